From an optimization exercise on the open Yosys and OpenROAD flow, aimed at small area; shortcuts taken in it are not production practice. In this exercise RTL edits were held to simulation tests only and were not proved equivalent to the original. Order is by start time. A run may have started before the one above it ended, and the first run may already hold edits. The series may have gaps, and a smaller design here may also do less where the tests do not look. The clock cells of runs 6 to 8 come from the design's own scripts or RTL, not from TritonCTS. The clock port is modelled as an ideal driver, which makes a skipped or thinned clock tree look cheaper than it is; a real chip needs a root buffer or a tree. Power figures rest on the tool's default switching activity, not on a simulated workload.

### design/flow/run.sh
#!/bin/bash
# synth_recipe.tcl (not shown) runs the flow's synth.tcl, then flattens the netlist and writes it again
# the make line also repeats each setting of config.mk as NAME=value (left out here)
make -C /OpenROAD-flow-scripts/flow DESIGN_CONFIG=/design/flow/config.mk WORK_HOME=/design/flow/orfs CLKGATE_MAP_FILE= SYNTH_SCRIPT=/design/flow/synth_recipe.tcl finish
### design/flow/config.mk
export PLATFORM = sky130hd
export DESIGN_NAME = stopwatch
export DESIGN_NICKNAME = stopwatch
export VERILOG_FILES = /design/flow/design.v
export SDC_FILE = /design/flow/constraint.sdc
export NUM_CORES = 4
export LEC_CHECK = 0
export CAP_MARGIN = 20
export CORE_MARGIN = 2
export CORE_UTILIZATION = 40
export SLEW_MARGIN = 20
### design/flow/constraint.sdc
create_clock -name core_clock -period 4.0 [get_ports {clkIn}]
set_input_delay 0.8000 -clock core_clock [delete_from_list [all_inputs] [get_ports {clkIn}]]
set_output_delay 0.8000 -clock core_clock [all_outputs]
set_load 0.01 [all_outputs]
### design/flow/design.v
module stopwatch_fsm
  (
    input clkIn,
    input rstIn,
    input btnRunIn,
    input btnPauseIn,
    input btnClearIn,
    output reg enCounterOut,
    output reg clrCounterOut);
    parameter IDLE  = 4'b0001;
    parameter RUN   = 4'b0010;
    parameter PAUSE = 4'b0100;
    parameter CLEAR = 4'b1000;
    reg [3:0] state;
  always @ (posedge clkIn) begin
    if (rstIn == 1'b1) begin
      state         <= IDLE;
      enCounterOut  <= 1'b0;
      clrCounterOut <= 1'b0;
    end
    else begin
      case (state)
        IDLE:
          begin
            enCounterOut  <= 1'b0;
            clrCounterOut <= 1'b0;
            if (btnRunIn == 1'b1) begin
              state <= RUN;
            end
            else if (btnClearIn == 1'b1) begin
              state <= CLEAR;
            end
          end
        RUN:
          begin
            enCounterOut  <= 1'b1;
            clrCounterOut <= 1'b0;
            if (btnPauseIn == 1'b1) begin
              state <= PAUSE;
            end
            else if (btnClearIn == 1'b1) begin
              state <= CLEAR;
            end
          end
        PAUSE:
          begin
            enCounterOut  <= 1'b0;
            clrCounterOut <= 1'b0;
            if (btnRunIn == 1'b1) begin
              state <= RUN;
            end
            else if (btnClearIn == 1'b1) begin
              state <= CLEAR;
            end
          end
        CLEAR:
          begin
            enCounterOut  <= 1'b0;
            clrCounterOut <= 1'b1;
            state <= IDLE;
          end
        default: state <= IDLE;
      endcase
    end
  end
endmodule
module stopwatch_counter
  #(
    parameter CLK_FREQUENCY = 100000000)  
  (
    input clkIn,
    input rstIn,
    input enCounterIn,
    input clrCounterIn,
    output reg [3:0] milliBcdOneOut,
    output reg [3:0] milliBcdTenOut,
    output reg [3:0] milliBcdHundredOut,
    output reg [3:0] secondBcdOneOut,
    output reg [3:0] secondBcdTenOut,
    output reg [3:0] minuteBcdOneOut,
    output reg [3:0] minuteBcdTenOut,
    output reg [3:0] hourBcdOneOut);
  localparam UPDATE_COUNT = CLK_FREQUENCY / 1000;
  reg incrMilliBcdOneCnt;
  reg incrMilliBcdTenCnt;
  reg incrMilliBcdHundredCnt;
  reg incrSecondBcdOneCnt;
  reg incrSecondBcdTenCnt;
  reg incrMinuteBcdOneCnt;
  reg incrMinuteBcdTenCnt;
  reg incrHourBcdOneCnt;
  integer cnt;
  always @ (posedge clkIn) begin
    if (rstIn == 1'b1 || clrCounterIn == 1'b1) begin
      cnt <= 0;
      incrMilliBcdOneCnt <= 1'b0;
    end
    else begin
      incrMilliBcdOneCnt <= 1'b0;
      if (cnt == UPDATE_COUNT-1) begin
        incrMilliBcdOneCnt <= 1'b1;
        cnt <= 0;
      end
      else begin
        if (enCounterIn == 1'b1) begin
          cnt <= cnt + 1;
        end
      end
    end
  end
  always @ (posedge clkIn) begin
    if (rstIn == 1'b1 || clrCounterIn == 1'b1) begin
      milliBcdOneOut     <= 0;
      incrMilliBcdTenCnt <= 1'b0;
    end
    else begin
      incrMilliBcdTenCnt <= 1'b0;
      if (milliBcdOneOut == 10) begin
        incrMilliBcdTenCnt <= 1'b1;
        milliBcdOneOut <= 0;
      end
      else begin
        if (incrMilliBcdOneCnt == 1'b1) begin
          milliBcdOneOut <= milliBcdOneOut + 1;
        end
      end
    end
  end
  always @ (posedge clkIn) begin
    if (rstIn == 1'b1 || clrCounterIn == 1'b1) begin
      milliBcdTenOut     <= 0;
      incrMilliBcdHundredCnt <= 1'b0;
    end
    else begin
      incrMilliBcdHundredCnt <= 1'b0;
      if (milliBcdTenOut == 10) begin
        incrMilliBcdHundredCnt <= 1'b1;
        milliBcdTenOut <= 0;
      end
      else begin
        if (incrMilliBcdTenCnt == 1'b1) begin
          milliBcdTenOut <= milliBcdTenOut + 1;
        end
      end
    end
  end
  always @ (posedge clkIn) begin
    if (rstIn == 1'b1 || clrCounterIn == 1'b1) begin
      milliBcdHundredOut     <= 0;
      incrSecondBcdOneCnt <= 1'b0;
    end
    else begin
      incrSecondBcdOneCnt <= 1'b0;
      if (milliBcdHundredOut == 10) begin
        incrSecondBcdOneCnt <= 1'b1;
        milliBcdHundredOut <= 0;
      end
      else begin
        if (incrMilliBcdHundredCnt == 1'b1) begin
          milliBcdHundredOut <= milliBcdHundredOut + 1;
        end
      end
    end
  end
  always @ (posedge clkIn) begin
    if (rstIn == 1'b1 || clrCounterIn == 1'b1) begin
      secondBcdOneOut     <= 0;
      incrSecondBcdTenCnt <= 1'b0;
    end
    else begin
      incrSecondBcdTenCnt <= 1'b0;
      if (secondBcdOneOut == 10) begin
        incrSecondBcdTenCnt <= 1'b1;
        secondBcdOneOut <= 0;
      end
      else begin
        if (incrSecondBcdOneCnt == 1'b1) begin
          secondBcdOneOut <= secondBcdOneOut + 1;
        end
      end
    end
  end
  always @ (posedge clkIn) begin
    if (rstIn == 1'b1 || clrCounterIn == 1'b1) begin
      secondBcdTenOut     <= 0;
      incrMinuteBcdOneCnt <= 1'b0;
    end
    else begin
      incrMinuteBcdOneCnt <= 1'b0;
      if (secondBcdTenOut == 6) begin
        incrMinuteBcdOneCnt <= 1'b1;
        secondBcdTenOut <= 0;
      end
      else begin
        if (incrSecondBcdTenCnt == 1'b1) begin
          secondBcdTenOut <= secondBcdTenOut + 1;
        end
      end
    end
  end
  always @ (posedge clkIn) begin
    if (rstIn == 1'b1 || clrCounterIn == 1'b1) begin
      minuteBcdOneOut     <= 0;
      incrMinuteBcdTenCnt <= 1'b0;
    end
    else begin
      incrMinuteBcdTenCnt <= 1'b0;
      if (minuteBcdOneOut == 10) begin
        incrMinuteBcdTenCnt <= 1'b1;
        minuteBcdOneOut <= 0;
      end
      else begin
        if (incrMinuteBcdOneCnt == 1'b1) begin
          minuteBcdOneOut <= minuteBcdOneOut + 1;
        end
      end
    end
  end
  always @ (posedge clkIn) begin
    if (rstIn == 1'b1 || clrCounterIn == 1'b1) begin
      minuteBcdTenOut     <= 0;
      incrHourBcdOneCnt <= 1'b0;
    end
    else begin
      incrHourBcdOneCnt <= 1'b0;
      if (minuteBcdTenOut == 6) begin
        incrHourBcdOneCnt <= 1'b1;
        minuteBcdTenOut <= 0;
      end
      else begin
        if (incrMinuteBcdTenCnt == 1'b1) begin
          minuteBcdTenOut <= minuteBcdTenOut + 1;
        end
      end
    end
  end
  always @ (posedge clkIn) begin
    if (rstIn == 1'b1 || clrCounterIn == 1'b1) begin
      hourBcdOneOut <= 0;
    end
    else begin
      if (hourBcdOneOut == 10) begin
        hourBcdOneOut <= 0;
      end
      else begin
        if (incrHourBcdOneCnt == 1'b1) begin
          hourBcdOneOut <= hourBcdOneOut + 1;
        end
      end
    end
  end
endmodule
module mux_controller
  #(
    parameter INPUT_COUNT      = 8,
    parameter INPUT_DATA_WIDTH = 4,
    parameter CLK_FREQUENCY    = 100000000,  
    parameter REFRESH_RATE     = 1)         
  (
    input clkIn,
    input rstIn,
    input [INPUT_DATA_WIDTH-1:0] channe0In,
    input [INPUT_DATA_WIDTH-1:0] channe1In,
    input [INPUT_DATA_WIDTH-1:0] channe2In,
    input [INPUT_DATA_WIDTH-1:0] channe3In,
    input [INPUT_DATA_WIDTH-1:0] channe4In,
    input [INPUT_DATA_WIDTH-1:0] channe5In,
    input [INPUT_DATA_WIDTH-1:0] channe6In,
    input [INPUT_DATA_WIDTH-1:0] channe7In,
    output [$clog2(INPUT_COUNT)-1:0] selOut,
    output reg [INPUT_DATA_WIDTH-1:0] channelOut);
  localparam REFRESH_COUNT = CLK_FREQUENCY / REFRESH_RATE;
  integer cnt;
  reg [$clog2(INPUT_COUNT)-1:0] channelSel;
  assign selOut = channelSel;
  always @ (posedge clkIn) begin
    if (rstIn == 1'b1) begin
      channelSel <= 0;
      cnt        <= 0;
    end
    else begin
      if (cnt == REFRESH_COUNT-1) begin
        channelSel <= channelSel + 1;
        cnt <= 0;
      end
      else begin
        cnt <= cnt + 1;
      end
    end
  end
  always @ (posedge clkIn) begin
    if (rstIn == 1'b1) begin
      channelOut <= 0;
    end
    else begin
      case (channelSel)
        0 : channelOut <= channe0In;
        1 : channelOut <= channe1In;
        2 : channelOut <= channe2In;
        3 : channelOut <= channe3In;
        4 : channelOut <= channe4In;
        5 : channelOut <= channe5In;
        6 : channelOut <= channe6In;
        7 : channelOut <= channe7In;
        default : channelOut <= 0;
      endcase
    end
  end
endmodule
module seven_seg_display 
  #(
    parameter DIGIT_COUNT = 8,  
    parameter DP_SEG_EN  = 1'b0,
    parameter ACTIVE_LOW = 1'b1)
  (
    input clkIn,
    input rstIn,
    input [$clog2(DIGIT_COUNT)-1:0] selIn,
    input [3:0] bcdIn,
    output reg [DIGIT_COUNT-1:0] aSegOut,
    output [7:0] cSegOut);
  reg [6:0] ledSeg;
  integer i;
  always @ (posedge clkIn) begin
    for (i = 0; i < DIGIT_COUNT; i = i + 1) begin
      if (i == selIn) begin
        aSegOut[i] = 1'b1 ^ ACTIVE_LOW;
      end
      else begin
        aSegOut[i] = 1'b0 ^ ACTIVE_LOW;
      end
    end
  end
  always @ (posedge clkIn) begin
    if (rstIn == 1'b1) begin
      ledSeg <= 7'b0000000;
    end
    else begin
      case (bcdIn)
        0 : ledSeg <= 7'b0111111;
        1 : ledSeg <= 7'b0000110;
        2 : ledSeg <= 7'b1011011;
        3 : ledSeg <= 7'b1001111;
        4 : ledSeg <= 7'b1100110;
        5 : ledSeg <= 7'b1101101;
        6 : ledSeg <= 7'b1111101;
        7 : ledSeg <= 7'b0000111;
        8 : ledSeg <= 7'b1111111;
        9 : ledSeg <= 7'b1100111;
        default : ledSeg <= 7'b0000000;
      endcase
    end
  end
  assign cSegOut = (ACTIVE_LOW == 1'b1) ? ~{DP_SEG_EN, ledSeg} : {DP_SEG_EN, ledSeg};
endmodule
module stopwatch (
  input clkIn,
  input rstIn,
  input btnRunIn,
  input btnPauseIn,
  input btnClearIn,
  output [7:0] aSegOut,
  output [7:0] cSegOut);
  localparam CLK_FREQUENCY = 2000;
  wire enCounter;
  wire clrCounter;
  wire [3:0] milliBcdOne;
  wire [3:0] milliBcdTen;
  wire [3:0] milliBcdHundred;
  wire [3:0] secondBcdOne;
  wire [3:0] secondBcdTen;
  wire [3:0] minuteBcdOne;
  wire [3:0] minuteBcdTen;
  wire [3:0] hourBcdOne;
  wire [3:0] muxSelData;
  wire [2:0] muxSel;
  stopwatch_fsm FSM (
    .clkIn(clkIn),
    .rstIn(rstIn),
    .btnRunIn(btnRunIn),
    .btnPauseIn(btnPauseIn),
    .btnClearIn(btnClearIn),
    .enCounterOut(enCounter),
    .clrCounterOut(clrCounter));
  stopwatch_counter #(.CLK_FREQUENCY(CLK_FREQUENCY)) COUNTER (
    .clkIn(clkIn),
    .rstIn(rstIn),
    .enCounterIn(enCounter),
    .clrCounterIn(clrCounter),
    .milliBcdOneOut(milliBcdOne),
    .milliBcdTenOut(milliBcdTen),
    .milliBcdHundredOut(milliBcdHundred),
    .secondBcdOneOut(secondBcdOne),
    .secondBcdTenOut(secondBcdTen),
    .minuteBcdOneOut(minuteBcdOne),
    .minuteBcdTenOut(minuteBcdTen),
    .hourBcdOneOut(hourBcdOne));
  mux_controller #(.CLK_FREQUENCY(CLK_FREQUENCY), .REFRESH_RATE(480)) DATA_SEL_CONTROLLER (
    .clkIn(clkIn),
    .rstIn(rstIn),
    .channe0In(milliBcdOne),
    .channe1In(milliBcdTen),
    .channe2In(milliBcdHundred),
    .channe3In(secondBcdOne),
    .channe4In(secondBcdTen),
    .channe5In(minuteBcdOne),
    .channe6In(minuteBcdTen),
    .channe7In(hourBcdOne),
    .selOut(muxSel),
    .channelOut(muxSelData));
  seven_seg_display SSEG_CONTROLLER (
    .clkIn(clkIn),
    .rstIn(rstIn),
    .selIn(muxSel),
    .bcdIn(muxSelData),
    .aSegOut(aSegOut),
    .cSegOut(cSegOut));
endmodule
==> results of run 1 <==
[power by group]
| group | leakage [nW] | switching (W) | internal [W] | total (W) |
|---|---|---|---|---|
| Sequential | 1.07 | 0.0000282 | 0.00134 | 0.00137 |
| Combinational | 1.25 | 0.0000958 | 0.0000733 | 0.000169 |
| Clock | 0.285 | 0.000558 | 0.000958 | 0.00152 |
[metal layers]
| layer | wire [um] | up-vias | track usage (%) | share of wire (%) |
|---|---|---|---|---|
| met1 | 5870 | 2303 | 19.6 | 47 |
| met3 | 484 | 26 | 4.82 | 3.9 |
| met5 | 0 | - | 0 | 0 |
| li1 | - | 2435 | - | - |
| met2 | 5860 | 90 | 26.8 | 47 |
| met4 | 250 | 0 | 6.33 | 2.0 |
[cell type report]
cell class	instances	area share, %
multi-input combinational	513	46.7
sequential	132	37.3
clock buffer	22	6.70
tap	188	3.32
timing repair buffer	22	3.00
clock inverter	10	1.48
inverter	27	1.43
[cell usage in the layout (no fill, tap or decap), types with 4 or more instances in the layout]
master           synthesis  routed
a211oi_1                12      12
a21oi_1                 21      21
a222oi_1                 5       5
and2_1                   5       5
and3_1                  13      13
and4_1                   7       7
clkbuf_16                0      17
clkdlybuf4s50_1          0      19
clkinv_2                 0       6
dfxtp_1                132     132
ha_1                    31      31
inv_1                   27      27
nand2_1                 50      50
nand3_1                 20      20
nand3b_1                 8       8
nand4_1                 37      37
nor2_1                 124     124
nor2_2                   5       5
nor3_1                  12      12
nor3_2                   4       4
nor4_1                  16      16
nor4_2                   4       4
o21ai_0                  8       8
or3_1                    8       8
xnor2_1                 33      33
xor2_1                  51      51
[critical path: cells and delay by family, from the launching register on]
family	cells	cell delay [ps]
and+or+nand+nor	5	1590
adders and majority gates	1	260
DFF	1	430
[stage by stage]
step	area [um2]	util (%)	setup slack [ps]	cells	total power (W)
CTS	7080	46.7	1600	914	0.00309
finish	7080	46.7	1590	914	0.00305
global placement	6500	42.9	1320	882	0.00156
global route	7080	46.7	1320	914	0.00317
floorplan	6190	-	2220	700	0.00151
detailed placement	6500	42.9	1290	882	0.00157
[sequential cells by signal, summed over array words and instances, names as in the netlist, 4 cells and up]
register,cells
SSEG_CONTROLLER.aSegOut,8
COUNTER.milliBcdOneOut,4
COUNTER.secondBcdOneOut,4
COUNTER.minuteBcdOneOut,4
COUNTER.secondBcdTenOut,4
COUNTER.milliBcdTenOut,4
DATA_SEL_CONTROLLER.cnt,32
COUNTER.milliBcdHundredOut,4
FSM.state,4
COUNTER.hourBcdOneOut,4
COUNTER.minuteBcdTenOut,4
DATA_SEL_CONTROLLER.channelOut,4
COUNTER.cnt,32
SSEG_CONTROLLER.ledSeg,7
[path summary, 6_finish.rpt]
path                            slack, ps                          to                  startpoint  cells after the start
worst max-delay path                 1590  DATA_SEL_CONTROLLER.cnt[6]  DATA_SEL_CONTROLLER.cnt[0]                      6
worst min-delay path                  490             COUNTER.cnt[31]             COUNTER.cnt[31]                      2
worst max register to register       1590  DATA_SEL_CONTROLLER.cnt[6]  DATA_SEL_CONTROLLER.cnt[0]                      6
worst min register to register        490             COUNTER.cnt[31]             COUNTER.cnt[31]                      2
[logic make-up after synthesis]
kind of cell / after synthesis
simple gates: 332
fa+ha+maj: 31
flops: 132
xor+xnor: 84
mux: 2
buf+inv: 55
compound gates: 63
other cells: 1
==> metrics.md, run 1 <==
| Metric | Value |
|---|---|
| Status | `no timing/DRC/antenna violations` |
| Total number of H-tree levels | `4` |
| Post-Synth Simple-Gate Area | `28.2%` |
| Overall routing resource usage | `16.1%` |
| CTS Hold Buffers Added | `0` |
| Area share of the largest cell type after synthesis | `42.7%` |
| DIE HEIGHT | `128 um` |
| Initial antenna violation count | `0` |
| DR vias | `4854` |
| Worst-Margin Slew | `773 ps` |
| Synth Area in Adders | `6.27%` |
| Via count of the first global-routing pass | `4662` |
| Main combinational cell family by area after synthesis | `simple AND/OR/NAND/NOR gates` |
| CTS sink cnt | `132` |
| CP endpoint kind | `flip-flop` |
| Port bufs | `19` |
| Relative slew slack | `48.0%` |
| Multi-input logic area | `3310 um2` |
| Worst Path Arrival | `2690 ps` |
| Syn_nets | `736` |
| Ant diodes | `0` |
| Layout cells sized above 1 | `7.99%` |
| Row cnt | `45` |
| DRT Pass-1 Iters | `5` |
| Nets@finish | `749` |
| Synth Area in Compound Gates | `6.67%` |
| Crit-path slowest cell | `or2_2` |
| Die area | `16500 um2` |
| ANT nets after route | `0` |
| Crit path largest cell delay | `570 ps` |
| Largest net degree at the start of global routing | `33` |
| Max clock buf depth | `2` |
| Postcts setup bufs | `0` |
| CTS buffer count | `17` |
| PD cells | `432 nW/um2` |
| Synth Area in XOR/XNOR | `11.9%` |
| Synthesis Warnings | `4` |
| CP Cell Sequence | `ha_1 > nor4b_1 > nand4_1 > nor2_2 > or2_2 > nor2_1` |
| CTS tree | `done` |
| CP required | `4280 ps` |
| Vias per cell | `5.31` |
| Max Clock Freq | `415 MHz` |
| Global-route wire length before repair | `21.5 mm` |
| Drt drc | `0` |
| Area growth syn-to-layout | `14.4%` |
| FFs w/ async S/R, synth | `0%` |
| Critical path type | `reg -> reg` |
| Max VDD drop | `0.262 mV` |
| Fill cells | `1416` |
| CTS clock-pin slew for the worst setup and hold paths | `60 ps` |
| Synthesized area | `6190 um2` |
| Most common library cells after synthesis | `dfxtp_1, nor2_1, xor2_1` |
| Clk latency of the worst-skew pair | `420 ps` |
| Post-CTS sizing | `0` |
| Top post-synthesis cells by area | `dfxtp_1, nor2_1, xor2_1` |
| Post-Synthesis Cells | `700` |
| Most common flop cell mapped by yosys | `dfxtp_1` |
| Min-Delay Path Class | `reg -> reg` |
| Die Wd | `128 um` |
| Most frequent cell after synthesis | `dfxtp_1` |
| Iter 0 DRT Violations | `326` |
| Multiplexer share of the synthesized area | `0.323%` |
| Core area | `15100 um2` |
| RSZ-0062 raised after global routing | `no` |
| Clk_skew | `5.84 ps` |
| Crit start category | `flip-flop` |
| Maxcap violations | `0` |
| Leak | `2.61 nW` |
| EDFF count, synth | `0` |
| Clk root buf | `clkbuf_16` |
| DP HPWL | `8.52 mm` |
| Sequential area share after synthesis | `42.7%` |
| Final setup fails | `0` |
| Worst hold margin | `490 ps` |
| Number of synthesized register bits | `132` |
| Initial Util | `40.9%` |
| Final min period | `2410 ps` |
| WL/cell | `13.6 um` |
| Syn_area_per_cell | `8.84 um2` |
| Dominant cell type by area after synthesis | `dfxtp_1` |
| Crit-path max FO | `32` |
| Synth cell types | `51` |
| Fin. max-slew vios | `0` |
| Top Ports | `21` |
| Final Hold Vio Count | `0` |
| Drt total wl | `12.5 mm` |
| Fin crit share | `60.3%` |
| Final setup TNS | `0 ps` |
| Register area | `2640 um2` |
| Routability cong. | `0.829` |
| Grt ovf | `0` |
==> run 2: changes to the inputs <==
==> design/flow/design.v (replaced) <==
module stopwatch (
  input clkIn,
  input rstIn,
  input btnRunIn,
  input btnPauseIn,
  input btnClearIn,
  output [7:0] aSegOut,
  output [7:0] cSegOut);
  localparam [1:0] S_IDLE  = 2'd0;   
  localparam [1:0] S_IDLEC = 2'd1;   
  localparam [1:0] S_RUN   = 2'd2;
  localparam [1:0] S_CLEAR = 2'd3;
  reg [1:0] state;
  reg       en;
  always @(posedge clkIn) begin
    if (rstIn) begin
      state <= S_IDLE;
      en    <= 1'b0;
    end else begin
      en <= (state == S_RUN);
      case (state)
        S_RUN:   state <= btnPauseIn ? S_IDLE : (btnClearIn ? S_CLEAR : S_RUN);
        S_CLEAR: state <= S_IDLEC;
        default: state <= btnRunIn ? S_RUN : (btnClearIn ? S_CLEAR : S_IDLE);
      endcase
    end
  end
  wire clr = rstIn | (state == S_IDLEC);
  reg pc, tick;
  always @(posedge clkIn) begin
    if (clr) begin
      pc   <= 1'b0;
      tick <= 1'b0;
    end else begin
      tick <= pc;
      pc   <= ~pc & en;
    end
  end
  reg [3:0] d0, d1, d2, d3, d5, d7;
  reg [2:0] d4, d6;
  wire z0 = (d0 == 4'hF);
  wire z1 = (d1 == 4'hF);
  wire z2 = (d2 == 4'hF);
  wire z3 = (d3 == 4'hF);
  wire z4 = (d4 == 3'h7);
  wire z5 = (d5 == 4'hF);
  wire z6 = (d6 == 3'h7);
  function [3:0] nxt10(input [3:0] d, input inc);
    if (d == 4'd10)      nxt10 = 4'hF;
    else if (d == 4'hF)  nxt10 = inc ? 4'd1 : 4'd0;
    else                 nxt10 = inc ? d + 4'd1 : d;
  endfunction
  function [2:0] nxt6(input [2:0] d, input inc);
    if (d == 3'd6)       nxt6 = 3'h7;
    else if (d == 3'h7)  nxt6 = inc ? 3'd1 : 3'd0;
    else                 nxt6 = inc ? d + 3'd1 : d;
  endfunction
  always @(posedge clkIn) begin
    if (clr) begin
      d0 <= 4'd0; d1 <= 4'd0; d2 <= 4'd0; d3 <= 4'd0;
      d4 <= 3'd0; d5 <= 4'd0; d6 <= 3'd0; d7 <= 4'd0;
    end else begin
      d0 <= nxt10(d0, tick);
      d1 <= nxt10(d1, z0);
      d2 <= nxt10(d2, z1);
      d3 <= nxt10(d3, z2);
      d4 <= nxt6(d4, z3);
      d5 <= nxt10(d5, z4);
      d6 <= nxt6(d6, z5);
      d7 <= (d7 == 4'd10) ? 4'd0 : (z6 ? d7 + 4'd1 : d7);
    end
  end
  reg [1:0] rc;     
  reg [2:0] sel;    
  reg [2:0] psel;   
  reg [3:0] ch;     
  reg [3:0] seg;    
  always @(posedge clkIn) begin
    psel <= sel;
    if (rstIn) begin
      rc  <= 2'd0;
      sel <= 3'd0;
      ch  <= 4'd0;
      seg <= 4'd10;
    end else begin
      {sel, rc} <= {sel, rc} + 5'd1;
      case (sel)
        3'd0: ch <= d0;
        3'd1: ch <= d1;
        3'd2: ch <= d2;
        3'd3: ch <= d3;
        3'd4: ch <= {z4, d4};
        3'd5: ch <= d5;
        3'd6: ch <= {z6, d6};
        default: ch <= d7;
      endcase
      seg <= ch;
    end
  end
  localparam [55:0] LOW = {7'b0000111, 7'b1111101, 7'b1101101, 7'b1100110,
                           7'b1001111, 7'b1011011, 7'b0000110, 7'b0111111};
  localparam [27:0] HIGH = {7'b0111111, 7'b0000000, 7'b1100111, 7'b1111111};
  wire [6:0] led = seg[3] ? HIGH[seg[1:0]*7 +: 7] : LOW[seg[2:0]*7 +: 7];
  assign cSegOut = ~{1'b0, led};
  assign aSegOut = ~(8'd1 << psel);
endmodule
==> metrics.md, run 2 <==
| Metric | Value |
|---|---|
| Fin. max-slew vios | `0 (unchanged)` |
| PD cells | `291 nW/um2 (was 432 nW/um2)` |
| DR vias | `2406 (was 4854)` |
| Drt drc | `0 (unchanged)` |
| Final Hold Vio Count | `0 (unchanged)` |
| Most frequent cell after synthesis | `dfxtp_1 (unchanged)` |
| Synthesis Warnings | `1 (was 4)` |
| Global-route wire length before repair | `10.1 mm (was 21.5 mm)` |
| Dominant cell type by area after synthesis | `dfxtp_1 (unchanged)` |
| Postcts setup bufs | `0 (unchanged)` |
| Total number of H-tree levels | `2 (was 4)` |
| Routability cong. | `0.762 (was 0.829)` |
| CP required | `3200 ps (was 4280 ps)` |
| Number of synthesized register bits | `51 (was 132)` |
| Max VDD drop | `0.125 mV (was 0.262 mV)` |
| Net switching power | `0.000225 W (was 0.000682 W)` |
| Most frequent cells in the layout | `dfxtp_1, ha_1, clkdlybuf4s50_1, inv_1, o21ai_0 (was dfxtp_1, nor2_1, xor2_1, nand2_1, nand4_1)` |
| Largest net degree at the start of global routing | `35 (was 33)` |
| DIE HEIGHT | `90.3 um (was 128 um)` |
| Clock power frac | `38.5% (was 49.6%)` |
| Max Clock Freq | `371 MHz (was 415 MHz)` |
| Clk_skew | `5.88 ps (was 5.84 ps)` |
| CTS tree | `done (unchanged)` |
| Via count of the first global-routing pass | `2095 (was 4662)` |
| Iter 0 DRT Violations | `185 (was 326)` |
| Top post-synthesis cells by area | `dfxtp_1, ha_1, and3b_1 (was dfxtp_1, nor2_1, xor2_1)` |
| Worst-Margin Slew | `1000 ps (was 773 ps)` |
| Relative slew slack | `33.0% (was 48.0%)` |
| Final setup TNS | `0 ps (unchanged)` |
| Nets@finish | `368 (was 749)` |
| Synthesized area | `2980 um2 (was 6190 um2)` |
| Worst Path Arrival | `1890 ps (was 2690 ps)` |
| Fill cells | `719 (was 1416)` |
| Syn_area_per_cell | `9.03 um2 (was 8.84 um2)` |
| Internal Pwr Total | `0.000738 W (was 0.00237 W)` |
| WL/cell | `13.6 um (about the same)` |
| EDFF count, synth | `0 (unchanged)` |
| Drt total wl | `5.97 mm (was 12.5 mm)` |
| Initial antenna violation count | `0 (unchanged)` |
| CTS Hold Buffers Added | `0 (unchanged)` |
| CTS clock-pin slew for the worst setup and hold paths | `90 ps (was 60 ps)` |
| Crit start category | `flip-flop (unchanged)` |
| Fin crit share | `67.4% (was 60.3%)` |
| DRT Pass-1 Iters | `5 (unchanged)` |
| Synth cell types | `59 (was 51)` |
| Reg power frac | `55.0% (was 44.8%)` |
| DP HPWL | `4.24 mm (was 8.52 mm)` |
| Top Ports | `21 (unchanged)` |
| Area after DPL | `3200 um2 (was 6500 um2)` |
| Most common flop cell mapped by yosys | `dfxtp_1 (unchanged)` |
| Min-Delay Path Class | `reg -> reg (unchanged)` |
| Final instance area | `3310 um2 (was 7080 um2)` |
| Row cnt | `31 (was 45)` |
| Die Wd | `90.3 um (was 128 um)` |
| CTS sink cnt | `51 (was 132)` |
| Vias per cell | `5.49 (was 5.31)` |
| Crit-path max FO | `5 (was 32)` |
| Port bufs | `19 (unchanged)` |
| Area share of the largest cell type after synthesis | `34.3% (was 42.7%)` |
| CP endpoint kind | `primary output (was flip-flop)` |
| Final core utilization | `45.7% (was 46.7%)` |
| Layout cells sized above 1 | `9.14% (was 7.99%)` |
| Most common cell after layout, fill and taps aside | `dfxtp_1 (unchanged)` |
| Clk latency of the worst-skew pair | `310 ps (was 420 ps)` |
| Post-CTS sizing | `0 (unchanged)` |
| Maxcap violations | `0 (unchanged)` |
| Initial Util | `41.1% (was 40.9%)` |
| Comb power frac | `6.6% (was 5.5%)` |
| Post-Synthesis Cells | `330 (was 700)` |
| Core area | `7250 um2 (was 15100 um2)` |
| Critical path type | `reg -> out (was reg -> reg)` |
| Syn_nets | `360 (was 736)` |
| Leak | `1.29 nW (was 2.61 nW)` |
| Sequential area share after synthesis | `34.3% (was 42.7%)` |
| Final setup fails | `0 (unchanged)` |
| FFs w/ async S/R, synth | `0% (unchanged)` |
| Most common library cells after synthesis | `dfxtp_1, ha_1, inv_1 (was dfxtp_1, nor2_1, xor2_1)` |
| Net Sw Frac | `23.4% (was 22.3%)` |
| Overall routing resource usage | `14.6% (was 16.1%)` |
| Status | `no timing/DRC/antenna violations (unchanged)` |
| RSZ-0062 raised after global routing | `no (unchanged)` |
| Grt ovf | `0 (unchanged)` |
| Final min period | `2690 ps (was 2410 ps)` |
| Clk root buf | `clkbuf_8 (was clkbuf_16)` |
| CTS buffer count | `5 (was 17)` |
| ANT nets after route | `0 (unchanged)` |
| Ant diodes | `0 (unchanged)` |
| Area growth syn-to-layout | `11.1% (was 14.4%)` |
| Die area | `8160 um2 (was 16500 um2)` |
| Max clock buf depth | `2 (unchanged)` |
-- run 2: final cells by class --
cell class | count | area (um2) | share of cell area (%)
sequential | 51 | 1020 | 30.8
tap | 99 | 124 | 3.74
timing repair buffer | 20 | 198 | 5.97
inverter | 18 | 67.6 | 2.04
multi-input combinational | 242 | 1790 | 53.9
clock buffer | 5 | 68.8 | 2.08
clock inverter | 3 | 46.3 | 1.40
-- run 2: stage by stage --
step / hold slack (ps) / total power [W] / setup WS (ps) / std cells
3_3_place_gp: 409 / 0.000604 / 1590 / 430
5_1_grt: 460 / 0.000999 / 1180 / 438
2_1_floorplan: 357 / 0.000578 / 2110 / 330
3_5_place_dp: 409 / 0.000605 / 1590 / 430
4_1_cts: 430 / 0.000973 / 1280 / 438
6_report: 427 / 0.000962 / 1310 / 438
-- run 2: cell families (layout without fill, tap and decap cells) --
group | Yosys count | in the layout | share of synthesized area [%]
other | 1 | 1 | 0.126
AND/OR/NAND/NOR | 106 | 106 | 21.3
buffers and inverters | 37 | 46 | 5.79
XOR/XNOR | 8 | 8 | 2.35
multiplexers | 4 | 4 | 1.55
adder cells (fa/ha/maj) | 25 | 25 | 10.5
flip-flops | 51 | 51 | 34.3
AO/OA/AOI/OAI | 98 | 98 | 24.1
-- run 2: final timing paths --
path / from / end / slack [ps] / depth (start not counted)
worst min register to register: pc / pc / 430 / 1
worst max register to register: sel[0] / ch[0] / 2140 / 3
worst min-delay path: pc / pc / 430 / 1
worst max-delay path: seg[1] / cSegOut[3] / 1310 / 4
-- run 2: power by group through the flow --
stage / combinational, W / clock, W / sequential [W]
final: 0.0000631 / 0.000370 / 0.000529
after global routing: 0.0000690 / 0.000399 / 0.000531
after CTS: 0.0000639 / 0.000380 / 0.000529
after detailed placement: 0.0000637 / 0 / 0.000541
after global placement: 0.0000633 / 0 / 0.000541
after floorplan: 0.0000444 / 0 / 0.000533
-- run 2: metal layers --
layer	up-vias	routed length, um	share of wire [%]	global-route usage [%]
li1	1239	-	-	-
met1	1125	3030	51	20.7
met2	37	2710	45	23.2
met3	5	156	2.6	2.09
met4	0	65	1.1	4.23
met5	-	0	0	0
-- run 2: worst max-delay path: stages (launching register included) --
cell and delay (ps):
dfxtp_1 390, inv_1 110, ha_1 350, mux2i_1 190, clkdlybuf4s50_1 550
==> run 3: changes to the inputs <==
==> design/flow/design.v (replaced) <==
module stopwatch (
  input clkIn,
  input rstIn,
  input btnRunIn,
  input btnPauseIn,
  input btnClearIn,
  output [7:0] aSegOut,
  output [7:0] cSegOut);
  localparam [1:0] S_IDLE  = 2'd0;   
  localparam [1:0] S_IDLEC = 2'd1;   
  localparam [1:0] S_RUN   = 2'd3;
  localparam [1:0] S_CLEAR = 2'd2;
  reg [1:0] state;
  reg       en;
  always @(posedge clkIn) begin
    if (rstIn) begin
      state <= S_IDLE;
      en    <= 1'b0;
    end else begin
      en <= (state == S_RUN);
      case (state)
        S_RUN:   state <= btnPauseIn ? S_IDLE : (btnClearIn ? S_CLEAR : S_RUN);
        S_CLEAR: state <= S_IDLEC;
        default: state <= btnRunIn ? S_RUN : (btnClearIn ? S_CLEAR : S_IDLE);
      endcase
    end
  end
  wire clr = rstIn | (state == S_IDLEC);
  reg pc, tick;
  always @(posedge clkIn) begin
    if (clr) begin
      pc   <= 1'b0;
      tick <= 1'b0;
    end else begin
      tick <= pc;
      pc   <= ~pc & en;
    end
  end
  function [3:0] nx_ones0(input [3:0] d, input inc);
    begin
      nx_ones0[0] = (d[0] & ~inc) | (d[1] & d[2] & ~d[3]) | (d[1] & ~d[3] & inc) | (d[0] & d[2]);
      nx_ones0[1] = (d[1] & ~inc) | (~d[2] & d[3]) | (d[3] & ~inc) | (d[2] & ~d[3] & inc);
      nx_ones0[2] = (d[2] & ~inc) | (~d[0] & ~d[2] & inc) | (d[2] & d[3]);
      nx_ones0[3] = (d[1] & d[3]) | (d[0] & ~d[1] & d[2] & inc);
    end
  endfunction
  function [3:0] nx_ones(input [3:0] d, input inc);
    begin
      nx_ones[0] = (d[0] & ~inc) | (d[1] & d[2] & ~d[3]) | (d[1] & ~d[3] & inc) | (d[0] & d[2]);
      nx_ones[1] = (d[1] & ~inc) | (~d[2] & d[3]) | (d[3] & ~inc) | (d[2] & ~d[3] & inc);
      nx_ones[2] = (d[2] & ~inc) | (~d[0] & ~d[2] & inc) | (d[2] & d[3]);
      nx_ones[3] = (d[1] & d[3]) | (d[0] & ~d[1] & d[2] & inc);
    end
  endfunction
  function [2:0] nx_tens(input [2:0] d, input inc);
    begin
      nx_tens[0] = (d[0] & ~d[2] & ~inc) | (d[1] & d[2]) | (d[1] & inc);
      nx_tens[1] = (d[1] & ~inc) | (d[2] & inc) | (d[0] & d[2]);
      nx_tens[2] = (d[2] & ~inc) | (~d[0] & ~d[2] & inc);
    end
  endfunction
  function [3:0] nx_hour(input [3:0] d, input inc);
    begin
      nx_hour[0] = (d[0] & ~inc) | (~d[1] & d[3]) | (d[1] & ~d[3] & inc) | (d[0] & d[2]);
      nx_hour[1] = (d[1] & ~inc) | (~d[2] & d[3]) | (d[3] & ~inc) | (d[2] & ~d[3] & inc);
      nx_hour[2] = (d[2] & ~inc) | (~d[0] & ~d[2] & inc) | (d[2] & d[3]);
      nx_hour[3] = (d[0] & ~d[1] & d[2] & inc) | (d[1] & d[3]);
    end
  endfunction
  function zo(input [3:0] d); zo = (~d[0] & d[1] & d[2] & ~d[3]); endfunction
  function zt(input [2:0] d); zt = (~d[0] & d[1] & d[2]); endfunction
  reg [3:0] d0, d1, d2, d3, d5, d7;
  reg [2:0] d4, d6;
  always @(posedge clkIn) begin
    if (clr) begin
      d0 <= 4'd7; d1 <= 4'd7; d2 <= 4'd7; d3 <= 4'd7;
      d4 <= 3'd7; d5 <= 4'd7; d6 <= 3'd7; d7 <= 4'd7;
    end else begin
      d0 <= nx_ones0(d0, tick);
      d1 <= nx_ones(d1, zo(d0));
      d2 <= nx_ones(d2, zo(d1));
      d3 <= nx_ones(d3, zo(d2));
      d4 <= nx_tens(d4, zo(d3));
      d5 <= nx_ones(d5, zt(d4));
      d6 <= nx_tens(d6, zo(d5));
      d7 <= nx_hour(d7, zt(d6));
    end
  end
  reg [1:0] rc;     
  reg [2:0] sel;    
  reg [2:0] psel;   
  reg [3:0] ch;     
  reg [3:0] seg;    
  always @(posedge clkIn) begin
    psel <= sel;
    if (rstIn) begin
      rc  <= 2'd0;
      sel <= 3'd0;
      ch  <= 4'd7;
      seg <= 4'd12;
    end else begin
      rc <= {rc[0], ~rc[1]};   
      if (rc == 2'd2) sel <= {sel[2] ^ (sel[1] & sel[0]), sel[1] ^ sel[0], ~sel[0]};
      case (sel)
        3'd0: ch <= d0;
        3'd1: ch <= d1;
        3'd2: ch <= d2;
        3'd3: ch <= d3;
        3'd4: ch <= {1'b0, d4};
        3'd5: ch <= d5;
        3'd6: ch <= {1'b0, d6};
        default: ch <= d7;
      endcase
      seg <= ch;
    end
  end
  assign cSegOut[0] = (seg[0] & seg[1] & ~seg[2] & ~seg[3]) | (~seg[0] & ~seg[1] & seg[2]);
  assign cSegOut[1] = (~seg[0] & seg[1] & ~seg[2] & ~seg[3]) | (~seg[1] & seg[3]) | (seg[0] & ~seg[1] & seg[2]);
  assign cSegOut[2] = (seg[0] & ~seg[1] & ~seg[2]) | (~seg[1] & seg[3]);
  assign cSegOut[3] = ~((~seg[0] & ~seg[2]) | (seg[0] & ~seg[1]) | (seg[1] & seg[2] & ~seg[3]));
  assign cSegOut[4] = ~((seg[0] & ~seg[1]) | (~seg[0] & ~seg[2] & seg[3]) | (seg[1] & seg[2] & ~seg[3]));
  assign cSegOut[5] = ~((~seg[0] & seg[1]) | (seg[2] & ~seg[3]));
  assign cSegOut[6] = (seg[0] & seg[1]) | (~seg[1] & seg[3]) | (seg[1] & seg[2] & ~seg[3]);
  assign cSegOut[7] = 1'b1;
  assign aSegOut = ~(8'd1 << psel);
endmodule
==> metrics.md, run 3 <==
| Metric | Value |
|---|---|
| Worst-Margin Slew | `597 ps (was 1000 ps)` |
| Worst hold margin | `406 ps (was 427 ps)` |
| Status | `no timing/DRC/antenna violations (unchanged)` |
| Most common cell after layout, fill and taps aside | `dfxtp_1 (unchanged)` |
| CP Cell Sequence | `nor2b_1 > o2bb2ai_1 > a21oi_1 > clkdlybuf4s50_1 (was inv_1 > ha_1 > mux2i_1 > clkdlybuf4s50_1)` |
| Synthesized area | `2450 um2 (was 2980 um2)` |
| Final worst setup slack | `1510 ps (was 1310 ps)` |
| Ant diodes | `0 (unchanged)` |
| Nets@finish | `295 (was 368)` |
| Clk_skew | `5.85 ps (was 5.88 ps)` |
| Global-route wire length before repair | `8.36 mm (was 10.1 mm)` |
| Routability cong. | `0.770 (was 0.762)` |
| Port bufs | `19 (unchanged)` |
| CP endpoint kind | `primary output (unchanged)` |
| Post-CTS sizing | `0 (unchanged)` |
| Number of synthesized register bits | `51 (unchanged)` |
| Placed cells | `353 (was 430)` |
| Fin crit share | `62.3% (was 67.4%)` |
| CTS buffer count | `5 (unchanged)` |
| Most frequent cell after synthesis | `dfxtp_1 (unchanged)` |
| Fill cells | `583 (was 719)` |
| Most common library cells after synthesis | `dfxtp_1, nor2_1, nand2_1, o21ai_0, a21oi_1 (was dfxtp_1, ha_1, inv_1)` |
| Dominant cell type by area after synthesis | `dfxtp_1 (unchanged)` |
| Sequential area share after synthesis | `41.7% (was 34.3%)` |
| Overall routing resource usage | `15.9% (was 14.6%)` |
| DRT Pass-1 Iters | `5 (unchanged)` |
| Crit start category | `flip-flop (unchanged)` |
| Final min period | `2490 ps (was 2690 ps)` |
| Die Wd | `82.2 um (was 90.3 um)` |
| CP required | `3200 ps (about the same)` |
| Crit path largest cell delay | `480 ps (was 550 ps)` |
| Total power draw | `0.000941 W (was 0.000962 W)` |
| Register area | `1020 um2 (unchanged)` |
| Die area | `6760 um2 (was 8160 um2)` |
| Max Clock Freq | `401 MHz (was 371 MHz)` |
| Synthesis Warnings | `1 (unchanged)` |
| Worst Path Arrival | `1690 ps (was 1890 ps)` |
| Top post-synthesis cells by area | `dfxtp_1, o21ai_0, nor2_1 (was dfxtp_1, ha_1, and3b_1)` |
| DP HPWL | `3.30 mm (was 4.24 mm)` |
| Relative slew slack | `60.1% (was 33.0%)` |
| Final setup fails | `0 (unchanged)` |
| Area share of the largest cell type after synthesis | `41.7% (was 34.3%)` |
| Postcts setup bufs | `0 (unchanged)` |
| ANT nets after route | `0 (unchanged)` |
| RSZ-0062 raised after global routing | `no (unchanged)` |
| Total number of H-tree levels | `2 (unchanged)` |
| Critical path type | `reg -> out (unchanged)` |
| Via count of the first global-routing pass | `1757 (was 2095)` |
| Synth cell types | `49 (was 59)` |
| Max clock buf depth | `2 (unchanged)` |
| Most common flop cell mapped by yosys | `dfxtp_1 (unchanged)` |
| Most frequent cells in the layout | `dfxtp_1, nor2_1, nand2_1, o21ai_0, clkdlybuf4s50_1 (was dfxtp_1, ha_1, clkdlybuf4s50_1, inv_1, o21ai_0)` |
| Clk latency of the worst-skew pair | `300 ps (was 310 ps)` |
| EDFF count, synth | `0 (unchanged)` |
| Syn_nets | `281 (was 360)` |
| Worst Path Buf+Inv | `1 (was 2)` |
| Row cnt | `28 (was 31)` |
| Initial antenna violation count | `0 (unchanged)` |
| PD cells | `341 nW/um2 (was 291 nW/um2)` |
| Clk root buf | `clkbuf_8 (unchanged)` |
| WL/cell | `13.2 um (was 13.6 um)` |
| CTS clock-pin slew for the worst setup and hold paths | `90 ps (about the same)` |
| Iter 0 DRT Violations | `132 (was 185)` |
| Final setup TNS | `0 ps (unchanged)` |
| Area growth syn-to-layout | `12.7% (was 11.1%)` |
| Post-Synthesis Cells | `271 (was 330)` |
| Top Ports | `21 (unchanged)` |
| Maxcap violations | `0 (unchanged)` |
| Final Hold Vio Count | `0 (unchanged)` |
| Drt total wl | `4.77 mm (was 5.97 mm)` |
| Grt ovf | `0 (unchanged)` |
| FFs w/ async S/R, synth | `0% (unchanged)` |
| Post-Layout Cell Count | `361 (was 438)` |
| CTS sink cnt | `51 (unchanged)` |
| CTS Hold Buffers Added | `0 (unchanged)` |
| Crit-path slowest cell | `clkdlybuf4s50_1 (unchanged)` |
| Largest net degree at the start of global routing | `23 (was 35)` |
| Fin. max-slew vios | `0 (unchanged)` |
| CTS tree | `done (unchanged)` |
| Max VDD drop | `0.172 mV (was 0.125 mV)` |
| Core area | `5920 um2 (was 7250 um2)` |
| Layout cells sized above 1 | `9.44% (was 9.14%)` |
| Min-Delay Path Class | `reg -> reg (unchanged)` |
| Drt drc | `0 (unchanged)` |
| Syn_area_per_cell | `9.03 um2 (about the same)` |
| DR vias | `1969 (was 2406)` |
| Pre-CTS WS | `1600 ps (was 1590 ps)` |
| Initial Util | `41.3% (was 41.1%)` |
| Crit path max-delay family | `buffers and inverters (unchanged)` |
| Vias per cell | `5.45 (was 5.49)` |
| DIE HEIGHT | `82.2 um (was 90.3 um)` |
| Crit-path max FO | `8 (was 5)` |
| Multi-input logic area | `1300 um2 (was 1790 um2)` |
| Leak | `0.973 nW (was 1.29 nW)` |
## run 3: cell types whose count changed after synthesis, sizes merged, moves of 7 or more
cell	change
nor3b	-7
and3b	-10
a31oi	-8
ha	-20
buf	-8
nor3	+9
o311ai	+8
and3	-10
inv	-7
a311oi	-7
nor2	+8
nand3	-7
## run 3: worst paths after layout
check / slack (ps) / startpoint / end / cells after the start
worst max-delay path: 1510 / seg[1] / cSegOut[4] / 4
worst min-delay path: 410 / rc[1] / rc[0] / 1
worst max register to register: 2190 / sel[0] / ch[2] / 5
worst min register to register: 410 / rc[1] / rc[0] / 1
## run 3: per-layer routing
layer	share of wire (%)	vias to the layer above	GRT usage (%)	routed length, um
li1	-	1026	-	-
met1	50	908	21.7	2380
met2	45	26	24.8	2160
met3	3.0	9	3.26	141
met4	1.9	0	5.67	91
met5	0	-	0	0
## run 3: cells by family (layout without fill, tap and decap cells)
group / after synthesis / in the layout / synth area share, %
simple gates: 111 / 111 / 28.0
fa+ha+maj: 5 / 5 / 2.56
mux: 3 / 3 / 1.28
xor+xnor: 1 / 1 / 0.358
other cells: 1 / 1 / 0.153
buf+inv: 24 / 39 / 5.01
compound gates: 75 / 75 / 20.9
flops: 51 / 51 / 41.7
## run 3: cell type report
class / count / share of cell area, %
clock buffer: 8 / 3.63
inverter: 11 / 1.50
multi-input combinational: 196 / 47.3
sequential: 51 / 37.0
tap: 75 / 3.40
timing repair buffer: 20 / 7.17
## run 3: metrics by stage
stage	cell area, um2	util, %
after floorplan	2450	-
after global placement	2660	44.9
after detailed placement	2660	44.9
after CTS	2760	46.6
after global routing	2760	46.6
final	2760	46.6
## run 3: where the power goes
part / switching, W / internal, W / leakage, nW
Combinational: 0.0000427 / 0.0000451 / 0.506
Sequential: 0.0000114 / 0.000519 / 0.415
Clock: 0.000165 / 0.000158 / 0.0515
Total: 0.000219 / 0.000722 / 0.973
==> run 4: changes to the inputs <==
==> design/flow/design.v (replaced) <==
module stopwatch (
  input clkIn,
  input rstIn,
  input btnRunIn,
  input btnPauseIn,
  input btnClearIn,
  output [7:0] aSegOut,
  output [7:0] cSegOut);
  localparam [1:0] S_IDLE  = 2'd0;   
  localparam [1:0] S_IDLEC = 2'd1;   
  localparam [1:0] S_RUN   = 2'd3;
  localparam [1:0] S_CLEAR = 2'd2;
  reg [1:0] state;
  reg       en;
  always @(posedge clkIn) begin
    if (rstIn) begin
      state <= S_IDLE;
      en    <= 1'b0;
    end else begin
      en <= (state == S_RUN);
      case (state)
        S_RUN:   state <= btnPauseIn ? S_IDLE : (btnClearIn ? S_CLEAR : S_RUN);
        S_CLEAR: state <= S_IDLEC;
        default: state <= btnRunIn ? S_RUN : (btnClearIn ? S_CLEAR : S_IDLE);
      endcase
    end
  end
  wire clr = rstIn | (state == S_IDLEC);
  reg pc, tick;
  always @(posedge clkIn) begin
    if (clr) begin
      pc   <= 1'b0;
      tick <= 1'b0;
    end else begin
      tick <= pc;
      pc   <= ~pc & en;
    end
  end
  function [3:0] nx_ones0(input [3:0] d, input inc);
    begin
      nx_ones0[0] = ~((~d[1] & ~d[2] & ~d[3]) | (~d[0] & ~inc) | (d[0] & ~d[2] & inc) | (~d[1] & ~d[3] & inc));
      nx_ones0[1] = (d[1] & ~inc) | (~d[1] & ~d[2] & inc) | (~d[0] & inc);
      nx_ones0[2] = (d[2] & ~inc) | (d[0] & d[1] & inc) | (d[2] & ~d[3]) | (~d[0] & d[2]);
      nx_ones0[3] = (d[2] & d[3]) | (d[0] & ~d[1] & d[2] & inc);
    end
  endfunction
  function [3:0] nx_ones(input [3:0] d, input inc);
    begin
      nx_ones[0] = ~((~d[1] & ~d[2] & ~d[3]) | (~d[0] & ~inc) | (d[0] & ~d[2] & inc) | (~d[1] & ~d[3] & inc));
      nx_ones[1] = (d[1] & ~inc) | (~d[0] & inc);
      nx_ones[2] = ~((~d[2] & ~inc) | (~d[0] & ~d[2]) | (d[0] & ~d[1] & d[3] & inc));
      nx_ones[3] = (d[2] & d[3]) | (d[0] & ~d[1] & inc);
    end
  endfunction
  function [2:0] nx_tens(input [2:0] d, input inc);
    begin
      nx_tens[0] = (d[0] & d[1] & ~inc) | (~d[0] & d[1] & inc) | (d[0] & d[2]);
      nx_tens[1] = (d[1] & ~inc) | (~d[0] & inc);
      nx_tens[2] = (~d[0] & d[2]) | (d[0] & inc) | (d[1] & d[2]);
    end
  endfunction
  function [3:0] nx_hour(input [3:0] d, input inc);
    begin
      nx_hour[0] = ~((~d[0] & ~inc) | (d[0] & ~d[2] & inc) | (~d[1] & ~d[3] & inc) | (~d[2] & d[3]));
      nx_hour[1] = (d[1] & ~inc) | (~d[0] & inc);
      nx_hour[2] = ~((~d[2] & ~inc) | (~d[0] & ~d[2]) | (d[0] & ~d[1] & d[3] & inc));
      nx_hour[3] = (d[2] & d[3]) | (d[0] & ~d[1] & inc);
    end
  endfunction
  function zo(input [3:0] d); zo = (d[0] & ~d[1] & ~d[2] & ~d[3]); endfunction
  function zt(input [2:0] d); zt = (d[0] & ~d[1] & ~d[2]); endfunction
  reg [3:0] d0, d1, d2, d3, d5, d7;
  reg [2:0] d4, d6;
  always @(posedge clkIn) begin
    if (clr) begin
      d0 <= 4'd0; d1 <= 4'd0; d2 <= 4'd0; d3 <= 4'd0;
      d4 <= 3'd0; d5 <= 4'd0; d6 <= 3'd0; d7 <= 4'd0;
    end else begin
      d0 <= nx_ones0(d0, tick);
      d1 <= nx_ones(d1, zo(d0));
      d2 <= nx_ones(d2, zo(d1));
      d3 <= nx_ones(d3, zo(d2));
      d4 <= nx_tens(d4, zo(d3));
      d5 <= nx_ones(d5, zt(d4));
      d6 <= nx_tens(d6, zo(d5));
      d7 <= nx_hour(d7, zt(d6));
    end
  end
  reg [1:0] rc;     
  reg [2:0] sel;    
  reg [2:0] psel;   
  reg [3:0] ch;     
  reg [3:0] seg;    
  always @(posedge clkIn) begin
    psel <= sel;
    if (rstIn) begin
      rc  <= 2'd0;
      sel <= 3'd0;
      ch  <= 4'd0;
      seg <= 4'd10;
    end else begin
      rc <= {rc[0], ~rc[1]};   
      if (rc == 2'd2) sel <= {sel[2] ^ (sel[1] & sel[0]), sel[1] ^ sel[0], ~sel[0]};
      case (sel)
        3'd0: ch <= d0;
        3'd1: ch <= d1;
        3'd2: ch <= d2;
        3'd3: ch <= d3;
        3'd4: ch <= {1'b0, d4};
        3'd5: ch <= d5;
        3'd6: ch <= {1'b0, d6};
        default: ch <= d7;
      endcase
      seg <= ch;
    end
  end
  assign cSegOut[0] = (~seg[2] & seg[3]) | (~seg[0] & seg[1]);
  assign cSegOut[1] = (~seg[2] & seg[3]) | (seg[0] & seg[2] & ~seg[3]);
  assign cSegOut[2] = (~seg[2] & seg[3]) | (seg[0] & seg[1] & ~seg[2]);
  assign cSegOut[3] = (~seg[0] & seg[1]) | (~seg[1] & seg[3]);
  assign cSegOut[4] = (~seg[0] & seg[1]) | (~seg[0] & seg[2]) | (~seg[1] & seg[3]) | (seg[1] & seg[2] & ~seg[3]);
  assign cSegOut[5] = (seg[1] & ~seg[2]) | (~seg[2] & seg[3]) | (~seg[0] & ~seg[1] & seg[2]);
  assign cSegOut[6] = (~seg[1] & ~seg[2]) | (~seg[0] & ~seg[2]) | (~seg[0] & seg[3]);
  assign cSegOut[7] = 1'b1;
  assign aSegOut = ~(8'd1 << psel);
endmodule
==> design/flow/flow/run.sh (new file) <==
#!/bin/bash
# Own layout flow: the standard flow, with two changes.
#  1. Synthesis is ORFS's own script with a stronger, area-oriented ABC
#     script and without half/full-adder extraction. Everything before ABC
#     (and so every register and its name) is as in the standard synthesis;
#     the flow gives each register the instance name the standard synthesis
#     gave it (pairing them by their Q nets) and falls back to the standard
#     netlist if the registers do not pair up.
#  2. Port buffers use the smallest buffer, and clock-tree synthesis uses
#     small clock buffers without dummy loads.
# Each tool's output goes to a log file of its own in the work folder.
set -euo pipefail
WORK=$PWD
FLOW=$WORK/flow
R=$WORK/orfs/results/$FLOW_PLATFORM/stopwatch/base

bash standard.sh synth > log_synth_standard.txt 2>&1
cp $R/1_2_yosys.v $WORK/standard_1_2_yosys.v

# 2. own synthesis
sed -e 's|^\( *\)extract_fa .*$|\1# (adder extraction skipped)|' \
    -e 's|log_cmd abc {\*}\$abc_args|log_cmd abc -script $::env(OWN_ABC_SCRIPT) {*}$lib_args {*}$lib_dont_use_args|' \
    $FLOW_HOME/scripts/synth.tcl > $WORK/own_synth_body.tcl
sed -e "s|source \$::env(SCRIPTS_DIR)/synth.tcl|source $WORK/own_synth_body.tcl|" \
    $WORK/synth_recipe.tcl > $WORK/own_synth.tcl
if OWN_ABC_SCRIPT=$FLOW/area.abc make -C $FLOW_HOME DESIGN_CONFIG=$WORK/config.mk \
     WORK_HOME=$WORK/orfs CLKGATE_MAP_FILE= SYNTH_SCRIPT=$WORK/own_synth.tcl do-yosys \
     > log_synth_own.txt 2>&1 \
   && cp $R/1_2_yosys.v $WORK/own_1_2_yosys.v \
   && python3 $FLOW/fix_regs.py $WORK/standard_1_2_yosys.v $WORK/own_1_2_yosys.v > log_fix_regs.txt 2>&1; then
  echo "using own synthesis" >> log_fix_regs.txt
  cp $WORK/own_1_2_yosys.v $R/1_2_yosys.v
else
  echo "falling back to the standard synthesis" >> log_fix_regs.txt
  cp $WORK/standard_1_2_yosys.v $R/1_2_yosys.v
fi
rm -f $R/1_synth.odb $R/1_synth.sdc

# 3. the rest of the standard flow
export BUFFER_PORTS_ARGS="-buffer_cell sky130_fd_sc_hd__buf_1"
export CTS_ARGS="${OWN_CTS_ARGS:--sink_clustering_enable -repair_clock_nets -dont_use_dummy_load -buf_list sky130_fd_sc_hd__clkbuf_8 -sink_clustering_size 30}"
bash standard.sh > log_layout.txt 2>&1
==> design/flow/flow/area.abc (new file) <==
strash
&get -n
&fraig -x
&put
dc2
balance; rewrite; refactor; balance; rewrite; rewrite -z; balance; refactor -z; rewrite -z; balance
dc2
balance; rewrite; refactor; balance; rewrite; rewrite -z; balance; refactor -z; rewrite -z; balance
dch -f
&get -n
&dch -f
&nf -R 1000
&put
==> design/flow/flow/fix_regs.py (new file) <==
# Give the own synthesis's flip-flops the instance names the standard
# synthesis gave them, pairing them by the net on their Q pin, so the layout's
# registers carry the standard synthesis's names. Exit 1 (and leave the own
# netlist alone) unless both netlists hold the same registers: same count,
# same Q nets, same cell types.
# usage: fix_regs.py standard.v own.v
import re, sys

FF = re.compile(r'sky130_fd_sc_hd__(?:df|edf|sdf|dl)\w*$')
HEAD = re.compile(r'^(\s*)(sky130_fd_sc_hd__\w+)\s+(\S+)\s*\(\s*$')

def cells(lines):
    """[(line index of header, cell type, name, Q net or None)]"""
    out = []
    i = 0
    while i < len(lines):
        m = HEAD.match(lines[i])
        if m:
            j = i
            body = []
            while not lines[j].rstrip().endswith(');'):
                j += 1
                body.append(lines[j])
            q = re.search(r'\.Q\((.*?)\)\s*,?\s*$', "\n".join(body), re.M)
            out.append((i, m.group(2), m.group(3), q.group(1).strip() if q else None))
            i = j
        i += 1
    return out

std_lines = open(sys.argv[1]).read().split("\n")
own_text = open(sys.argv[2]).read()
std = {q: (t, n) for _, t, n, q in cells(std_lines) if FF.match(t)}
std_names = {n for t, n in std.values()}

# move the own netlist's private names out of the way of the standard ones
AUTO = re.compile(r'(?<=[\s(,{])_(\d+)_(?=[\s),\[;}])')
own_text = AUTO.sub(lambda m: "_o%s_" % m.group(1), own_text)
own_lines = own_text.split("\n")
own = [(i, t, n, q) for i, t, n, q in cells(own_lines) if FF.match(t)]

ok = len(own) == len(std) and len(std) > 0
for i, t, n, q in own:
    if q not in std or std[q][0] != t:
        print("unmatched register", n, t, q)
        ok = False
if not ok:
    print(len(std), "standard registers,", len(own), "own registers: not the same")
    sys.exit(1)
for i, t, n, q in own:
    m = HEAD.match(own_lines[i])
    own_lines[i] = "%s%s %s (" % (m.group(1), t, std[q][1])
names = [n for _, _, n, _ in cells(own_lines)]
if len(names) != len(set(names)):
    print("duplicate instance names after renaming")
    sys.exit(1)
open(sys.argv[2], "w").write("\n".join(own_lines))
print(len(own), "registers renamed to the standard synthesis's names")
==> design/flow/standard.sh (new file) <==
#!/bin/bash
# synth_recipe.tcl (not shown) runs the flow's synth.tcl, then flattens the netlist and writes it again
# the make line also repeats each setting of config.mk as NAME=value (left out here)
make -C /OpenROAD-flow-scripts/flow DESIGN_CONFIG=/design/flow/config.mk WORK_HOME=/design/flow/orfs CLKGATE_MAP_FILE= SYNTH_SCRIPT=/design/flow/synth_recipe.tcl "${@:-finish}"
removed: design/flow/run.sh
==> metrics.md, run 4 <==
| Metric | Value |
|---|---|
| Main combinational cell family by area after synthesis | `compound AO/OA/AOI/OAI gates (was simple AND/OR/NAND/NOR gates)` |
| Crit start category | `flip-flop (unchanged)` |
| Clk root buf | `clkbuf_8 (unchanged)` |
| Synth Area in XOR/XNOR | `0% (was 0.358%)` |
| Crit path max-delay family | `flip-flops (was buffers and inverters)` |
| Reg2reg start | `d0[0] (was sel[0])` |
| Overall routing resource usage | `15.0% (was 15.9%)` |
| Drt total wl | `3.92 mm (was 4.77 mm)` |
| Most common cell after layout, fill and taps aside | `dfxtp_1 (unchanged)` |
| Layout cells sized above 1 | `2.34% (was 9.44%)` |
| Worst Path Buf+Inv | `2 (was 1)` |
| Status | `no timing/DRC/antenna violations (unchanged)` |
| Post-Synthesis Cells | `232 (was 271)` |
| Most frequent cells in the layout | `dfxtp_1, nor2_1, o21ai_0, a21oi_1, buf_1 (was dfxtp_1, nor2_1, nand2_1, o21ai_0, clkdlybuf4s50_1)` |
| Row cnt | `25 (was 28)` |
| Synth Area in Adders | `0% (was 2.56%)` |
| CTS sink cnt | `51 (unchanged)` |
| Max VDD drop | `0.260 mV (was 0.172 mV)` |
| DIE HEIGHT | `75.4 um (was 82.2 um)` |
| Die area | `5690 um2 (was 6760 um2)` |
| EDFF count, synth | `0 (unchanged)` |
| Max Clock Freq | `498 MHz (was 401 MHz)` |
| Critical path depth | `3 (was 4)` |
| Drt drc | `0 (unchanged)` |
| Synth cell types | `36 (was 49)` |
| R2r setup slk | `2410 ps (was 2190 ps)` |
| Clk latency of the worst-skew pair | `290 ps (was 300 ps)` |
| DR vias | `1720 (was 1969)` |
| Port bufs | `19 (unchanged)` |
| FF-to-FF End | `d1[2] (was ch[2])` |
| RSZ-0062 raised after global routing | `no (unchanged)` |
| Largest net degree at the start of global routing | `19 (was 23)` |
| Final Hold Vio Count | `0 (unchanged)` |
| Final min period | `2010 ps (was 2490 ps)` |
| Worst hold margin | `414 ps (was 406 ps)` |
| ANT nets after route | `0 (unchanged)` |
| Post-Synth Simple-Gate Area | `21.2% (was 28.0%)` |
| Multiplexer share of the synthesized area | `0% (was 1.28%)` |
| Synthesis Warnings | `1 (unchanged)` |
| Die Wd | `75.4 um (was 82.2 um)` |
| Nets@finish | `263 (was 295)` |
| Area share of the largest cell type after synthesis | `50.1% (was 41.7%)` |
| Vias per cell | `5.33 (was 5.45)` |
| Dominant cell type by area after synthesis | `dfxtp_1 (unchanged)` |
| DP HPWL | `2.90 mm (was 3.30 mm)` |
| PD cells | `359 nW/um2 (was 341 nW/um2)` |
| Worst Path Arrival | `1210 ps (was 1690 ps)` |
| Reg2reg path depth | `3 (was 5)` |
| Crit path largest cell delay | `390 ps (was 480 ps)` |
| Postcts setup bufs | `0 (unchanged)` |
| CTS buffer count | `5 (unchanged)` |
| Min-Delay Path Class | `reg -> reg (unchanged)` |
| Hold path depth | `1 (unchanged)` |
| Post-Layout Cell Count | `323 (was 361)` |
| CP Cell Sequence | `clkinv_1 > o31ai_1 > buf_1 (was nor2b_1 > o2bb2ai_1 > a21oi_1 > clkdlybuf4s50_1)` |
| Leak | `0.751 nW (was 0.973 nW)` |
| Ant diodes | `0 (unchanged)` |
| Initial Util | `42.3% (was 41.3%)` |
| Post-CTS sizing | `0 (unchanged)` |
| Top Ports | `21 (unchanged)` |
| Area growth syn-to-layout | `11.0% (was 12.7%)` |
| Final instance area | `2260 um2 (was 2760 um2)` |
| FFs w/ async S/R, synth | `0% (unchanged)` |
| Crit-path slowest cell | `dfxtp_1 (was clkdlybuf4s50_1)` |
| Final setup fails | `0 (unchanged)` |
| Global-route wire length before repair | `6.43 mm (was 8.36 mm)` |
| Sequential area share after synthesis | `50.1% (was 41.7%)` |
| Initial antenna violation count | `0 (unchanged)` |
| Fin crit share | `50.2% (was 62.3%)` |
| Worst-Margin Slew | `680 ps (was 597 ps)` |
| Iter 0 DRT Violations | `93 (was 132)` |
| Maxcap violations | `0 (unchanged)` |
| Fin. max-slew vios | `0 (unchanged)` |
| Area after DPL | `2190 um2 (was 2660 um2)` |
| Core area | `4820 um2 (was 5920 um2)` |
| Synthesized area | `2040 um2 (was 2450 um2)` |
| Placed cells | `318 (was 353)` |
| Worst setup path end | `cSegOut[2] (was cSegOut[4])` |
| Number of synthesized register bits | `51 (unchanged)` |
| Relative slew slack | `54.0% (was 60.1%)` |
| Max clock buf depth | `2 (unchanged)` |
| Via count of the first global-routing pass | `1386 (was 1757)` |
| CP endpoint kind | `primary output (unchanged)` |
| Critical Path Start | `seg[1] (unchanged)` |
| Synth Area in Compound Gates | `26.5% (was 20.9%)` |
| Total number of H-tree levels | `2 (unchanged)` |
| CTS clock-pin slew for the worst setup and hold paths | `80 ps (was 90 ps)` |
| Crit-path max FO | `5 (was 8)` |
| Critical path type | `reg -> out (unchanged)` |
| Most common flop cell mapped by yosys | `dfxtp_1 (unchanged)` |
| Final setup TNS | `0 ps (unchanged)` |
| Clk_skew | `12.7 ps (was 5.85 ps)` |
| CTS Hold Buffers Added | `0 (unchanged)` |
| Syn_nets | `237 (was 281)` |
| Total power draw | `0.000812 W (was 0.000941 W)` |
| DRT Pass-1 Iters | `4 (was 5)` |
| Grt ovf | `0 (unchanged)` |
| Syn_area_per_cell | `8.79 um2 (was 9.03 um2)` |
| Top post-synthesis cells by area | `dfxtp_1, nor2_1, o21ai_0 (was dfxtp_1, o21ai_0, nor2_1)` |
| Most frequent cell after synthesis | `dfxtp_1 (unchanged)` |
| Routability cong. | `0.754 (was 0.770)` |
| CP required | `3200 ps (about the same)` |
| Most common library cells after synthesis | `dfxtp_1, nor2_1, o21ai_0 (was dfxtp_1, nor2_1, nand2_1, o21ai_0, a21oi_1)` |
| CTS tree | `done (unchanged)` |
| WL/cell | `12.1 um (was 13.2 um)` |
-- run 4: cell types whose count changed after synthesis, moves of 6 or more --
cell,change
o311ai_0,-8
clkinv_1,+9
nor2b_1,-8
nor3_1,-10
nor2_1,+15
nand2_1,-7
and3_1,+6
or2_2,-6
inv_1,-11
a22oi_1,+10
a221oi_1,+6
-- run 4: worst min path at each step --
| stage | from | endpoint | slack, ps |
|---|---|---|---|
| global route | pc | pc | 440 |
| finish | pc | pc | 410 |
| floorplan | pc | pc | 380 |
| global placement | ch[1] | seg[1] | 400 |
| CTS | pc | pc | 410 |
| detailed placement | pc | pc | 400 |
-- run 4: final cells by class --
type                            instances  area, um2
Clock buffer                            5       68.8
Fill cell                             470       2550
Inverter                                9       33.8
Multi-Input combinational cell        171        977
Sequential cell                        51       1020
Tap cell                               67       83.8
Timing Repair Buffer                   20       78.8
-- run 4: kinds of logic (layout without fill, tap and decap cells) --
family          after synthesis  count (layout)
simple gates                 87              87
buf+inv                      10              34
compound gates               83              83
other cells                   1               1
flops                        51              51
-- run 4: layer usage --
metal,part of all wire (%),up-vias,track usage [%]
li1,-,910,-
met1,51,764,20.6
met2,43,42,23.1
met3,4.9,4,3.57
met4,1.2,0,5.26
met5,0,-,0
-- run 4: power breakdown --
group / total (W) / switching (W) / leakage (nW) / internal (W)
Sequential: 0.000520 / 0.00000684 / 0.413 / 0.000514
Clock: 0.000256 / 0.000143 / 0.0359 / 0.000113
Combinational: 0.0000353 / 0.0000229 / 0.303 / 0.0000124
Total: 0.000812 / 0.000173 / 0.751 / 0.000639
-- run 4: metrics by stage --
stage          utilization, %  setup slack, ps
2_1_floorplan               -             2260
3_3_place_gp             45.6             1900
3_5_place_dp             45.6             1910
4_1_cts                  47.0             1970
5_1_grt                  47.0             1860
6_report                 47.0             1990
==> run 5: changes to the inputs <==
--- a/design/flow/design.v
+++ b/design/flow/design.v
@@ -86,33 +86,29 @@
       d7 <= nx_hour(d7, zt(d6));
     end
   end
+  reg       r1;     
   reg [1:0] rc;     
-  reg [2:0] sel;    
   reg [2:0] psel;   
   reg [3:0] ch;     
   reg [3:0] seg;    
+  wire [2:0] sel = r1 ? 3'd0 :
+                   (rc == 2'd0) ? {psel[2] ^ (psel[1] & psel[0]), psel[1] ^ psel[0], ~psel[0]} : psel;
   always @(posedge clkIn) begin
+    r1   <= rstIn;
     psel <= sel;
-    if (rstIn) begin
-      rc  <= 2'd0;
-      sel <= 3'd0;
-      ch  <= 4'd0;
-      seg <= 4'd10;
-    end else begin
-      rc <= {rc[0], ~rc[1]};   
-      if (rc == 2'd2) sel <= {sel[2] ^ (sel[1] & sel[0]), sel[1] ^ sel[0], ~sel[0]};
-      case (sel)
-        3'd0: ch <= d0;
-        3'd1: ch <= d1;
-        3'd2: ch <= d2;
-        3'd3: ch <= d3;
-        3'd4: ch <= {1'b0, d4};
-        3'd5: ch <= d5;
-        3'd6: ch <= {1'b0, d6};
-        default: ch <= d7;
-      endcase
-      seg <= ch;
-    end
+    rc   <= rstIn ? 2'd0 : {rc[0], ~rc[1]};
+    if (rstIn) ch <= 4'd0;
+    else case (sel)
+      3'd0: ch <= d0;
+      3'd1: ch <= d1;
+      3'd2: ch <= d2;
+      3'd3: ch <= d3;
+      3'd4: ch <= {1'b0, d4};
+      3'd5: ch <= d5;
+      3'd6: ch <= {1'b0, d6};
+      default: ch <= d7;
+    endcase
+    seg <= rstIn ? 4'd10 : ch;
   end
   assign cSegOut[0] = (~seg[2] & seg[3]) | (~seg[0] & seg[1]);
   assign cSegOut[1] = (~seg[2] & seg[3]) | (seg[0] & seg[2] & ~seg[3]);
==> metrics.md, run 5 <==
| Metric | Value |
|---|---|
| Overall routing resource usage | `15.4% (was 15.0%)` |
| Leak | `0.715 nW (was 0.751 nW)` |
| CP Cell Sequence | `clkinv_1 > or3_1 > buf_1 (was clkinv_1 > o31ai_1 > buf_1)` |
| Status | `no timing/DRC/antenna violations (unchanged)` |
| Most common cell after layout, fill and taps aside | `dfxtp_1 (unchanged)` |
| Most common library cells after synthesis | `dfxtp_1, nor2_1, o21ai_0 (unchanged)` |
| CP required | `3200 ps (about the same)` |
| Final min period | `2270 ps (was 2010 ps)` |
| Fin. max-slew vios | `0 (unchanged)` |
| Die Wd | `74.5 um (was 75.4 um)` |
| CTS Hold Buffers Added | `0 (unchanged)` |
| Row cnt | `25 (unchanged)` |
| R2r setup slk | `2050 ps (was 2410 ps)` |
| Top post-synthesis cells by area | `dfxtp_1, nor2_1, a22oi_1 (was dfxtp_1, nor2_1, o21ai_0)` |
| Global-route wire length before repair | `6.57 mm (was 6.43 mm)` |
| EDFF count, synth | `0 (unchanged)` |
| Final Hold Vio Count | `0 (unchanged)` |
| Worst Path Buf+Inv | `2 (unchanged)` |
| Worst Path Arrival | `1470 ps (was 1210 ps)` |
| FFs w/ async S/R, synth | `0% (unchanged)` |
| Synthesis Warnings | `1 (unchanged)` |
| Nets@finish | `265 (was 263)` |
| WL/cell | `12.7 um (was 12.1 um)` |
| Relative slew slack | `39.0% (was 54.0%)` |
| Initial antenna violation count | `0 (unchanged)` |
| Max layer used | `met4 (unchanged)` |
| Top Ports | `21 (unchanged)` |
| Max Clock Freq | `440 MHz (was 498 MHz)` |
| ANT nets after route | `0 (unchanged)` |
| Metal-1 WL | `1.94 mm (was 2.00 mm)` |
| DP HPWL | `3.08 mm (was 2.90 mm)` |
| Synthesized area | `1990 um2 (was 2040 um2)` |
| Max clock buf depth | `2 (unchanged)` |
| RSZ-0062 raised after global routing | `no (unchanged)` |
| Area share of the largest cell type after synthesis | `49.4% (was 50.1%)` |
| Layout cells sized above 1 | `2.33% (was 2.34%)` |
| Drt drc | `0 (unchanged)` |
| Fin crit share | `56.8% (was 50.2%)` |
| Final setup fails | `0 (unchanged)` |
| Postcts setup bufs | `0 (unchanged)` |
| Post-CTS sizing | `0 (unchanged)` |
| Crit start category | `flip-flop (unchanged)` |
| Clock power frac | `31.2% (was 31.5%)` |
| CP endpoint kind | `primary output (unchanged)` |
| Post-Synthesis Cells | `234 (was 232)` |
| Synth cell types | `32 (was 36)` |
| Max VDD drop | `0.161 mV (was 0.260 mV)` |
| Net switching power | `0.000191 W (was 0.000173 W)` |
| Comb power frac | `7.0% (was 4.3%)` |
| Net Sw Frac | `23.3% (was 21.3%)` |
| Reg power frac | `61.8% (was 64.1%)` |
| Syn_nets | `239 (was 237)` |
| Crit path max-delay family | `flip-flops (unchanged)` |
| Number of synthesized register bits | `49 (was 51)` |
| Drt total wl | `4.14 mm (was 3.92 mm)` |
| DR vias | `1769 (was 1720)` |
| Min-Delay Path Class | `reg -> reg (unchanged)` |
| Syn_area_per_cell | `8.49 um2 (was 8.79 um2)` |
| CTS buffer count | `5 (unchanged)` |
| Clk root buf | `clkbuf_8 (unchanged)` |
| DIE HEIGHT | `74.5 um (was 75.4 um)` |
| Ant diodes | `0 (unchanged)` |
| Worst-Margin Slew | `902 ps (was 680 ps)` |
| Most common flop cell mapped by yosys | `dfxtp_1 (unchanged)` |
| Grt ovf | `0 (unchanged)` |
| Port bufs | `19 (unchanged)` |
| Vias per cell | `5.44 (was 5.33)` |
| Crit path largest cell delay | `500 ps (was 390 ps)` |
| Crit-path max FO | `10 (was 5)` |
| CTS sink cnt | `49 (was 51)` |
| Initial Util | `41.8% (was 42.3%)` |
| Iter 0 DRT Violations | `97 (was 93)` |
| Most frequent cell after synthesis | `dfxtp_1 (unchanged)` |
| Die area | `5540 um2 (was 5690 um2)` |
| CTS tree | `done (unchanged)` |
| Via count of the first global-routing pass | `1462 (was 1386)` |
| PD cells | `370 nW/um2 (was 359 nW/um2)` |
| Clk_skew | `15.3 ps (was 12.7 ps)` |
| Routability cong. | `0.873 (was 0.754)` |
| Most frequent cells in the layout | `dfxtp_1, nor2_1, o21ai_0, a21oi_1, buf_1 (unchanged)` |
| Total number of H-tree levels | `2 (unchanged)` |
| Maxcap violations | `0 (unchanged)` |
| CTS clock-pin slew for the worst setup and hold paths | `90 ps (was 80 ps)` |
| Final setup TNS | `0 ps (unchanged)` |
| Sequential area share after synthesis | `49.4% (was 50.1%)` |
| WL met2 | `1.90 mm (was 1.68 mm)` |
| Placed cells | `320 (was 318)` |
| Largest net degree at the start of global routing | `20 (was 19)` |
| Post-Layout Cell Count | `325 (was 323)` |
| Core area | `4750 um2 (was 4820 um2)` |
| Internal Pwr Total | `0.000627 W (was 0.000639 W)` |
| Clk latency of the worst-skew pair | `300 ps (was 290 ps)` |
| Crit-path slowest cell | `dfxtp_1 (unchanged)` |
| Area growth syn-to-layout | `11.3% (was 11.0%)` |
| Dominant cell type by area after synthesis | `dfxtp_1 (unchanged)` |
| DRT Pass-1 Iters | `4 (unchanged)` |
| Critical path type | `reg -> out (unchanged)` |
| Met3 routed WL | `205 um (was 191 um)` |
==> run 5: cell types whose count changed in the layout (fill, tap and decap cells not counted), sizes merged, moves of 3 or more <==
cell / previous run / this run
a22oi: 11 / 17
a221oi: 11 / 8
a32o: 3 / 0
a41oi: 0 / 3
nand2: 12 / 16
nand3b: 3 / 0
a31oi: 4 / 1
==> run 5: per-layer routing <==
layer | GRT usage (%) | vias up
met5 | 0 | -
met4 | 5.95 | 0
met3 | 3.66 | 7
met2 | 25.3 | 47
met1 | 19.7 | 800
li1 | - | 915
==> run 5: metrics by stage <==
step | util [%] | hold WS (ps) | area, um2 | worst slack (ps) | power (W)
finish | 46.5 | 404 | 2210 | 1730 | 0.000817
global route | 46.5 | 421 | 2210 | 1610 | 0.000854
CTS | 46.5 | 406 | 2210 | 1710 | 0.000828
detailed placement | 45.0 | 395 | 2140 | 2050 | 0.000574
global placement | 45.0 | 389 | 2140 | 2050 | 0.000574
floorplan | - | 383 | 1990 | 2180 | 0.000553
==> run 5: layout make-up <==
| type | count | area [um2] |
|---|---|---|
| fillers | 491 | 2540 |
| clock buffers | 5 | 68.8 |
| multi-input cells | 174 | 960 |
| repair buffers | 20 | 78.8 |
| flip-flops and latches | 49 | 981 |
| inverters | 10 | 37.5 |
| well taps | 67 | 83.8 |
==> run 5: cell families after synthesis <==
family | synth area share [%]
buffers and inverters | 2.27
flip-flops | 49.4
other | 0.189
AND/OR/NAND/NOR | 20.9
AO/OA/AOI/OAI | 26.8
XOR/XNOR | 0.441
==> run 5: worst register-to-register path, cell delays in order (launching register included) <==
cell and delay (ps):
dfxtp_1 330, nor2_1 200, and3_1 210, o32a_1 180, or2_0 190, clkinv_1 120, nor2_1 240, a22oi_1 140
a41oi_1 260
==> run 5: power groups by stage <==
stage | registers, W | logic [W] | clock network [W]
CTS | 0.000505 | 0.0000573 | 0.000266
finish | 0.000505 | 0.0000572 | 0.000255
floorplan | 0.000515 | 0.0000387 | 0
detailed placement | 0.000517 | 0.0000570 | 0
global placement | 0.000517 | 0.0000569 | 0
global route | 0.000507 | 0.0000637 | 0.000284
==> run 5: final timing paths <==
check / startpoint / endpoint / depth (start not counted)
worst max register to register: rc[1] / ch[0] / 8
worst max-delay path: psel[1] / aSegOut[6] / 3
worst min-delay path: pc / pc / 1
worst min register to register: pc / pc / 1
==> run 6: changes to the inputs <==
==> design/flow/design.v (replaced) <==
module stopwatch (
  input clkIn,
  input rstIn,
  input btnRunIn,
  input btnPauseIn,
  input btnClearIn,
  output [7:0] aSegOut,
  output [7:0] cSegOut);
  localparam [1:0] S_IDLE  = 2'd0;   
  localparam [1:0] S_IDLEC = 2'd1;   
  localparam [1:0] S_RUN   = 2'd3;
  localparam [1:0] S_CLEAR = 2'd2;
  reg [1:0] state;
  reg       en;
  always @(posedge clkIn) begin
    if (rstIn) begin
      state <= S_IDLE;
      en    <= 1'b0;
    end else begin
      en <= (state == S_RUN);
      case (state)
        S_RUN:   state <= btnPauseIn ? S_IDLE : (btnClearIn ? S_CLEAR : S_RUN);
        S_CLEAR: state <= S_IDLEC;
        default: state <= btnRunIn ? S_RUN : (btnClearIn ? S_CLEAR : S_IDLE);
      endcase
    end
  end
  wire clr = rstIn | (state == S_IDLEC);
  reg pc, tick;
  always @(posedge clkIn) begin
    if (clr) begin
      pc   <= 1'b0;
      tick <= 1'b0;
    end else begin
      tick <= pc;
      pc   <= ~pc & en;
    end
  end
  function [3:0] nx_ones0(input [3:0] d, input inc);
    begin
      nx_ones0[0] = ~((~d[0] & ~inc) | (~d[1] & d[2] & ~d[3]) | (~d[1] & ~d[3] & inc) | (d[0] & d[2] & inc));
      nx_ones0[1] = (d[1] & ~inc) | (~d[0] & inc) | (~d[1] & d[2] & inc);
      nx_ones0[2] = ~((~d[2] & ~inc) | (~d[2] & ~d[3]) | (d[0] & d[1] & inc) | (~d[0] & ~d[2]));
      nx_ones0[3] = (~d[2] & d[3]) | (d[0] & ~d[1] & ~d[2] & inc);
    end
  endfunction
  function [3:0] nx_ones(input [3:0] d, input inc);
    begin
      nx_ones[0] = ~((~d[0] & ~inc) | (~d[1] & d[2] & ~d[3]) | (~d[1] & ~d[3] & inc) | (d[0] & d[2] & inc));
      nx_ones[1] = (d[1] & ~inc) | (~d[0] & inc);
      nx_ones[2] = (d[2] & ~inc) | (d[0] & ~d[1] & d[3] & inc) | (~d[0] & d[2]);
      nx_ones[3] = (~d[2] & d[3]) | (d[0] & ~d[1] & inc);
    end
  endfunction
  function [2:0] nx_tens(input [2:0] d, input inc);
    begin
      nx_tens[0] = (d[0] & ~d[2]) | (~d[0] & d[1] & inc) | (d[0] & d[1] & ~inc);
      nx_tens[1] = (d[1] & ~inc) | (~d[0] & inc);
      nx_tens[2] = (d[0] & ~d[1]) | (d[2] & ~inc) | (~d[0] & d[2]);
    end
  endfunction
  function [3:0] nx_hour(input [3:0] d, input inc);
    begin
      nx_hour[0] = ~((~d[0] & ~inc) | (~d[1] & ~d[3] & inc) | (d[0] & d[2] & inc) | (d[2] & d[3]));
      nx_hour[1] = (d[1] & ~inc) | (~d[0] & inc);
      nx_hour[2] = (d[2] & ~inc) | (d[0] & ~d[1] & d[3] & inc) | (~d[0] & d[2]);
      nx_hour[3] = (~d[2] & d[3]) | (d[0] & ~d[1] & inc);
    end
  endfunction
  function zo(input [3:0] d); zo = (d[0] & ~d[1] & d[2] & ~d[3]); endfunction
  function zt(input [2:0] d); zt = (d[0] & ~d[1] & d[2]); endfunction
  reg [3:0] d0, d1, d2, d3, d5, d7;
  reg [2:0] d4, d6;
  always @(posedge clkIn) begin
    if (clr) begin
      d0 <= 4'd4; d1 <= 4'd4; d2 <= 4'd4; d3 <= 4'd4;
      d4 <= 3'd4; d5 <= 4'd4; d6 <= 3'd4; d7 <= 4'd4;
    end else begin
      d0 <= nx_ones0(d0, tick);
      d1 <= nx_ones(d1, zo(d0));
      d2 <= nx_ones(d2, zo(d1));
      d3 <= nx_ones(d3, zo(d2));
      d4 <= nx_tens(d4, zo(d3));
      d5 <= nx_ones(d5, zt(d4));
      d6 <= nx_tens(d6, zo(d5));
      d7 <= nx_hour(d7, zt(d6));
    end
  end
  reg       r1;     
  reg [1:0] rc;     
  reg [2:0] psel;   
  reg [3:0] ch;     
  reg [3:0] seg;    
  wire [2:0] sel = r1 ? 3'd0 :
                   (rc == 2'd0) ? {psel[2] ^ (psel[1] & psel[0]), psel[1] ^ psel[0], ~psel[0]} : psel;
  always @(posedge clkIn) begin
    r1   <= rstIn;
    psel <= sel;
    rc   <= rstIn ? 2'd0 : {rc[0], ~rc[1]};
    if (rstIn) ch <= 4'd4;
    else case (sel)
      3'd0: ch <= d0;
      3'd1: ch <= d1;
      3'd2: ch <= d2;
      3'd3: ch <= d3;
      3'd4: ch <= {1'b0, d4};
      3'd5: ch <= d5;
      3'd6: ch <= {1'b0, d6};
      default: ch <= d7;
    endcase
    seg <= rstIn ? 4'd13 : ch;
  end
  assign cSegOut[0] = (~seg[0] & seg[1]) | (seg[2] & seg[3]);
  assign cSegOut[1] = (seg[0] & ~seg[2] & ~seg[3]) | (seg[2] & seg[3]);
  assign cSegOut[2] = ~((~seg[2]) | (~seg[1] & ~seg[3]) | (~seg[0]));
  assign cSegOut[3] = (~seg[0] & seg[1]) | (~seg[1] & seg[3]);
  assign cSegOut[4] = (~seg[0] & ~seg[2]) | (~seg[1] & seg[3]) | (seg[1] & ~seg[2] & ~seg[3]) | (~seg[0] & seg[1]);
  assign cSegOut[5] = (~seg[0] & ~seg[1] & ~seg[2]) | (seg[2] & seg[3]) | (seg[1] & seg[2]);
  assign cSegOut[6] = (~seg[1] & seg[2]) | (~seg[0] & seg[3]) | (~seg[0] & seg[2]);
  assign cSegOut[7] = 1'b1;
  assign aSegOut = ~(8'd1 << psel);
endmodule
--- a/design/flow/flow/run.sh
+++ b/design/flow/flow/run.sh
@@ -6,8 +6,11 @@
 #     the flow gives each register the instance name the standard synthesis
 #     gave it (pairing them by their Q nets) and falls back to the standard
 #     netlist if the registers do not pair up.
-#  2. Port buffers use the smallest buffer, and clock-tree synthesis uses
-#     small clock buffers without dummy loads.
+#  2. Port buffers use the smallest buffer. Clock-tree synthesis is replaced
+#     (cts_hook.tcl, sourced by ORFS's cts.tcl) by a two-level tree: a few
+#     leaf clock buffers, each at the centre of a group of registers, driven
+#     by one root buffer on the clock port. The CTS_ARGS below only matter
+#     if the hook is taken out.
 # Each tool's output goes to a log file of its own in the work folder.
 set -euo pipefail
 WORK=$PWD
@@ -39,4 +42,10 @@
 # 3. the rest of the standard flow
 export BUFFER_PORTS_ARGS="-buffer_cell sky130_fd_sc_hd__buf_1"
 export CTS_ARGS="${OWN_CTS_ARGS:--sink_clustering_enable -repair_clock_nets -dont_use_dummy_load -buf_list sky130_fd_sc_hd__clkbuf_8 -sink_clustering_size 30}"
+if [[ -f $FLOW/cts_hook.tcl ]]; then
+  export PRE_CTS_TCL=$FLOW/cts_hook.tcl
+  export OWN_CTS_LEAF=${OWN_CTS_LEAF:-sky130_fd_sc_hd__clkbuf_8}
+  export OWN_CTS_ROOT=${OWN_CTS_ROOT:-sky130_fd_sc_hd__clkbuf_2}
+  export OWN_CTS_GROUPS=${OWN_CTS_GROUPS:-3}
+fi
 bash standard.sh > log_layout.txt 2>&1
==> design/flow/flow/cts_hook.tcl (new file) <==
# Sourced by ORFS's cts.tcl before clock-tree synthesis (PRE_CTS_TCL). It
# replaces TritonCTS for this small design with a two-level tree: the flops
# are split into a few groups by position, each group gets a clock buffer at
# its centre, and one root buffer at the port side drives those buffers. The
# port thus feeds one buffer pin; every register is one root buffer and one
# leaf buffer away from the port.
proc clock_tree_synthesis { args } {
  set leaf_cell $::env(OWN_CTS_LEAF)
  set root_cell $::env(OWN_CTS_ROOT)
  set ngroups $::env(OWN_CTS_GROUPS)
  set block [ord::get_db_block]
  set dbu [$block getDbUnitsPerMicron]
  set clk_name [[[$block findBTerm clkIn] getNet] getName]
  set clk_net [get_nets $clk_name]
  # sinks: register clock pins on the clock net, with their positions
  set loc_of [dict create]
  foreach it [[$block findNet $clk_name] getITerms] {
    set inst [$it getInst]
    dict set loc_of [string map {"\\" ""} [$inst getName]] [$inst getLocation]
  }
  set sinks {}
  foreach pin [get_pins -of_objects $clk_net] {
    if { [get_property $pin direction] ne "input" } { continue }
    set fn [get_full_name $pin]
    set iname [string map {"\\" ""} [string range $fn 0 [expr { [string last "/" $fn] - 1 }]]]
    set loc [dict get $loc_of $iname]
    lappend sinks [list $pin [expr { [lindex $loc 0] / double($dbu) }] [expr { [lindex $loc 1] / double($dbu) }]]
  }
  set n [llength $sinks]
  # k-means on the sink positions, started from points spread along x
  set sorted [lsort -real -index 1 $sinks]
  set centres {}
  for { set k 0 } { $k < $ngroups } { incr k } {
    set s [lindex $sorted [expr { int(($k + 0.5) * $n / $ngroups) }]]
    lappend centres [list [lindex $s 1] [lindex $s 2]]
  }
  for { set it 0 } { $it < 50 } { incr it } {
    set groups {}
    for { set k 0 } { $k < $ngroups } { incr k } { lappend groups {} }
    foreach s $sinks {
      set best 0; set bd 1e30
      for { set k 0 } { $k < $ngroups } { incr k } {
        lassign [lindex $centres $k] cx cy
        set d [expr { abs([lindex $s 1] - $cx) + abs([lindex $s 2] - $cy) }]
        if { $d < $bd } { set bd $d; set best $k }
      }
      lset groups $best [concat [lindex $groups $best] [list $s]]
    }
    set centres {}
    foreach g $groups {
      if { [llength $g] == 0 } { lappend centres {0 0}; continue }
      set sx 0; set sy 0
      foreach s $g { set sx [expr { $sx + [lindex $s 1] }]; set sy [expr { $sy + [lindex $s 2] }] }
      lappend centres [list [expr { $sx / [llength $g] }] [expr { $sy / [llength $g] }]]
    }
  }
  set k 0
  set rx 0; set ry 0; set nb 0
  foreach g $groups c $centres {
    if { [llength $g] == 0 } { continue }
    set pins {}
    foreach s $g { lappend pins [lindex $s 0] }
    puts "own cts: leaf buffer $k drives [llength $pins] registers at $c"
    insert_buffer -buffer_cell $leaf_cell -net $clk_name -load_pins $pins \
      -location $c -buffer_name clkbuf_leaf_$k -net_name clknet_leaf_$k
    set rx [expr { $rx + [lindex $c 0] }]; set ry [expr { $ry + [lindex $c 1] }]; incr nb
    incr k
  }
  insert_buffer -buffer_cell $root_cell -net $clk_name \
    -location [list [expr { $rx / $nb }] [expr { $ry / $nb }]] \
    -buffer_name clkbuf_root -net_name clknet_root
  set_propagated_clock [all_clocks]
}
==> metrics.md, run 6 <==
| Metric | Value |
|---|---|
| Status | `no timing/DRC/antenna violations (unchanged)` |
| Most frequent cells in the layout | `dfxtp_1, nor2_1, a21oi_1, nand2_1, buf_1 (was dfxtp_1, nor2_1, o21ai_0, a21oi_1, buf_1)` |
| Initial Util | `42.0% (was 41.8%)` |
| Layout cells sized above 1 | `1.93% (was 2.33%)` |
| CP required | `3200 ps (about the same)` |
| CTS Hold Buffers Added | `0 (unchanged)` |
| Worst Path Arrival | `1560 ps (was 1470 ps)` |
| Dominant cell type by area after synthesis | `dfxtp_1 (unchanged)` |
| Syn_nets | `242 (was 239)` |
| Area share of the largest cell type after synthesis | `49.1% (was 49.4%)` |
| Most common flop cell mapped by yosys | `dfxtp_1 (unchanged)` |
| EDFF count, synth | `0 (unchanged)` |
| Min-Delay Path Class | `reg -> reg (unchanged)` |
| Post-Synth Simple-Gate Area | `19.9% (was 20.9%)` |
| WL/cell | `12.6 um (was 12.7 um)` |
| Number of synthesized register bits | `49 (unchanged)` |
| Synth Area in XOR/XNOR | `0.439% (was 0.441%)` |
| Worst-Margin Slew | `791 ps (was 902 ps)` |
| Synthesized area | `2000 um2 (was 1990 um2)` |
| DR vias | `1745 (was 1769)` |
| Critical path type | `reg -> out (unchanged)` |
| FFs w/ async S/R, synth | `0% (unchanged)` |
| Top Ports | `21 (unchanged)` |
| Post-Layout Cell Count | `326 (was 325)` |
| Worst hold margin | `408 ps (was 404 ps)` |
| Nets@finish | `266 (was 265)` |
| Iter 0 DRT Violations | `82 (was 97)` |
| Most frequent cell after synthesis | `dfxtp_1 (unchanged)` |
| Grt ovf | `0 (unchanged)` |
| DIE HEIGHT | `74.7 um (was 74.5 um)` |
| Synth Area in Adders | `0% (unchanged)` |
| Vias per cell | `5.35 (was 5.44)` |
| Core area | `4750 um2 (unchanged)` |
| Post-Synthesis Cells | `237 (was 234)` |
| Global-route wire length before repair | `6.71 mm (was 6.57 mm)` |
| Overall routing resource usage | `14.9% (was 15.4%)` |
| Ant diodes | `0 (unchanged)` |
| Largest net degree at the start of global routing | `20 (unchanged)` |
| Maxcap violations | `0 (unchanged)` |
| CTS clock-pin slew for the worst setup and hold paths | `100 ps (was 90 ps)` |
| Final setup TNS | `0 ps (unchanged)` |
| DRT Pass-1 Iters | `4 (unchanged)` |
| Final min period | `2360 ps (was 2270 ps)` |
| Max VDD drop | `0.184 mV (was 0.161 mV)` |
| Placed cells | `322 (was 320)` |
| Synthesis Warnings | `1 (unchanged)` |
| Area growth syn-to-layout | `9.90% (was 11.3%)` |
| Sequential area share after synthesis | `49.1% (was 49.4%)` |
| Drt drc | `0 (unchanged)` |
| Most common cell after layout, fill and taps aside | `dfxtp_1 (unchanged)` |
| Critical Path Start | `psel[1] (unchanged)` |
| Postcts setup bufs | `0 (unchanged)` |
| Post-CTS sizing | `0 (unchanged)` |
| PD cells | `361 nW/um2 (was 370 nW/um2)` |
| Most common library cells after synthesis | `dfxtp_1, nor2_1, a21oi_1 (was dfxtp_1, nor2_1, o21ai_0)` |
| Port bufs | `19 (unchanged)` |
| Routability cong. | `0.792 (was 0.873)` |
| ANT nets after route | `0 (unchanged)` |
| Synth Area in Compound Gates | `27.3% (was 26.8%)` |
| DP HPWL | `3.06 mm (was 3.08 mm)` |
| Relative slew slack | `46.8% (was 39.0%)` |
| Total power draw | `0.000792 W (was 0.000817 W)` |
| RSZ-0062 raised after global routing | `no (unchanged)` |
| Die Wd | `74.7 um (was 74.5 um)` |
| Multiplexer share of the synthesized area | `0% (unchanged)` |
| HP Start | `pc (unchanged)` |
| Main combinational cell family by area after synthesis | `compound AO/OA/AOI/OAI gates (unchanged)` |
| Via count of the first global-routing pass | `1452 (was 1462)` |
| Fin. max-slew vios | `0 (unchanged)` |
| Max Clock Freq | `424 MHz (was 440 MHz)` |
| CP endpoint kind | `primary output (unchanged)` |
| Row cnt | `25 (unchanged)` |
| Crit-path max FO | `10 (unchanged)` |
| Fin crit share | `58.9% (was 56.8%)` |
| Clk_skew | `11.6 ps (was 15.3 ps)` |
| Syn_area_per_cell | `8.43 um2 (was 8.49 um2)` |
| Leak | `0.746 nW (was 0.715 nW)` |
| Crit start category | `flip-flop (unchanged)` |
| Top post-synthesis cells by area | `dfxtp_1, nor2_1, a21oi_1 (was dfxtp_1, nor2_1, a22oi_1)` |
| Initial antenna violation count | `0 (unchanged)` |
| Drt total wl | `4.12 mm (was 4.14 mm)` |
| Clk latency of the worst-skew pair | `370 ps (was 300 ps)` |
| Die area | `5570 um2 (was 5540 um2)` |
| Synth cell types | `34 (was 32)` |
| Final Hold Vio Count | `0 (unchanged)` |
| Reg2reg start | `psel[1] (was rc[1])` |
| Final setup fails | `0 (unchanged)` |
[run 6: cell count changes after synthesis, moves of 4 or more]
cell and delta:
nand2b_1 -4, a221o_1 +5, a21oi_1 +5, a221oi_1 -6
a22oi_1 -6, a31oi_1 +5, clkinv_1 +4, o21ai_0 -6
o211ai_1 +5
[run 6: worst max-delay path, stage by stage (launching register included)]
cell and delay, ps:
dfxtp_1 520, clkinv_1 180, or3_1 360, buf_1 130
[run 6: final cells by class, clock buffers not listed]
type / instances / area [um2]
repair buffers: 19 / 71.3
multi-input cells: 173 / 960
inverters: 14 / 52.6
flip-flops and latches: 49 / 981
well taps: 67 / 83.8
fillers: 481 / 2560
[run 6: kinds of logic (layout without fill, tap and decap cells)]
kind of cell / Yosys count / in the layout
xor gates and xnor gates: 1 / 1
buffers and inverters: 15 / 37
and+or+nand+nor: 87 / 87
other: 1 / 1
AOI/OAI and AO/OA: 84 / 84
DFF: 49 / 49
[run 6: worst paths after layout]
check | end | slack, ps | depth (start not counted)
min | pc | 410 | 1
max | aSegOut[2] | 1640 | 3
min reg2reg | pc | 410 | 1
max reg2reg | ch[2] | 1920 | 8
[run 6: power by group]
part           switching, W  internal (W)
clock              0.000141     0.0000746
sequential        0.0000119      0.000497
combinational     0.0000440     0.0000231
[run 6: through the flow]
| stage | instance area [um2] | utilization (%) | worst slack [ps] |
|---|---|---|---|
| after floorplan | 2000 | - | 2100 |
| after detailed placement | 2140 | 45.1 | 1440 |
| after global placement | 2140 | 45.1 | 1520 |
| after CTS | 2190 | 46.1 | 1630 |
| after global routing | 2190 | 46.2 | 1550 |
| final | 2190 | 46.2 | 1640 |
[run 6: per-layer routing]
metal  global-route usage [%]  vias up  part of all wire, %
li1                         -      925                    -
met1                     20.5      791                   50
met2                     26.4       24                   45
met3                     1.34        5                  3.6
met4                     1.98        0                  1.5
met5                        0        -                    0
==> run 7: changes to the inputs <==
==> design/flow/design.v: back to that of run 5 <==
==> metrics.md, run 7 <==
| Metric | Value |
|---|---|
| Status | `no timing/DRC/antenna violations (unchanged)` |
| Final setup TNS | `0 ps (unchanged)` |
| RSZ-0062 raised after global routing | `no (unchanged)` |
| Largest net degree at the start of global routing | `20 (unchanged)` |
| EDFF count, synth | `0 (unchanged)` |
| Die Wd | `74.5 um (was 74.7 um)` |
| Iter 0 DRT Violations | `104 (was 82)` |
| Syn_area_per_cell | `8.49 um2 (was 8.43 um2)` |
| Most common cell after layout, fill and taps aside | `dfxtp_1 (unchanged)` |
| Dominant cell type by area after synthesis | `dfxtp_1 (unchanged)` |
| Top post-synthesis cells by area | `dfxtp_1, nor2_1, a22oi_1 (was dfxtp_1, nor2_1, a21oi_1)` |
| Grt ovf | `0 (unchanged)` |
| Core area | `4750 um2 (unchanged)` |
| Crit start category | `flip-flop (unchanged)` |
| Synthesized area | `1990 um2 (was 2000 um2)` |
| Final min period | `2350 ps (was 2360 ps)` |
| Port bufs | `19 (unchanged)` |
| Overall routing resource usage | `14.7% (was 14.9%)` |
| Final Hold Vio Count | `0 (unchanged)` |
| Relative slew slack | `39.7% (was 46.8%)` |
| Min-Delay Path Class | `reg -> reg (unchanged)` |
| Area growth syn-to-layout | `10.1% (was 9.90%)` |
| Crit-path max FO | `10 (unchanged)` |
| DR vias | `1765 (was 1745)` |
| Maxcap violations | `0 (unchanged)` |
| Synth Area in XOR/XNOR | `0.441% (was 0.439%)` |
| DRT Pass-1 Iters | `4 (unchanged)` |
| Max Clock Freq | `425 MHz (was 424 MHz)` |
| Number of synthesized register bits | `49 (unchanged)` |
| Most frequent cell after synthesis | `dfxtp_1 (unchanged)` |
| Fin crit share | `58.8% (was 58.9%)` |
| DIE HEIGHT | `74.5 um (was 74.7 um)` |
| Placed cells | `320 (was 322)` |
| Syn_nets | `239 (was 242)` |
| ANT nets after route | `0 (unchanged)` |
| Post-Layout Cell Count | `324 (was 326)` |
| Met3 routed WL | `187 um (was 147 um)` |
| CP Cell Sequence | `clkinv_1 > or3_1 > buf_1 (unchanged)` |
| Post-Synth Simple-Gate Area | `20.9% (was 19.9%)` |
| Register area | `981 um2 (unchanged)` |
| Drt drc | `0 (unchanged)` |
| Ant diodes | `0 (unchanged)` |
| Top Ports | `21 (unchanged)` |
| Routability cong. | `0.873 (was 0.792)` |
| Worst-Margin Slew | `893 ps (was 791 ps)` |
| Sequential area share after synthesis | `49.4% (was 49.1%)` |
| CP endpoint kind | `primary output (unchanged)` |
| Crit path largest cell delay | `500 ps (was 520 ps)` |
| CTS Hold Buffers Added | `0 (unchanged)` |
| Max layer used | `met4 (unchanged)` |
| Initial Util | `41.8% (was 42.0%)` |
| Clk_skew | `22.5 ps (was 11.6 ps)` |
| Drt total wl | `4.17 mm (was 4.12 mm)` |
| Fill cells | `488 (was 481)` |
| FFs w/ async S/R, synth | `0% (unchanged)` |
| Multi-input logic area | `960 um2 (unchanged)` |
| Most common flop cell mapped by yosys | `dfxtp_1 (unchanged)` |
| Final setup fails | `0 (unchanged)` |
| Synthesis Warnings | `1 (unchanged)` |
| Crit-path slowest cell | `dfxtp_1 (unchanged)` |
| Most frequent cells in the layout | `dfxtp_1, nor2_1, o21ai_0, a21oi_1, buf_1 (was dfxtp_1, nor2_1, a21oi_1, nand2_1, buf_1)` |
| Synth Area in Adders | `0% (unchanged)` |
| Critical path type | `reg -> out (unchanged)` |
| CP required | `3200 ps (about the same)` |
| Post-CTS sizing | `0 (unchanged)` |
| Layout cells sized above 1 | `1.95% (was 1.93%)` |
| WL/cell | `12.9 um (was 12.6 um)` |
| Via count of the first global-routing pass | `1457 (was 1452)` |
| Clk latency of the worst-skew pair | `400 ps (was 370 ps)` |
| Worst Path Arrival | `1550 ps (was 1560 ps)` |
| Row cnt | `25 (unchanged)` |
| Synth cell types | `32 (was 34)` |
| PD cells | `358 nW/um2 (was 361 nW/um2)` |
| Vias per cell | `5.45 (was 5.35)` |
| Area share of the largest cell type after synthesis | `49.4% (was 49.1%)` |
| Main combinational cell family by area after synthesis | `compound AO/OA/AOI/OAI gates (unchanged)` |
| Synth Area in Compound Gates | `26.8% (was 27.3%)` |
| WL met2 | `1.88 mm (was 1.85 mm)` |
| CTS clock-pin slew for the worst setup and hold paths | `100 ps (about the same)` |
| Metal-1 WL | `1.98 mm (was 2.06 mm)` |
| Max VDD drop | `0.191 mV (was 0.184 mV)` |
| Final core utilization | `46.0% (was 46.2%)` |
| Multiplexer share of the synthesized area | `0% (unchanged)` |
| Fin. max-slew vios | `0 (unchanged)` |
| DP HPWL | `3.08 mm (was 3.06 mm)` |
| Initial antenna violation count | `0 (unchanged)` |
| Global-route wire length before repair | `6.63 mm (was 6.71 mm)` |
| Leak | `0.705 nW (was 0.746 nW)` |
| Most common library cells after synthesis | `dfxtp_1, nor2_1, o21ai_0 (was dfxtp_1, nor2_1, a21oi_1)` |
| Nets@finish | `264 (was 266)` |
| Post-Synthesis Cells | `234 (was 237)` |
| Die area | `5540 um2 (was 5570 um2)` |
| Postcts setup bufs | `0 (unchanged)` |
run 7: changes by cell type in the layout (fill, tap and decap cells not counted), sizes merged, moves of 5 or more:
| cell | delta |
|---|---|
| a21oi | -5 |
| a221o | -5 |
| a221oi | +6 |
| a22oi | +6 |
| a31oi | -5 |
| o211ai | -5 |
| o21ai | +6 |
run 7: cell families (layout without fill, tap and decap cells):
group                  after synthesis  count (layout)
AO/OA/AOI/OAI                       83              83
XOR/XNOR                             1               1
buffers and inverters               11              34
flip-flops                          49              49
other                                1               1
AND/OR/NAND/NOR                     89              89
run 7: area by class of cell, clock buffers not listed:
type / count / share of cell area [%]
sequential: 49 / 44.9
multi-input combinational: 174 / 43.9
tap: 67 / 3.83
timing repair buffer: 20 / 3.60
inverter: 10 / 1.72
run 7: worst paths after layout:
check	start	to	slack, ps	cells after the start
worst max-delay path	psel[1]	aSegOut[6]	1650	3
worst max register to register	psel[0]	ch[0]	2030	7
worst min register to register	pc	pc	410	1
worst min-delay path	pc	pc	410	1
run 7: per-stage QoR:
step / worst slack (ps) / total power [W] / hold slack [ps] / cell area [um2]
4_1_cts: 1620 / 0.000791 / 410 / 2190
5_1_grt: 1530 / 0.000818 / 425 / 2190
2_1_floorplan: 2180 / 0.000553 / 383 / 1990
6_report: 1650 / 0.000782 / 407 / 2190
3_5_place_dp: 2050 / 0.000574 / 395 / 2140
3_3_place_gp: 2050 / 0.000574 / 389 / 2140
run 7: worst max-delay path, delay by kind of cell, from the launching register on:
kind | cells | cell delay, ps
buffers and inverters | 2 | 310
flip-flops | 1 | 500
AND/OR/NAND/NOR | 1 | 360
run 7: metal layers:
layer | track usage [%] | vias up
li1 | - | 914
met1 | 20.1 | 793
met2 | 25.2 | 49
met3 | 1.36 | 9
met4 | 3.57 | 0
met5 | 0 | -
run 7: where the power goes:
part	leakage [nW]	switching, W	internal (W)
Combinational	0.282	0.0000387	0.0000184
Clock	0.0257	0.000145	0.0000743
Sequential	0.397	0.0000101	0.000495
Total	0.705	0.000194	0.000588
==> run 8: changes to the inputs <==
--- a/design/flow/design.v
+++ b/design/flow/design.v
@@ -86,7 +86,7 @@
       d7 <= nx_hour(d7, zt(d6));
     end
   end
-  reg       r1;     
+  wire      r1 = (~seg[0] & ~seg[2] & seg[3]);
   reg [1:0] rc;     
   reg [2:0] psel;   
   reg [3:0] ch;     
@@ -94,7 +94,6 @@
   wire [2:0] sel = r1 ? 3'd0 :
                    (rc == 2'd0) ? {psel[2] ^ (psel[1] & psel[0]), psel[1] ^ psel[0], ~psel[0]} : psel;
   always @(posedge clkIn) begin
-    r1   <= rstIn;
     psel <= sel;
     rc   <= rstIn ? 2'd0 : {rc[0], ~rc[1]};
     if (rstIn) ch <= 4'd0;
@@ -108,7 +107,7 @@
       3'd6: ch <= {1'b0, d6};
       default: ch <= d7;
     endcase
-    seg <= rstIn ? 4'd10 : ch;
+    seg <= rstIn ? 4'd8 : ch;
   end
   assign cSegOut[0] = (~seg[2] & seg[3]) | (~seg[0] & seg[1]);
   assign cSegOut[1] = (~seg[2] & seg[3]) | (seg[0] & seg[2] & ~seg[3]);
--- a/design/flow/flow/run.sh
+++ b/design/flow/flow/run.sh
@@ -1,7 +1,8 @@
 #!/bin/bash
 # Own layout flow: the standard flow, with two changes.
-#  1. Synthesis is ORFS's own script with a stronger, area-oriented ABC
-#     script and without half/full-adder extraction. Everything before ABC
+#  1. Synthesis is ORFS's own script with stronger, area-oriented ABC
+#     scripts (each of flow/abc_*.abc is tried and the smallest netlist
+#     kept) and without half/full-adder extraction. Everything before ABC
 #     (and so every register and its name) is as in the standard synthesis;
 #     the flow gives each register the instance name the standard synthesis
 #     gave it (pairing them by their Q nets) and falls back to the standard
@@ -20,21 +21,38 @@
 bash standard.sh synth > log_synth_standard.txt 2>&1
 cp $R/1_2_yosys.v $WORK/standard_1_2_yosys.v
 
-# 2. own synthesis
+# 2. own synthesis, once per ABC script in flow/abc_*.abc; the smallest
+#    netlist whose registers pair up with the standard synthesis's is kept
 sed -e 's|^\( *\)extract_fa .*$|\1# (adder extraction skipped)|' \
     -e 's|log_cmd abc {\*}\$abc_args|log_cmd abc -script $::env(OWN_ABC_SCRIPT) {*}$lib_args {*}$lib_dont_use_args|' \
     $FLOW_HOME/scripts/synth.tcl > $WORK/own_synth_body.tcl
 sed -e "s|source \$::env(SCRIPTS_DIR)/synth.tcl|source $WORK/own_synth_body.tcl|" \
     $WORK/synth_recipe.tcl > $WORK/own_synth.tcl
-if OWN_ABC_SCRIPT=$FLOW/area.abc make -C $FLOW_HOME DESIGN_CONFIG=$WORK/config.mk \
-     WORK_HOME=$WORK/orfs CLKGATE_MAP_FILE= SYNTH_SCRIPT=$WORK/own_synth.tcl do-yosys \
-     > log_synth_own.txt 2>&1 \
-   && cp $R/1_2_yosys.v $WORK/own_1_2_yosys.v \
-   && python3 $FLOW/fix_regs.py $WORK/standard_1_2_yosys.v $WORK/own_1_2_yosys.v > log_fix_regs.txt 2>&1; then
-  echo "using own synthesis" >> log_fix_regs.txt
-  cp $WORK/own_1_2_yosys.v $R/1_2_yosys.v
+STAT=$WORK/orfs/reports/$FLOW_PLATFORM/stopwatch/base/synth_stat.txt
+best=""
+best_area=""
+for script in $FLOW/abc_*.abc; do
+  n=$(basename $script .abc)
+  if OWN_ABC_SCRIPT=$script make -C $FLOW_HOME DESIGN_CONFIG=$WORK/config.mk \
+       WORK_HOME=$WORK/orfs CLKGATE_MAP_FILE= SYNTH_SCRIPT=$WORK/own_synth.tcl do-yosys \
+       > log_synth_own_$n.txt 2>&1 \
+     && cp $R/1_2_yosys.v $WORK/own_$n.v \
+     && python3 $FLOW/fix_regs.py $WORK/standard_1_2_yosys.v $WORK/own_$n.v > log_fix_regs_$n.txt 2>&1; then
+    area=$(sed -n "s/.*Chip area for module.*: *//p" $STAT | head -1)
+    echo "$n: area $area" >> log_choice.txt
+    if [[ -n "$area" ]] && { [[ -z "$best" ]] || python3 -c "import sys; sys.exit(0 if float('$area') < float('$best_area') else 1)"; }; then
+      best=$n
+      best_area=$area
+    fi
+  else
+    echo "$n: failed or registers do not pair up" >> log_choice.txt
+  fi
+done
+if [[ -n "$best" ]]; then
+  echo "using own synthesis $best ($best_area)" >> log_choice.txt
+  cp $WORK/own_$best.v $R/1_2_yosys.v
 else
-  echo "falling back to the standard synthesis" >> log_fix_regs.txt
+  echo "falling back to the standard synthesis" >> log_choice.txt
   cp $WORK/standard_1_2_yosys.v $R/1_2_yosys.v
 fi
 rm -f $R/1_synth.odb $R/1_synth.sdc
==> design/flow/flow/abc_1.abc (new file) <==
strash
&get -n
&fraig -x
&put
dc2
balance; rewrite; refactor; balance; rewrite; rewrite -z; balance; refactor -z; rewrite -z; balance
dc2
balance; rewrite; refactor; balance; rewrite; rewrite -z; balance; refactor -z; rewrite -z; balance
dch -f
&get -n
&dch -f
&nf -R 1000
&put
==> design/flow/flow/abc_2.abc (new file) <==
strash
&get -n
&fraig -x
&put
dc2
balance; rewrite; refactor; balance; rewrite; rewrite -z; balance; refactor -z; rewrite -z; balance
dc2
dch -f
&get -n
&dch -f
&nf -a -R 1000
&put
==> design/flow/flow/abc_3.abc (new file) <==
strash
&get -n
&fraig -x
&put
dc2
balance; rewrite; refactor; balance; rewrite; rewrite -z; balance; refactor -z; rewrite -z; balance
dc2
balance; rewrite; refactor; balance; rewrite; rewrite -z; balance; refactor -z; rewrite -z; balance
dch -f
&get -n
&dch -f
&nf -R 1000 -F 8 -A 8
&put
==> design/flow/flow/abc_4.abc (new file) <==
strash
&get -n
&fraig -x
&put
dc2
balance; rewrite; refactor; balance; rewrite; rewrite -z; balance; refactor -z; rewrite -z; balance
dc2
balance; rewrite; refactor; balance; rewrite; rewrite -z; balance; refactor -z; rewrite -z; balance
dc2
balance; rewrite; refactor; balance; rewrite; rewrite -z; balance; refactor -z; rewrite -z; balance
dch -f
&get -n
&dch -f
&nf -R 1000
&put
==> design/flow/flow/abc_5.abc (new file) <==
strash
&get -n
&fraig -x
&put
dc2
balance; rewrite; refactor; balance; rewrite; rewrite -z; balance; refactor -z; rewrite -z; balance
dc2
balance; rewrite; refactor; balance; rewrite; rewrite -z; balance; refactor -z; rewrite -z; balance
dch -f
&get -n
&dch -f
&nf -R 1000 -p
&put
removed: design/flow/flow/area.abc
==> metrics.md, run 8 <==
| Metric | Value |
|---|---|
| Met3 GRT Util | `1.36% (unchanged)` |
| Port bufs | `19 (unchanged)` |
| Ant diodes | `0 (unchanged)` |
| Global-route wire length before repair | `6.80 mm (was 6.63 mm)` |
| Grt met1 use | `22.0% (was 20.1%)` |
| Die area | `5500 um2 (was 5540 um2)` |
| Area after DPL | `2120 um2 (was 2140 um2)` |
| DP HPWL | `2.98 mm (was 3.08 mm)` |
| Top Ports | `21 (unchanged)` |
| Post-Layout Cell Count | `320 (was 324)` |
| Min-Delay Path Class | `reg -> reg (unchanged)` |
| ANT nets after route | `0 (unchanged)` |
| CP Cell Sequence | `or3b_1 > buf_1 (was clkinv_1 > or3_1 > buf_1)` |
| Status | `no timing/DRC/antenna violations (unchanged)` |
| Row cnt | `25 (unchanged)` |
| DRT Pass-1 Iters | `5 (was 4)` |
| Critical Path Start | `psel[0] (was psel[1])` |
| Via count of the first global-routing pass | `1471 (was 1457)` |
| Final setup TNS | `0 ps (unchanged)` |
| Comb power frac | `8.2% (was 7.3%)` |
| Crit path largest cell delay | `490 ps (was 500 ps)` |
| Reg power frac | `64.6% (was 64.7%)` |
| Layer with the highest usage | `met2 (unchanged)` |
| Max VDD drop | `0.277 mV (was 0.191 mV)` |
| Worst setup path end | `aSegOut[1] (was aSegOut[6])` |
| Layout cells sized above 1 | `1.98% (was 1.95%)` |
| Worst Path Buf+Inv | `1 (was 2)` |
| Clock power frac | `27.2% (was 28.0%)` |
| Iter 0 DRT Violations | `87 (was 104)` |
| Routability cong. | `0.818 (was 0.873)` |
| PD cells | `352 nW/um2 (was 358 nW/um2)` |
| Crit start category | `flip-flop (unchanged)` |
| Relative slew slack | `53.9% (was 39.7%)` |
| Die Wd | `74.1 um (was 74.5 um)` |
| CTS clock-pin slew for the worst setup and hold paths | `90 ps (was 100 ps)` |
| WL/cell | `12.6 um (was 12.9 um)` |
| Reg2reg path depth | `8 (was 7)` |
| Clk latency of the worst-skew pair | `360 ps (was 400 ps)` |
| Final min period | `2160 ps (was 2350 ps)` |
| Overall routing resource usage | `15.1% (was 14.7%)` |
| Placed cells | `316 (was 320)` |
| Max Clock Freq | `463 MHz (was 425 MHz)` |
| Core area | `4720 um2 (was 4750 um2)` |
| Leak | `0.719 nW (was 0.705 nW)` |
| R2r setup slk | `1890 ps (was 2030 ps)` |
| Drt drc | `0 (unchanged)` |
| Most common cell after layout, fill and taps aside | `dfxtp_1 (unchanged)` |
| Fin crit share | `54.0% (was 58.8%)` |
| CP required | `3200 ps (about the same)` |
| Initial Util | `41.7% (was 41.8%)` |
| Postcts setup bufs | `0 (unchanged)` |
| Final setup fails | `0 (unchanged)` |
| RSZ-0062 raised after global routing | `no (unchanged)` |
| DR vias | `1679 (was 1765)` |
| Syn_nets | `235 (was 239)` |
| Crit-path max FO | `11 (was 10)` |
| Synthesis Warnings | `1 (unchanged)` |
| Fin. max-slew vios | `0 (unchanged)` |
| CTS Hold Buffers Added | `0 (unchanged)` |
| Grt ovf | `0 (unchanged)` |
| Initial antenna violation count | `0 (unchanged)` |
| Critical path depth | `2 (was 3)` |
| Net switching power | `0.000183 W (was 0.000194 W)` |
| Internal Pwr Total | `0.000580 W (was 0.000588 W)` |
| CP endpoint kind | `primary output (unchanged)` |
| Synthesized area | `1970 um2 (was 1990 um2)` |
| Reg2reg start | `rc[1] (was psel[0])` |
| Largest net degree at the start of global routing | `19 (was 20)` |
| Syn_area_per_cell | `8.56 um2 (was 8.49 um2)` |
| Post-Synthesis Cells | `230 (was 234)` |
| Worst-Margin Slew | `683 ps (was 893 ps)` |
| Crit-path slowest cell | `dfxtp_1 (unchanged)` |
| Clk_skew | `11.4 ps (was 22.5 ps)` |
| DIE HEIGHT | `74.1 um (was 74.5 um)` |
| Critical path type | `reg -> out (unchanged)` |
| Net Sw Frac | `24.0% (was 24.8%)` |
| Vias per cell | `5.25 (was 5.45)` |
| Worst Path Arrival | `1360 ps (was 1550 ps)` |
| Post-CTS sizing | `0 (unchanged)` |
| Final core utilization | `45.9% (was 46.0%)` |
| Final instance area | `2170 um2 (was 2190 um2)` |
| Maxcap violations | `0 (unchanged)` |
| Nets@finish | `260 (was 264)` |
| Crit path max-delay family | `flip-flops (unchanged)` |
| Final Hold Vio Count | `0 (unchanged)` |
| Drt total wl | `4.04 mm (was 4.17 mm)` |
| FF-to-FF End | `ch[0] (unchanged)` |
| Most frequent cells in the layout | `dfxtp_1, nor2_1, o21ai_0, a21oi_1, buf_1 (unchanged)` |
| Area growth syn-to-layout | `10.2% (was 10.1%)` |
| Met2 Use GR | `25.3% (was 25.2%)` |
[run 8: cell type report, clock buffers not listed]
cell class,count,area (um2)
repair buffers,20,78.8
well taps,67,83.8
inverters,9,33.8
fillers,480,2550
multi-input cells,172,966
flip-flops and latches,48,961
[run 8: through the flow]
stage | total power, W | hold slack, ps | setup WS (ps)
floorplan | 0.000546 | 383 | 2210
global placement | 0.000567 | 398 | 1920
detailed placement | 0.000567 | 401 | 1910
CTS | 0.000776 | 418 | 1820
global route | 0.000801 | 441 | 1600
finish | 0.000763 | 417 | 1840
[run 8: worst reg2reg max path, cell delays in order, from the launching register on]
cell and delay [ps]:
dfxtp_1 320, nor2_1 200, nand3_1 160, xor2_1 220, or2_0 240, clkinv_1 160, nor3_1 430, a22oi_1 140
a31oi_1 180
[run 8: layer usage]
layer | wire (um) | vias up | part of all wire [%]
met5 | 0 | - | 0
met4 | 52 | 0 | 1.3
met3 | 180 | 4 | 4.5
met2 | 1770 | 36 | 44
met1 | 2040 | 752 | 50
li1 | - | 887 | -
[run 8: power groups by stage]
stage | combinational [W] | sequential, W | clock, W
after floorplan | 0.0000432 | 0.000503 | 0
after global placement | 0.0000629 | 0.000504 | 0
after detailed placement | 0.0000626 | 0.000505 | 0
after CTS | 0.0000629 | 0.000493 | 0.000220
after global routing | 0.0000707 | 0.000495 | 0.000235
final | 0.0000626 | 0.000493 | 0.000207
[run 8: worst min path at each step]
stage                 end  depth (start not counted)  start  slack (ps)
global placement       pc                          1     pc         400
CTS                    pc                          1     pc         420
floorplan              pc                          1     pc         380
finish                 pc                          1     pc         420
detailed placement     pc                          1     pc         400
global route        rc[0]                          1  rc[1]         440

==> port drivers added, routing unchanged <==
The results above use ideal ports. As a check the final layouts listed here were re-extracted and re-timed, cells and wires unchanged. Step 1, drivers: a clkbuf_16 drives clkIn and a buf_2 each remaining input, both assumed. Step 2 also shifts input and output timing later by t, the mid clock arrival at the registers, as if the neighbouring blocks saw the same clock. Slacks: no drivers / after step 1 / after step 2; pairs: no drivers / after step 1.
run | t (ns) | slack for setup (ns) | clock arrival spread, ns | pins driven straight from the clock port
run 1 | 0.459 | 1.588 / 1.588 / 1.297 | 0.006 / 0.006 | 1
run 2 | 0.333 | 1.305 / 1.276 / 1.588 | 0.007 / 0.007 | 1
run 3 | 0.331 | 1.508 / 1.478 / 1.611 | 0.006 / 0.006 | 1
run 4 | 0.317 | 1.991 / 1.960 / 1.937 | 0.013 / 0.013 | 1
run 5 | 0.317 | 1.728 / 1.703 / 2.008 | 0.015 / 0.015 | 1
run 6 | 0.383 | 1.644 / 1.621 / 1.767 | 0.012 / 0.012 | 1
run 7 | 0.411 | 1.650 / 1.625 / 2.011 | 0.022 / 0.023 | 1
run 8 | 0.378 | 1.842 / 1.818 / 1.889 | 0.012 / 0.011 | 1
After both steps setup and hold are still met in every run listed. The setup slack of run 1, which loses most, moves by 0.000 ns with the drivers and by -0.291 ns with both steps.
